Source: an optimization exercise on an open RTL-to-GDS flow (aim: small area). Production flows keep margins and buffers that such runs may drop.
The RTL was checked by simulation tests, not by an equivalence proof against the original design.
The runs stand in the order in which they began. Some may have run side by side, so a run need not build on the results above it, and the first need not be the original design.
Some runs may be left out. An edit can pass the tests and still lose a function that they never use.
Power and IR drop assume default switching activity.

### run.sh
#!/bin/bash
# synth_recipe.tcl (not shown) runs the flow's synth.tcl, then flattens the netlist and writes it again
# the make line also repeats each setting of config.mk as NAME=value (left out here)
make -C /OpenROAD-flow-scripts/flow DESIGN_CONFIG=/design/flow/config.mk WORK_HOME=/design/flow/orfs CLKGATE_MAP_FILE= SYNTH_SCRIPT=/design/flow/synth_recipe.tcl finish
### config.mk
export PLATFORM = sky130hd
export DESIGN_NAME = RAM_assign
export DESIGN_NICKNAME = RAM_assign
export VERILOG_FILES = /design/flow/design.v
export SDC_FILE = /design/flow/constraint.sdc
export NUM_CORES = 4
export LEC_CHECK = 0
export CAP_MARGIN = 20
export CORE_MARGIN = 2
export CORE_UTILIZATION = 40
export SLEW_MARGIN = 20
### constraint.sdc
create_clock -name core_clock -period 8.0 [get_ports {clk}]
set_input_delay 1.6000 -clock core_clock [delete_from_list [all_inputs] [get_ports {clk}]]
set_output_delay 1.6000 -clock core_clock [all_outputs]
set_load 0.01 [all_outputs]
### design.v
module RAM_assign(
    input [7:0] add_a,add_b,
    input [7:0] din_a,din_b,
    input clk,we_a,we_b,rst,
    output reg [7:0] dout_a,dout_b
);
integer i;
parameter width = 8,
          depth = 8;
          reg [width-1:0] MEM [0:2**depth-1];
          always @(posedge clk) begin
            if(we_a)
            MEM[add_a]<=din_a;
            else
            dout_a <= MEM[add_a];
            if(we_b)
            MEM[add_b]<=din_b;
            else
            dout_b<=MEM[add_b];
            if(~rst)begin
                for (i =0 ;i<width;i=i+1 ) begin
                    MEM[i]<=8'b0;
                end
            end
          end
    endmodule
==> out/results.md, run 1 <==
| Parameter | This run |
|:---|:---|
| Post-CTS setup buffer count | 0 |
| Largest net degree at the start of global routing | 141 |
| Layout cells sized above 1 | 51.11% |
| Fraction of the yosys area taken by sequential cells | 50.44% |
| Origin of the worst min-delay path | MEM[7][5] |
| Top cells by area in the synthesized netlist | sky130_fd_sc_hd__edfxtp_1 49%, sky130_fd_sc_hd__mux4_2 19%, sky130_fd_sc_hd__mux2_2 18% |
| Result of the run | finished clean |
| Slew of the pin with the lowest slew margin | 1.219 ns |
| Worst Hold Class | reg2reg |
| Netlist Area Pre-Place | 121,600 um^2 |
| Xor and xnor area share after synthesis | 0% |
| Met3 Routed Length | 54,330 um |
| Number of flops mapped to enable cells by yosys | 2,000 |
| Die outline area | 308,400 um^2 |
| Relative area change from synthesis to final layout | 9.987% |
| Kind of critical path | in2reg |
| Post-detailed-routing wire length | 458,600 um |
| Post-detail-place hpwl | 279,200 um |
| Area fraction in compound gates after synthesis | 6.499% |
| Routed metal-1 wirelength | 165,900 um |
| Net count, final | 7,390 |
| Multiplexer share of the synthesized area | 37.47% |
| Std cell rows | 202 |
| Kind of end point of the critical path | register |
| Vias | 81,220 |
| Required time reported for the critical path endpoint | 8.55 ns |
| Global route overflow | 0 |
| Share of the cycle needed by the critical path after routing | 62.55% |
| Post-layout min period | 5.004 ns |
| Initial drt markers | 13,060 |
| Final weighted congestion in routability-driven placement | 0.9476 |
| Worst vdd rail ir drop | 194.0 uV |
| Flip-flop and latch count after synthesis | 2,064 |
| TritonCTS clock tree | done |
| Antenna violations before repair | 27 |
| Initial core utilization | 40.19% |
| Worst hold path depth | 2 |
| Number of buffers on the longest clock path | 4 |
| Max Freq | 199.8 MHz |
| Synth Net Count | 7,827 |
| Syn Area/Cell | 15.61 um^2 |
| Number of maximum-capacitance constraint violations | 0 |
| Worst path buffer plus inverter count | 2 |
| Kind of launch point of the worst setup path | input port |
| Number of buffers inserted during clock tree synthesis | 237 |
| Arrival time at the worst endpoint | 5.56 ns |
| Number of hold-repair buffers added at the cts stage | 0 |
| Highest layer used for signal routing | met5 |
| Quantity of gates resized following cts | 0 |
| Routed length per placed instance | 39.74 um |
| Placeable core region | 302,500 um^2 |
| Die Y-Extent | 555.4 um |
| R2R Path End | dout_b[2] |
| Destination of the worst hold path | MEM[7][5] |
| Number of detailed-route iterations in the first pass | 7 |
| Cell with the most instances after synthesis | sky130_fd_sc_hd__edfxtp_1 |
| Number of clock sinks | 2,064 |
| Maximum fanout along the worst path | 15 |
| Critical-path cell list | clkdlybuf4s50_1, or3b_1, nor3b_2, buf_4, nand2_1, o21ai_0 |
| Area fraction of the dominant cell type after synthesis | 49.39% |
| Power per cell area | 194.3 nW/um^2 |
| Top-Level Pins | 52 |
| Setup TNS | 0 ns |
| DRC violations left | 0 |
| Fraction of the mapped netlist area in adder cells | 0% |
| Clock-pin slew reported for the worst setup and hold paths after clock tree synthesis | 0.06 ns |
| Deepest level of the CTS H-tree | 4 |
| Leakage dissipation | 40.58 nW |
| Number of max-slew violations in the final report | 0 |
| Worst-skew pair later-pin latency | 0.96 ns |
| Master of the slowest instance on the critical path | sky130_fd_sc_hd__nor3b_2 |
| Final hold violations | 0 |
| Number of different library cells in the post-synthesis netlist | 40 |
| Register-to-register setup slack | 4.73 ns |
| Setup repair after global routing missed its margin | no |
| Setup violation total in the final timing report | 0 |
| Async S/R FF share, synth | 0% |
| Delay of the slowest cell on the worst path | 0.80 ns |
| Library cell with the largest summed area after synthesis | sky130_fd_sc_hd__edfxtp_1 |
| Ranking of synthesized cells by instance count | 2,000 x sky130_fd_sc_hd__edfxtp_1, 1,984 x sky130_fd_sc_hd__mux2_2, 1,024 x sky130_fd_sc_hd__mux4_2, 751 x sky130_fd_sc_hd__clkbuf_1, 512 x sky130_fd_sc_hd__a22oi_1 |
| Number of cells traversed by the worst register-to-register path | 6 |
| Vias in the first global route | 79,450 |
| Total routing resource utilization after global routing | 29.06% |
| Global-route wire length before repair | 636,900 um |
| IO Port Bufs | 51 |
| Synthesized netlist cell count | 7,791 |
| Dominant combinational cell family by area after synthesis | multiplexers |
| Met2 Routed Length | 207,500 um |
| Clock root buffer | sky130_fd_sc_hd__clkbuf_16 |
| Basic-gate share of the synthesized area counting and, or, nand and nor cells | 2.200% |
| Yosys synthesis warning count | 1 |
| Horizontal extent of the die | 555.4 um |
| Hold Slack | 0.5189 ns |
| Worst max-slew margin expressed relative to the limit | 17.66% |
| Post-synth top flop | sky130_fd_sc_hd__edfxtp_1 |
| Ratio of routed vias to standard cells | 7.038 |
| Final clock skew | 0.08173 ns |
| Detail Route Antenna Nets | 0 |
| Crit path max-delay family | simple AND/OR/NAND/NOR gates |
| Origin of the critical flop-to-flop path | MEM[137][2] |
## cell usage in the layout, fill, tap and decap left out, types with 43 or more instances in the layout
master,netlist,routed
sky130_fd_sc_hd__mux2_2,1984,1984
sky130_fd_sc_hd__nand2_1,187,168
sky130_fd_sc_hd__clkbuf_16,0,242
sky130_fd_sc_hd__a21oi_1,256,256
sky130_fd_sc_hd__o21ai_1,0,53
sky130_fd_sc_hd__buf_12,0,43
sky130_fd_sc_hd__o22ai_1,156,155
sky130_fd_sc_hd__mux4_2,1024,1024
sky130_fd_sc_hd__buf_4,17,203
sky130_fd_sc_hd__o21ai_0,140,87
sky130_fd_sc_hd__clkinv_2,0,47
sky130_fd_sc_hd__nor2_1,101,98
sky130_fd_sc_hd__clkinv_1,0,46
sky130_fd_sc_hd__a22oi_1,512,512
sky130_fd_sc_hd__a311oi_1,48,48
sky130_fd_sc_hd__nor2_2,131,132
sky130_fd_sc_hd__edfxtp_1,2000,2000
sky130_fd_sc_hd__dfxtp_1,64,64
## layout make-up
type                       instances  area [um^2]
clock inverter                   137         1420
multi-input combinational       4747        56600
sequential                      2064        61340
inverter                           3        11.26
timing repair buffer             301         3025
tap                             3978         4977
clock buffer                     291         6320
fill                           26100       168800
antenna                           18        45.04
## power by group
group | internal [mW] | switching, mW | total, mW
logic | 1.09 | 1.77 | 2.86
clock network | 6.44 | 4.72 | 11.2
registers | 11.9 | 0.0507 | 12.0
total | 19.4 | 6.54 | 26.0
## routing by layer
metal  track usage, %  up-vias
met4            16.86       26
met1            37.42    42800
li1                 -    31340
met2            44.23     5838
met3            7.686     1214
met5           0.1719        -
## state kept, by name (all words and copies together) (netlist names)
name,flops
MEM,2048
dout_a,8
dout_b,8
## worst max path at each step
stage | start | cells past startpoint | endpoint | slack (ns)
finish | add_b[2] | 6 | MEM[129][5] | 3.00
global route | add_a[0] | 8 | dout_a[4] | 2.96
CTS | add_a[5] | 4 | MEM[44][7] | 3.05
detailed placement | add_a[5] | 4 | MEM[44][7] | 2.13
global placement | add_b[0] | 7 | dout_b[7] | 1.74
floorplan | add_a[0] | 9 | MEM[103][0] | 4.20
## kinds of logic after synthesis
kind of cell           after synthesis
multiplexers                      3024
AND/OR/NAND/NOR                    531
flip-flops                        2064
buffers and inverters              980
AO/OA/AOI/OAI                     1192
## worst reg2reg max path: stages (launching register included)
cell and delay [ns]:
sky130_fd_sc_hd__edfxtp_1 0.42, sky130_fd_sc_hd__mux4_2 0.48, sky130_fd_sc_hd__a22oi_1 0.41, sky130_fd_sc_hd__a21oi_1 0.27, sky130_fd_sc_hd__o41ai_1 1.09, sky130_fd_sc_hd__buf_4 0.26
sky130_fd_sc_hd__nand4_1 0.06
## per-stage QoR
| stage | utilization [%] | instances | total power [mW] | cell area (um^2) | setup slack (ns) |
|---|---|---|---|---|---|
| 2_1_floorplan | - | 7791 | 13.90 | 121600 | 4.199 |
| 3_5_place_dp | 41.62 | 11090 | 14.96 | 125900 | 2.128 |
| 5_1_grt | 44.20 | 11530 | 26.49 | 133700 | 2.957 |
| 3_3_place_gp | 41.59 | 11080 | 14.91 | 125800 | 1.741 |
| 4_1_cts | 44.18 | 11520 | 25.94 | 133700 | 3.053 |
| 6_report | 44.21 | 11540 | 25.98 | 133700 | 2.996 |
==> run 2, diff against run 1 <==
==> design.v (replaced) <==
module ram_inv(input a, output y);
    assign y = ~a;
endmodule
module ram_nand2(input a, b, output y);
    assign y = ~(a & b);
endmodule
module ram_nor2(input a, b, output y);
    assign y = ~(a | b);
endmodule
module ram_nand3(input a, b, c, output y);
    assign y = ~(a & b & c);
endmodule
module ram_nand4(input a, b, c, d, output y);
    assign y = ~(a & b & c & d);
endmodule
module ram_aoi222(input a0, b0, a1, b1, a2, b2, output y);
    assign y = ~((a0 & b0) | (a1 & b1) | (a2 & b2));
endmodule
module ram_wbit(input wa, wb, h, da, db, q, output d);
    assign d = (wb & db) | (wa & da) | (h & q);
endmodule
module ram_predec(input [3:0] a, output [15:0] yn);
    wire [3:0] an;
    genvar i;
    generate
        for (i = 0; i < 4; i = i + 1) begin : g_inv
            ram_inv u (.a(a[i]), .y(an[i]));
        end
        for (i = 0; i < 16; i = i + 1) begin : g
            ram_nand4 u (.a(i & 1 ? a[0] : an[0]), .b(i & 2 ? a[1] : an[1]),
                         .c(i & 4 ? a[2] : an[2]), .d(i & 8 ? a[3] : an[3]),
                         .y(yn[i]));
        end
    endgenerate
endmodule
module ram_rmux(input [255:0] sel, input [255:0] q, output yn);
    wire t0;
    ram_aoi222 u_t0 (.a0(sel[0]), .b0(q[0]), .a1(sel[1]), .b1(q[1]), .a2(sel[2]), .b2(q[2]), .y(t0));
    wire t1;
    ram_aoi222 u_t1 (.a0(sel[3]), .b0(q[3]), .a1(sel[4]), .b1(q[4]), .a2(sel[5]), .b2(q[5]), .y(t1));
    wire t2;
    ram_aoi222 u_t2 (.a0(sel[6]), .b0(q[6]), .a1(sel[7]), .b1(q[7]), .a2(sel[8]), .b2(q[8]), .y(t2));
    wire t3;
    ram_aoi222 u_t3 (.a0(sel[9]), .b0(q[9]), .a1(sel[10]), .b1(q[10]), .a2(sel[11]), .b2(q[11]), .y(t3));
    wire t4;
    ram_aoi222 u_t4 (.a0(sel[12]), .b0(q[12]), .a1(sel[13]), .b1(q[13]), .a2(sel[14]), .b2(q[14]), .y(t4));
    wire t5;
    ram_aoi222 u_t5 (.a0(sel[15]), .b0(q[15]), .a1(sel[16]), .b1(q[16]), .a2(sel[17]), .b2(q[17]), .y(t5));
    wire t6;
    ram_aoi222 u_t6 (.a0(sel[18]), .b0(q[18]), .a1(sel[19]), .b1(q[19]), .a2(sel[20]), .b2(q[20]), .y(t6));
    wire t7;
    ram_aoi222 u_t7 (.a0(sel[21]), .b0(q[21]), .a1(sel[22]), .b1(q[22]), .a2(sel[23]), .b2(q[23]), .y(t7));
    wire t8;
    ram_aoi222 u_t8 (.a0(sel[24]), .b0(q[24]), .a1(sel[25]), .b1(q[25]), .a2(sel[26]), .b2(q[26]), .y(t8));
    wire t9;
    ram_aoi222 u_t9 (.a0(sel[27]), .b0(q[27]), .a1(sel[28]), .b1(q[28]), .a2(sel[29]), .b2(q[29]), .y(t9));
    wire t10;
    ram_aoi222 u_t10 (.a0(sel[30]), .b0(q[30]), .a1(sel[31]), .b1(q[31]), .a2(sel[32]), .b2(q[32]), .y(t10));
    wire t11;
    ram_aoi222 u_t11 (.a0(sel[33]), .b0(q[33]), .a1(sel[34]), .b1(q[34]), .a2(sel[35]), .b2(q[35]), .y(t11));
    wire t12;
    ram_aoi222 u_t12 (.a0(sel[36]), .b0(q[36]), .a1(sel[37]), .b1(q[37]), .a2(sel[38]), .b2(q[38]), .y(t12));
    wire t13;
    ram_aoi222 u_t13 (.a0(sel[39]), .b0(q[39]), .a1(sel[40]), .b1(q[40]), .a2(sel[41]), .b2(q[41]), .y(t13));
    wire t14;
    ram_aoi222 u_t14 (.a0(sel[42]), .b0(q[42]), .a1(sel[43]), .b1(q[43]), .a2(sel[44]), .b2(q[44]), .y(t14));
    wire t15;
    ram_aoi222 u_t15 (.a0(sel[45]), .b0(q[45]), .a1(sel[46]), .b1(q[46]), .a2(sel[47]), .b2(q[47]), .y(t15));
    wire t16;
    ram_aoi222 u_t16 (.a0(sel[48]), .b0(q[48]), .a1(sel[49]), .b1(q[49]), .a2(sel[50]), .b2(q[50]), .y(t16));
    wire t17;
    ram_aoi222 u_t17 (.a0(sel[51]), .b0(q[51]), .a1(sel[52]), .b1(q[52]), .a2(sel[53]), .b2(q[53]), .y(t17));
    wire t18;
    ram_aoi222 u_t18 (.a0(sel[54]), .b0(q[54]), .a1(sel[55]), .b1(q[55]), .a2(sel[56]), .b2(q[56]), .y(t18));
    wire t19;
    ram_aoi222 u_t19 (.a0(sel[57]), .b0(q[57]), .a1(sel[58]), .b1(q[58]), .a2(sel[59]), .b2(q[59]), .y(t19));
    wire t20;
    ram_aoi222 u_t20 (.a0(sel[60]), .b0(q[60]), .a1(sel[61]), .b1(q[61]), .a2(sel[62]), .b2(q[62]), .y(t20));
    wire t21;
    ram_aoi222 u_t21 (.a0(sel[63]), .b0(q[63]), .a1(sel[64]), .b1(q[64]), .a2(sel[65]), .b2(q[65]), .y(t21));
    wire t22;
    ram_aoi222 u_t22 (.a0(sel[66]), .b0(q[66]), .a1(sel[67]), .b1(q[67]), .a2(sel[68]), .b2(q[68]), .y(t22));
    wire t23;
    ram_aoi222 u_t23 (.a0(sel[69]), .b0(q[69]), .a1(sel[70]), .b1(q[70]), .a2(sel[71]), .b2(q[71]), .y(t23));
    wire t24;
    ram_aoi222 u_t24 (.a0(sel[72]), .b0(q[72]), .a1(sel[73]), .b1(q[73]), .a2(sel[74]), .b2(q[74]), .y(t24));
    wire t25;
    ram_aoi222 u_t25 (.a0(sel[75]), .b0(q[75]), .a1(sel[76]), .b1(q[76]), .a2(sel[77]), .b2(q[77]), .y(t25));
    wire t26;
    ram_aoi222 u_t26 (.a0(sel[78]), .b0(q[78]), .a1(sel[79]), .b1(q[79]), .a2(sel[80]), .b2(q[80]), .y(t26));
    wire t27;
    ram_aoi222 u_t27 (.a0(sel[81]), .b0(q[81]), .a1(sel[82]), .b1(q[82]), .a2(sel[83]), .b2(q[83]), .y(t27));
    wire t28;
    ram_aoi222 u_t28 (.a0(sel[84]), .b0(q[84]), .a1(sel[85]), .b1(q[85]), .a2(sel[86]), .b2(q[86]), .y(t28));
    wire t29;
    ram_aoi222 u_t29 (.a0(sel[87]), .b0(q[87]), .a1(sel[88]), .b1(q[88]), .a2(sel[89]), .b2(q[89]), .y(t29));
    wire t30;
    ram_aoi222 u_t30 (.a0(sel[90]), .b0(q[90]), .a1(sel[91]), .b1(q[91]), .a2(sel[92]), .b2(q[92]), .y(t30));
    wire t31;
    ram_aoi222 u_t31 (.a0(sel[93]), .b0(q[93]), .a1(sel[94]), .b1(q[94]), .a2(sel[95]), .b2(q[95]), .y(t31));
    wire t32;
    ram_aoi222 u_t32 (.a0(sel[96]), .b0(q[96]), .a1(sel[97]), .b1(q[97]), .a2(sel[98]), .b2(q[98]), .y(t32));
    wire t33;
    ram_aoi222 u_t33 (.a0(sel[99]), .b0(q[99]), .a1(sel[100]), .b1(q[100]), .a2(sel[101]), .b2(q[101]), .y(t33));
    wire t34;
    ram_aoi222 u_t34 (.a0(sel[102]), .b0(q[102]), .a1(sel[103]), .b1(q[103]), .a2(sel[104]), .b2(q[104]), .y(t34));
    wire t35;
    ram_aoi222 u_t35 (.a0(sel[105]), .b0(q[105]), .a1(sel[106]), .b1(q[106]), .a2(sel[107]), .b2(q[107]), .y(t35));
    wire t36;
    ram_aoi222 u_t36 (.a0(sel[108]), .b0(q[108]), .a1(sel[109]), .b1(q[109]), .a2(sel[110]), .b2(q[110]), .y(t36));
    wire t37;
    ram_aoi222 u_t37 (.a0(sel[111]), .b0(q[111]), .a1(sel[112]), .b1(q[112]), .a2(sel[113]), .b2(q[113]), .y(t37));
    wire t38;
    ram_aoi222 u_t38 (.a0(sel[114]), .b0(q[114]), .a1(sel[115]), .b1(q[115]), .a2(sel[116]), .b2(q[116]), .y(t38));
    wire t39;
    ram_aoi222 u_t39 (.a0(sel[117]), .b0(q[117]), .a1(sel[118]), .b1(q[118]), .a2(sel[119]), .b2(q[119]), .y(t39));
    wire t40;
    ram_aoi222 u_t40 (.a0(sel[120]), .b0(q[120]), .a1(sel[121]), .b1(q[121]), .a2(sel[122]), .b2(q[122]), .y(t40));
    wire t41;
    ram_aoi222 u_t41 (.a0(sel[123]), .b0(q[123]), .a1(sel[124]), .b1(q[124]), .a2(sel[125]), .b2(q[125]), .y(t41));
    wire t42;
    ram_aoi222 u_t42 (.a0(sel[126]), .b0(q[126]), .a1(sel[127]), .b1(q[127]), .a2(sel[128]), .b2(q[128]), .y(t42));
    wire t43;
    ram_aoi222 u_t43 (.a0(sel[129]), .b0(q[129]), .a1(sel[130]), .b1(q[130]), .a2(sel[131]), .b2(q[131]), .y(t43));
    wire t44;
    ram_aoi222 u_t44 (.a0(sel[132]), .b0(q[132]), .a1(sel[133]), .b1(q[133]), .a2(sel[134]), .b2(q[134]), .y(t44));
    wire t45;
    ram_aoi222 u_t45 (.a0(sel[135]), .b0(q[135]), .a1(sel[136]), .b1(q[136]), .a2(sel[137]), .b2(q[137]), .y(t45));
    wire t46;
    ram_aoi222 u_t46 (.a0(sel[138]), .b0(q[138]), .a1(sel[139]), .b1(q[139]), .a2(sel[140]), .b2(q[140]), .y(t46));
    wire t47;
    ram_aoi222 u_t47 (.a0(sel[141]), .b0(q[141]), .a1(sel[142]), .b1(q[142]), .a2(sel[143]), .b2(q[143]), .y(t47));
    wire t48;
    ram_aoi222 u_t48 (.a0(sel[144]), .b0(q[144]), .a1(sel[145]), .b1(q[145]), .a2(sel[146]), .b2(q[146]), .y(t48));
    wire t49;
    ram_aoi222 u_t49 (.a0(sel[147]), .b0(q[147]), .a1(sel[148]), .b1(q[148]), .a2(sel[149]), .b2(q[149]), .y(t49));
    wire t50;
    ram_aoi222 u_t50 (.a0(sel[150]), .b0(q[150]), .a1(sel[151]), .b1(q[151]), .a2(sel[152]), .b2(q[152]), .y(t50));
    wire t51;
    ram_aoi222 u_t51 (.a0(sel[153]), .b0(q[153]), .a1(sel[154]), .b1(q[154]), .a2(sel[155]), .b2(q[155]), .y(t51));
    wire t52;
    ram_aoi222 u_t52 (.a0(sel[156]), .b0(q[156]), .a1(sel[157]), .b1(q[157]), .a2(sel[158]), .b2(q[158]), .y(t52));
    wire t53;
    ram_aoi222 u_t53 (.a0(sel[159]), .b0(q[159]), .a1(sel[160]), .b1(q[160]), .a2(sel[161]), .b2(q[161]), .y(t53));
    wire t54;
    ram_aoi222 u_t54 (.a0(sel[162]), .b0(q[162]), .a1(sel[163]), .b1(q[163]), .a2(sel[164]), .b2(q[164]), .y(t54));
    wire t55;
    ram_aoi222 u_t55 (.a0(sel[165]), .b0(q[165]), .a1(sel[166]), .b1(q[166]), .a2(sel[167]), .b2(q[167]), .y(t55));
    wire t56;
    ram_aoi222 u_t56 (.a0(sel[168]), .b0(q[168]), .a1(sel[169]), .b1(q[169]), .a2(sel[170]), .b2(q[170]), .y(t56));
    wire t57;
    ram_aoi222 u_t57 (.a0(sel[171]), .b0(q[171]), .a1(sel[172]), .b1(q[172]), .a2(sel[173]), .b2(q[173]), .y(t57));
    wire t58;
    ram_aoi222 u_t58 (.a0(sel[174]), .b0(q[174]), .a1(sel[175]), .b1(q[175]), .a2(sel[176]), .b2(q[176]), .y(t58));
    wire t59;
    ram_aoi222 u_t59 (.a0(sel[177]), .b0(q[177]), .a1(sel[178]), .b1(q[178]), .a2(sel[179]), .b2(q[179]), .y(t59));
    wire t60;
    ram_aoi222 u_t60 (.a0(sel[180]), .b0(q[180]), .a1(sel[181]), .b1(q[181]), .a2(sel[182]), .b2(q[182]), .y(t60));
    wire t61;
    ram_aoi222 u_t61 (.a0(sel[183]), .b0(q[183]), .a1(sel[184]), .b1(q[184]), .a2(sel[185]), .b2(q[185]), .y(t61));
    wire t62;
    ram_aoi222 u_t62 (.a0(sel[186]), .b0(q[186]), .a1(sel[187]), .b1(q[187]), .a2(sel[188]), .b2(q[188]), .y(t62));
    wire t63;
    ram_aoi222 u_t63 (.a0(sel[189]), .b0(q[189]), .a1(sel[190]), .b1(q[190]), .a2(sel[191]), .b2(q[191]), .y(t63));
    wire t64;
    ram_aoi222 u_t64 (.a0(sel[192]), .b0(q[192]), .a1(sel[193]), .b1(q[193]), .a2(sel[194]), .b2(q[194]), .y(t64));
    wire t65;
    ram_aoi222 u_t65 (.a0(sel[195]), .b0(q[195]), .a1(sel[196]), .b1(q[196]), .a2(sel[197]), .b2(q[197]), .y(t65));
    wire t66;
    ram_aoi222 u_t66 (.a0(sel[198]), .b0(q[198]), .a1(sel[199]), .b1(q[199]), .a2(sel[200]), .b2(q[200]), .y(t66));
    wire t67;
    ram_aoi222 u_t67 (.a0(sel[201]), .b0(q[201]), .a1(sel[202]), .b1(q[202]), .a2(sel[203]), .b2(q[203]), .y(t67));
    wire t68;
    ram_aoi222 u_t68 (.a0(sel[204]), .b0(q[204]), .a1(sel[205]), .b1(q[205]), .a2(sel[206]), .b2(q[206]), .y(t68));
    wire t69;
    ram_aoi222 u_t69 (.a0(sel[207]), .b0(q[207]), .a1(sel[208]), .b1(q[208]), .a2(sel[209]), .b2(q[209]), .y(t69));
    wire t70;
    ram_aoi222 u_t70 (.a0(sel[210]), .b0(q[210]), .a1(sel[211]), .b1(q[211]), .a2(sel[212]), .b2(q[212]), .y(t70));
    wire t71;
    ram_aoi222 u_t71 (.a0(sel[213]), .b0(q[213]), .a1(sel[214]), .b1(q[214]), .a2(sel[215]), .b2(q[215]), .y(t71));
    wire t72;
    ram_aoi222 u_t72 (.a0(sel[216]), .b0(q[216]), .a1(sel[217]), .b1(q[217]), .a2(sel[218]), .b2(q[218]), .y(t72));
    wire t73;
    ram_aoi222 u_t73 (.a0(sel[219]), .b0(q[219]), .a1(sel[220]), .b1(q[220]), .a2(sel[221]), .b2(q[221]), .y(t73));
    wire t74;
    ram_aoi222 u_t74 (.a0(sel[222]), .b0(q[222]), .a1(sel[223]), .b1(q[223]), .a2(sel[224]), .b2(q[224]), .y(t74));
    wire t75;
    ram_aoi222 u_t75 (.a0(sel[225]), .b0(q[225]), .a1(sel[226]), .b1(q[226]), .a2(sel[227]), .b2(q[227]), .y(t75));
    wire t76;
    ram_aoi222 u_t76 (.a0(sel[228]), .b0(q[228]), .a1(sel[229]), .b1(q[229]), .a2(sel[230]), .b2(q[230]), .y(t76));
    wire t77;
    ram_aoi222 u_t77 (.a0(sel[231]), .b0(q[231]), .a1(sel[232]), .b1(q[232]), .a2(sel[233]), .b2(q[233]), .y(t77));
    wire t78;
    ram_aoi222 u_t78 (.a0(sel[234]), .b0(q[234]), .a1(sel[235]), .b1(q[235]), .a2(sel[236]), .b2(q[236]), .y(t78));
    wire t79;
    ram_aoi222 u_t79 (.a0(sel[237]), .b0(q[237]), .a1(sel[238]), .b1(q[238]), .a2(sel[239]), .b2(q[239]), .y(t79));
    wire t80;
    ram_aoi222 u_t80 (.a0(sel[240]), .b0(q[240]), .a1(sel[241]), .b1(q[241]), .a2(sel[242]), .b2(q[242]), .y(t80));
    wire t81;
    ram_aoi222 u_t81 (.a0(sel[243]), .b0(q[243]), .a1(sel[244]), .b1(q[244]), .a2(sel[245]), .b2(q[245]), .y(t81));
    wire t82;
    ram_aoi222 u_t82 (.a0(sel[246]), .b0(q[246]), .a1(sel[247]), .b1(q[247]), .a2(sel[248]), .b2(q[248]), .y(t82));
    wire t83;
    ram_aoi222 u_t83 (.a0(sel[249]), .b0(q[249]), .a1(sel[250]), .b1(q[250]), .a2(sel[251]), .b2(q[251]), .y(t83));
    wire t84;
    ram_aoi222 u_t84 (.a0(sel[252]), .b0(q[252]), .a1(sel[253]), .b1(q[253]), .a2(sel[254]), .b2(q[254]), .y(t84));
    wire t85;
    ram_nand2 u_t85 (.a(sel[255]), .b(q[255]), .y(t85));
    wire r0_0;
    ram_nand4 u_r0_0 (.a(t0), .b(t1), .c(t2), .d(t3), .y(r0_0));
    wire r0_1;
    ram_nand4 u_r0_1 (.a(t4), .b(t5), .c(t6), .d(t7), .y(r0_1));
    wire r0_2;
    ram_nand4 u_r0_2 (.a(t8), .b(t9), .c(t10), .d(t11), .y(r0_2));
    wire r0_3;
    ram_nand4 u_r0_3 (.a(t12), .b(t13), .c(t14), .d(t15), .y(r0_3));
    wire r0_4;
    ram_nand4 u_r0_4 (.a(t16), .b(t17), .c(t18), .d(t19), .y(r0_4));
    wire r0_5;
    ram_nand4 u_r0_5 (.a(t20), .b(t21), .c(t22), .d(t23), .y(r0_5));
    wire r0_6;
    ram_nand4 u_r0_6 (.a(t24), .b(t25), .c(t26), .d(t27), .y(r0_6));
    wire r0_7;
    ram_nand4 u_r0_7 (.a(t28), .b(t29), .c(t30), .d(t31), .y(r0_7));
    wire r0_8;
    ram_nand4 u_r0_8 (.a(t32), .b(t33), .c(t34), .d(t35), .y(r0_8));
    wire r0_9;
    ram_nand4 u_r0_9 (.a(t36), .b(t37), .c(t38), .d(t39), .y(r0_9));
    wire r0_10;
    ram_nand4 u_r0_10 (.a(t40), .b(t41), .c(t42), .d(t43), .y(r0_10));
    wire r0_11;
    ram_nand4 u_r0_11 (.a(t44), .b(t45), .c(t46), .d(t47), .y(r0_11));
    wire r0_12;
    ram_nand4 u_r0_12 (.a(t48), .b(t49), .c(t50), .d(t51), .y(r0_12));
    wire r0_13;
    ram_nand4 u_r0_13 (.a(t52), .b(t53), .c(t54), .d(t55), .y(r0_13));
    wire r0_14;
    ram_nand4 u_r0_14 (.a(t56), .b(t57), .c(t58), .d(t59), .y(r0_14));
    wire r0_15;
    ram_nand4 u_r0_15 (.a(t60), .b(t61), .c(t62), .d(t63), .y(r0_15));
    wire r0_16;
    ram_nand4 u_r0_16 (.a(t64), .b(t65), .c(t66), .d(t67), .y(r0_16));
    wire r0_17;
    ram_nand4 u_r0_17 (.a(t68), .b(t69), .c(t70), .d(t71), .y(r0_17));
    wire r0_18;
    ram_nand4 u_r0_18 (.a(t72), .b(t73), .c(t74), .d(t75), .y(r0_18));
    wire r0_19;
    ram_nand4 u_r0_19 (.a(t76), .b(t77), .c(t78), .d(t79), .y(r0_19));
    wire r0_20;
    ram_nand4 u_r0_20 (.a(t80), .b(t81), .c(t82), .d(t83), .y(r0_20));
    wire r0_21;
    ram_nand2 u_r0_21 (.a(t84), .b(t85), .y(r0_21));
    wire r1_22;
    ram_nor2 u_r1_22 (.a(r0_0), .b(r0_1), .y(r1_22));
    wire r1_23;
    ram_nor2 u_r1_23 (.a(r0_2), .b(r0_3), .y(r1_23));
    wire r1_24;
    ram_nor2 u_r1_24 (.a(r0_4), .b(r0_5), .y(r1_24));
    wire r1_25;
    ram_nor2 u_r1_25 (.a(r0_6), .b(r0_7), .y(r1_25));
    wire r1_26;
    ram_nor2 u_r1_26 (.a(r0_8), .b(r0_9), .y(r1_26));
    wire r1_27;
    ram_nor2 u_r1_27 (.a(r0_10), .b(r0_11), .y(r1_27));
    wire r1_28;
    ram_nor2 u_r1_28 (.a(r0_12), .b(r0_13), .y(r1_28));
    wire r1_29;
    ram_nor2 u_r1_29 (.a(r0_14), .b(r0_15), .y(r1_29));
    wire r1_30;
    ram_nor2 u_r1_30 (.a(r0_16), .b(r0_17), .y(r1_30));
    wire r1_31;
    ram_nor2 u_r1_31 (.a(r0_18), .b(r0_19), .y(r1_31));
    wire r1_32;
    ram_nor2 u_r1_32 (.a(r0_20), .b(r0_21), .y(r1_32));
    wire r2_33;
    ram_nand4 u_r2_33 (.a(r1_22), .b(r1_23), .c(r1_24), .d(r1_25), .y(r2_33));
    wire r2_34;
    ram_nand4 u_r2_34 (.a(r1_26), .b(r1_27), .c(r1_28), .d(r1_29), .y(r2_34));
    wire r2_35;
    ram_nand3 u_r2_35 (.a(r1_30), .b(r1_31), .c(r1_32), .y(r2_35));
    wire r3_36;
    ram_nor2 u_r3_36 (.a(r2_33), .b(r2_34), .y(r3_36));
    wire r3_37;
    ram_inv u_r3_37 (.a(r2_35), .y(r3_37));
    wire r4_38;
    ram_nand2 u_r4_38 (.a(r3_36), .b(r3_37), .y(r4_38));
    ram_inv u_out (.a(r4_38), .y(yn));
endmodule
module RAM_assign(
    input [7:0] add_a,add_b,
    input [7:0] din_a,din_b,
    input clk,we_a,we_b,rst,
    output reg [7:0] dout_a,dout_b
);
    reg  [2047:0] mem;
    wire [2047:0] nxt;
    wire wea = we_a & ~(we_b & (add_a == add_b));
    wire [15:0] al_n, ah_n, bl_n, bh_n;
    ram_predec u_pal (.a(add_a[3:0]), .yn(al_n));
    ram_predec u_pah (.a(add_a[7:4]), .yn(ah_n));
    ram_predec u_pbl (.a(add_b[3:0]), .yn(bl_n));
    ram_predec u_pbh (.a(add_b[7:4]), .yn(bh_n));
    wire [15:0] ahw_n, bhw_n;
    wire        ahr_n, bhr_n, rst_n;
    genvar w, b, i;
    generate
        for (i = 0; i < 16; i = i + 1) begin : g_row
            wire ah, bh;
            ram_inv   u_ia (.a(ah_n[i]), .y(ah));
            ram_inv   u_ib (.a(bh_n[i]), .y(bh));
            ram_nand2 u_ga (.a(ah), .b(wea),  .y(ahw_n[i]));
            ram_nand2 u_gb (.a(bh), .b(we_b), .y(bhw_n[i]));
        end
    endgenerate
    ram_nand3 u_ra (.a(g_row[0].ah), .b(wea),  .c(rst), .y(ahr_n));
    ram_nand3 u_rb (.a(g_row[0].bh), .b(we_b), .c(rst), .y(bhr_n));
    ram_inv   u_rn (.a(rst), .y(rst_n));
    wire [255:0] sel_a, sel_b;    
    wire [255:0] wr_a, wr_b;      
    wire [255:0] hold;
    wire [7:0]   rd_an, rd_bn;
    generate
        for (w = 0; w < 256; w = w + 1) begin : g_word
            ram_nor2 u_sa (.a(ah_n[w/16]), .b(al_n[w%16]), .y(sel_a[w]));
            ram_nor2 u_sb (.a(bh_n[w/16]), .b(bl_n[w%16]), .y(sel_b[w]));
            if (w >= 8) begin : g_plain
                ram_nor2 u_wa (.a(ahw_n[w/16]), .b(al_n[w%16]), .y(wr_a[w]));
                ram_nor2 u_wb (.a(bhw_n[w/16]), .b(bl_n[w%16]), .y(wr_b[w]));
                ram_nor2 u_h  (.a(wr_a[w]), .b(wr_b[w]), .y(hold[w]));
            end else begin : g_rst
                wire hh, hhn;
                ram_nor2 u_wa (.a(ahr_n), .b(al_n[w]), .y(wr_a[w]));
                ram_nor2 u_wb (.a(bhr_n), .b(bl_n[w]), .y(wr_b[w]));
                ram_nor2 u_hh (.a(wr_a[w]), .b(wr_b[w]), .y(hh));
                ram_inv  u_hi (.a(hh), .y(hhn));
                ram_nor2 u_h  (.a(hhn), .b(rst_n), .y(hold[w]));
            end
            for (b = 0; b < 8; b = b + 1) begin : g_bit
                ram_wbit u_b (.wa(wr_a[w]), .wb(wr_b[w]), .h(hold[w]),
                              .da(din_a[b]), .db(din_b[b]),
                              .q(mem[8*w + b]), .d(nxt[8*w + b]));
            end
        end
        for (b = 0; b < 8; b = b + 1) begin : g_col
            wire [255:0] col;
            for (w = 0; w < 256; w = w + 1) begin : g_w
                assign col[w] = mem[8*w + b];
            end
            ram_rmux u_ra (.sel(sel_a), .q(col), .yn(rd_an[b]));
            ram_rmux u_rb (.sel(sel_b), .q(col), .yn(rd_bn[b]));
        end
    endgenerate
    always @(posedge clk)
        mem <= nxt;
    always @(posedge clk) begin
        if (!we_a) dout_a <= ~rd_an;
        if (!we_b) dout_b <= ~rd_bn;
    end
endmodule
--- a/config.mk
+++ b/config.mk
@@ -7,5 +7,13 @@
 export LEC_CHECK = 0
 export CAP_MARGIN = 20
+export CELL_PAD_IN_SITES_DETAIL_PLACEMENT = 2
+export CELL_PAD_IN_SITES_GLOBAL_PLACEMENT = 2
 export CORE_MARGIN = 2
-export CORE_UTILIZATION = 40
+export CORE_UTILIZATION = 35
+export CTS_BUF_LIST = sky130_fd_sc_hd__clkbuf_8
+export CTS_CLUSTER_DIAMETER = 50
+export CTS_CLUSTER_SIZE = 20
+export PLACE_DENSITY = 0.5
 export SLEW_MARGIN = 20
+export SYNTH_HIERARCHICAL = 1
+export SYNTH_MINIMUM_KEEP_SIZE = 0
==> run 2 against run 1 <==
Clock power shrank 13%. Clock-buffer cell count grew 20. Area after synthesis shrank 24%. Still clean on timing, DRC and antenna. First-iteration DRC count grew 120%.
==> out/results.md, run 2 <==
| Parameter | This run | Delta |
|:---|:---|:---|
| Result of the run | finished clean |  |
| Clock root buffer | sky130_fd_sc_hd__clkbuf_8 |  |
| Fraction of the yosys area taken by sequential cells | 44.88% | -5.6 points |
| Horizontal extent of the die | 517.9 um | -6.8% |
| Final hold violations | 0 | unchanged |
| Routed length per placed instance | 41.46 um | +4.3% |
| Largest register by flop count | mem |  |
| Deepest level of the CTS H-tree | 5 | +1 |
| Placeable core region | 262,500 um^2 | -13% |
| Clock-pin slew reported for the worst setup and hold paths after clock tree synthesis | 0.08 ns | +0.02 ns |
| Number of cells traversed by the worst register-to-register path | 8 | +2 |
| Final weighted congestion in routability-driven placement | 0.9948 | +5.0% |
| Syn Area/Cell | 9.579 um^2 | -39% |
| Relative area change from synthesis to final layout | 14.63% |  |
| Post-layout min period | 5.714 ns | +0.7098 ns |
| Kind of critical path | in2reg |  |
| Async S/R FF share, synth | 0% | unchanged |
| Worst max-slew margin expressed relative to the limit | 21.26% | +3.6 points |
| Power per cell area | 231.3 nW/um^2 | +19% |
| Filler instances | 28,450 | +9.0% |
| Number of flops mapped to enable cells by yosys | 16 | -99% |
| Kind of launch point of the worst setup path | input port |  |
| Vias in the first global route | 106,400 | +34% |
| Number of max-slew violations in the final report | 0 | unchanged |
| Setup slack of the critical path after layout | 2.286 ns | -0.7098 ns |
| Required time reported for the critical path endpoint | 8.95 ns | +0.40 ns |
| Synthesized netlist cell count | 9,648 | +24% |
| Number of buffers inserted during clock tree synthesis | 288 | +22% |
| Initial drt markers | 28,530 | +120% |
| Origin of the critical flop-to-flop path | mem[534] |  |
| Worst-skew pair later-pin latency | 1.10 ns | +0.14 ns |
| Origin of the worst min-delay path | mem[1957] |  |
| Max Freq | 175.0 MHz | -12% |
| Global-route wire length before repair | 805,800 um | +27% |
| Number of hold-repair buffers added at the cts stage | 0 | unchanged |
| Antenna violations before repair | 23 | -15% |
| Die Y-Extent | 517.9 um | -6.8% |
| Ranking of synthesized cells by instance count | 3,408 x sky130_fd_sc_hd__a222oi_1, 2,155 x sky130_fd_sc_hd__inv_1, 2,048 x sky130_fd_sc_hd__dfxtp_1, 1,480 x sky130_fd_sc_hd__nor2_1, 432 x sky130_fd_sc_hd__nand4_1 |  |
| Number of different library cells in the post-synthesis netlist | 13 | -68% |
| Total routing resource utilization after global routing | 40.50% | +11 points |
| Setup slack after placement | 1.508 ns | -0.6199 ns |
| Leakage dissipation | 49.52 nW | +22% |
| Largest net degree at the start of global routing | 102 | -28% |
| Register-to-register setup slack | 4.88 ns | +0.15 ns |
| Netlist Area Pre-Place | 92,420 um^2 | -24% |
| Yosys synthesis warning count | 7 | +6 |
| Top-Level Pins | 52 | unchanged |
| DRC violations left | 0 | unchanged |
| Placed Area | 99,360 um^2 | -21% |
| Number of buffers on the longest clock path | 4 | unchanged |
| Highest-count cells in the layout ignoring fill and taps | 3,408 x sky130_fd_sc_hd__a222oi_1, 2,180 x sky130_fd_sc_hd__inv_1, 2,048 x sky130_fd_sc_hd__dfxtp_1 |  |
| Share of the cycle needed by the critical path after routing | 71.42% | +8.9 points |
| Slew of the pin with the lowest slew margin | 1.178 ns | -0.04095 ns |
| Top cells by area in the synthesized netlist | sky130_fd_sc_hd__dfxtp_1 44%, sky130_fd_sc_hd__a222oi_1 37%, sky130_fd_sc_hd__inv_1 8.8% |  |
| Detail Route Antenna Nets | 0 | unchanged |
| Initial core utilization | 35.21% | -5.0 points |
| Synth Net Count | 9,684 | +24% |
| Layout cells sized above 1 | 6.745% | -44 points |
| Setup violation total in the final timing report | 0 | unchanged |
| Area fraction of the dominant cell type after synthesis | 44.36% | -5.0 points |
| Most common cell after layout, fill and taps aside | sky130_fd_sc_hd__a222oi_1 |  |
| Post-detailed-routing wire length | 577,700 um | +26% |
| Setup repair after global routing missed its margin | no |  |
| TritonCTS clock tree | done |  |
| Global route overflow | 0 | unchanged |
| Post-synth top flop | sky130_fd_sc_hd__dfxtp_1 |  |
| Arrival time at the worst endpoint | 6.66 ns | +1.10 ns |
| R2R Path End | dout_b[6] |  |
| Number of maximum-capacitance constraint violations | 0 | unchanged |
| Ratio of routed vias to standard cells | 7.761 | +10% |
| Post-CTS setup buffer count | 0 | unchanged |
| Worst hold path depth | 2 | unchanged |
| Setup TNS | 0 ns | unchanged |
| Die outline area | 268,200 um^2 | -13% |
| Std cell rows | 188 | -6.9% |
| Area of all placed cells without fillers | 105,900 um^2 | -21% |
| Quantity of gates resized following cts | 0 | unchanged |
| Largest registers | mem x2048, dout_a x8, dout_b x8 |  |
| Net count, final | 10,210 | +38% |
| Vias | 108,200 | +33% |
| Hold Slack | 0.5203 ns | +0.001485 ns |
| Worst vdd rail ir drop | 193.3 uV | -0.37% |
| Cell with the most instances after synthesis | sky130_fd_sc_hd__a222oi_1 |  |
| Worst Hold Class | reg2reg |  |
| Post-layout power | 24.51 mW | -5.7% |
| Post-detail-place hpwl | 372,000 um | +33% |
| Maximum fanout along the worst path | 16 | +1 |
| Number of detailed-route iterations in the first pass | 12 | +5 |
| Max FFs per register | 2,048 | unchanged |
| Destination of the worst hold path | mem[1957] |  |
| Flip-flop and latch count after synthesis | 2,064 | unchanged |
| Kind of end point of the critical path | register |  |
| Number of clock sinks | 2,064 | unchanged |
| Final clock skew | 0.06863 ns | -0.01310 ns |
| IO Port Bufs | 51 | unchanged |
| Library cell with the largest summed area after synthesis | sky130_fd_sc_hd__dfxtp_1 |  |
run 2: changes by cell type in the layout (fill, tap and decap cells not counted), moves of 303 or more:
cell,delta
sky130_fd_sc_hd__a22oi_1,-512
sky130_fd_sc_hd__dfxtp_1,+1984
sky130_fd_sc_hd__nor2_1,+1382
sky130_fd_sc_hd__inv_1,+2178
sky130_fd_sc_hd__mux4_2,-1024
sky130_fd_sc_hd__a222oi_1,+3408
sky130_fd_sc_hd__mux2_2,-1984
sky130_fd_sc_hd__clkbuf_8,+303
sky130_fd_sc_hd__edfxtp_1,-1984
sky130_fd_sc_hd__nand4_1,+416
run 2: area by class of cell:
| cell class | count | area [um^2] | share of cell area [%] |
|---|---|---|---|
| multi-input combinational | 5429 | 42870 | 40.47 |
| sequential | 2064 | 41480 | 39.15 |
| inverter | 2155 | 8089 | 7.635 |
| tap | 3515 | 4398 | 4.151 |
| clock buffer | 311 | 4280 | 4.040 |
| timing repair buffer | 237 | 2519 | 2.377 |
| clock inverter | 212 | 2277 | 2.149 |
| antenna | 12 | 30.03 | 0.02834 |
run 2: cells by family (layout without fill, tap and decap cells):
logic type	after synthesis	count (layout)	share of synthesized area (%)
buf+inv	2155	2915	8.752
other cells	0	12	0
simple gates	2012	2012	9.370
compound gates	3409	3409	36.92
xor+xnor	8	8	0.07582
flops	2064	2064	44.88
run 2: through the flow:
stage	utilization [%]	std cells
after detailed placement	37.85	13400
after global placement	37.84	13400
after global routing	40.35	13930
after floorplan	-	9648
final	40.36	13940
after CTS	40.35	13920
run 2: routing by layer:
| metal | share of wire (%) | track usage [%] | wire length, um |
|---|---|---|---|
| met2 | 44 | 62.33 | 254500 |
| met3 | 10 | 7.128 | 59640 |
| met1 | 39 | 52.39 | 224200 |
| met4 | 6.8 | 25.62 | 39260 |
| met5 | 0.020 | 0 | 115 |
run 2: critical path, stage by stage:
cell and delay (ns):
sky130_fd_sc_hd__clkdlybuf4s50_1 0.72, sky130_fd_sc_hd__inv_1 0.36, sky130_fd_sc_hd__nand4_1 0.87, sky130_fd_sc_hd__buf_4 0.54
sky130_fd_sc_hd__inv_1 0.08, sky130_fd_sc_hd__nand2_1 0.68, sky130_fd_sc_hd__nor2_1 0.89, sky130_fd_sc_hd__nor2_1 0.34
sky130_fd_sc_hd__a222oi_1 0.48, sky130_fd_sc_hd__inv_1 0.08
run 2: power by group:
| group | switching (mW) | internal, mW | total, mW |
|---|---|---|---|
| clock network | 5.11 | 4.65 | 9.76 |
| registers | 1.12 | 11.3 | 12.4 |
| logic | 1.53 | 0.838 | 2.37 |
| total | 7.77 | 16.7 | 24.5 |
run 2: worst max-delay path by stage:
| stage | from | end | cells past startpoint |
|---|---|---|---|
| after detailed placement | add_a[3] | dout_a[6] | 14 |
| after global routing | add_a[6] | mem[412] | 10 |
| final | add_a[7] | mem[436] | 10 |
| after CTS | add_a[3] | dout_a[6] | 14 |
| after floorplan | add_a[5] | mem[1008] | 8 |
| after global placement | add_a[3] | dout_a[6] | 14 |
run 2: per-module statistics from Yosys, one instance, submodules excluded, excerpt:
module,cells inside,copies in the design
ram_wbit,2,2048
ram_nand2,1,80
ram_aoi222,1,1360
ram_nor2,1,1480
ram_nand3,1,18
RAM_assign,2093,1
ram_nand4,1,432
ram_inv,1,89
==> run 3, diff against run 2 <==
==> design.v (replaced) <==
module RAM_assign(
    input [7:0] add_a,add_b,
    input [7:0] din_a,din_b,
    input clk,we_a,we_b,rst,
    output reg [7:0] dout_a,dout_b
);
    reg  [2047:0] mem;
    wire [2047:0] nxt;
    wire wea = we_a & ~(we_b & (add_a == add_b));
    wire [255:0] sel_a, sel_b;    
    wire [255:0] wr_a, wr_b;      
    wire [255:0] hold;
    reg  [7:0] rd_a, rd_b;
    integer k;
    genvar w;
    generate
        for (w = 0; w < 256; w = w + 1) begin : g_word
            assign sel_a[w] = (add_a == w);
            assign sel_b[w] = (add_b == w);
            assign wr_a[w]  = sel_a[w] & wea;
            assign wr_b[w]  = sel_b[w] & we_b;
            assign hold[w]  = ~(wr_a[w] | wr_b[w]);
            if (w < 8) begin : g_rst
                assign nxt[8*w +: 8] = {8{rst}} &
                    (({8{wr_b[w]}} & din_b) | ({8{wr_a[w]}} & din_a) |
                     ({8{hold[w]}} & mem[8*w +: 8]));
            end else begin : g_norst
                assign nxt[8*w +: 8] =
                    (({8{wr_b[w]}} & din_b) | ({8{wr_a[w]}} & din_a) |
                     ({8{hold[w]}} & mem[8*w +: 8]));
            end
        end
    endgenerate
    always @(posedge clk)
        mem <= nxt;
    always @(*) begin
        rd_a = 8'd0;
        rd_b = 8'd0;
        for (k = 0; k < 256; k = k + 1) begin
            rd_a = rd_a | ({8{sel_a[k]}} & mem[8*k +: 8]);
            rd_b = rd_b | ({8{sel_b[k]}} & mem[8*k +: 8]);
        end
    end
    always @(posedge clk) begin
        if (!we_a) dout_a <= rd_a;
        if (!we_b) dout_b <= rd_b;
    end
endmodule
==> config.mk (replaced) <==
export PLATFORM = sky130hd
export DESIGN_NAME = RAM_assign
export DESIGN_NICKNAME = RAM_assign
export VERILOG_FILES = /design/flow/design.v
export SDC_FILE = /design/flow/constraint.sdc
export NUM_CORES = 4
export LEC_CHECK = 0
export CAP_MARGIN = 20
export CORE_MARGIN = 2
export CORE_UTILIZATION = 40
export CTS_BUF_LIST = sky130_fd_sc_hd__clkbuf_8
export CTS_CLUSTER_DIAMETER = 50
export CTS_CLUSTER_SIZE = 20
export SLEW_MARGIN = 20
==> run 3 against run 2 <==
The run now fails in global routing (5_1_grt). Synthesized cell count up 43%. Area after synthesis up 14%.
==> out/results.md, run 3 <==
| Parameter | This run | Delta |
|:---|:---|:---|
| Async S/R FF share, synth | 0% | unchanged |
| Clock root buffer | sky130_fd_sc_hd__clkbuf_8 |  |
| Global-route wire length before repair | 1,746,000 um |  |
| Netlist Area Pre-Place | 105,600 um^2 | +14% |
| Flip-flop and latch count after synthesis | 2,064 | unchanged |
| Vias in the first global route | 156,200 |  |
| Multiplexer share of the synthesized area | 0.2322% | +0.23 points |
| Result of the run | stopped before the end |  |
| Top cells by area in the synthesized netlist | sky130_fd_sc_hd__dfxtp_1 39%, sky130_fd_sc_hd__a22oi_1 22%, sky130_fd_sc_hd__nand2_1 15% |  |
| Cell with the most instances after synthesis | sky130_fd_sc_hd__nand2_1 |  |
| Area fraction of the dominant cell type after synthesis | 38.82% | -5.5 points |
| Number of hold-repair buffers added at the cts stage | 0 | unchanged |
| Post-synth top flop | sky130_fd_sc_hd__dfxtp_1 |  |
| Xor and xnor area share after synthesis | 0.06634% | -0.0095 points |
| Library cell with the largest summed area after synthesis | sky130_fd_sc_hd__dfxtp_1 |  |
| Synthesized netlist cell count | 13,750 | +43% |
| Yosys synthesis warning count | 1 | -6 |
| Last stage the flow got to | global routing (5_1_grt) |  |
| Number of buffers inserted during clock tree synthesis | 243 | -16% |
| Initial core utilization | 40.24% | +5.0 points |
| Area fraction in compound gates after synthesis | 32.54% | -4.4 points |
| Basic-gate share of the synthesized area counting and, or, nand and nor cells | 23.71% | +14 points |
| Number of flops mapped to enable cells by yosys | 16 | unchanged |
| Top-Level Pins | 52 | unchanged |
| Horizontal extent of the die | 517.9 um | about the same |
| Final weighted congestion in routability-driven placement | 1.490 | +50% |
| IO Port Bufs | 51 | unchanged |
| Post-CTS setup buffer count | 0 | unchanged |
| Setup slack after placement | 1.271 ns | -0.2367 ns |
| Std cell rows | 188 | unchanged |
| Deepest level of the CTS H-tree | 4 | -1 |
| Fraction of the mapped netlist area in adder cells | 0% | unchanged |
| Total routing resource utilization after global routing | 93.23% |  |
| Number of buffers on the longest clock path | 4 | unchanged |
| Ranking of synthesized cells by instance count | 4,191 x sky130_fd_sc_hd__nand2_1, 3,048 x sky130_fd_sc_hd__a22oi_1, 2,048 x sky130_fd_sc_hd__dfxtp_1, 893 x sky130_fd_sc_hd__clkbuf_1, 651 x sky130_fd_sc_hd__nor2_1 |  |
| Synth Net Count | 13,790 | +42% |
| Error message | [ERROR GRT-0116] Global routing finished with congestion. Check the congestion regions in the DRC Viewer. |  |
| Global route overflow | 5,107 |  |
| Placed Area | 115,100 um^2 | +16% |
| Fraction of the yosys area taken by sequential cells | 39.27% | -5.6 points |
| Post-detail-place hpwl | 886,800 um | +140% |
| Number of different library cells in the post-synthesis netlist | 63 | +50 |
| Die Y-Extent | 517.9 um | about the same |
| Syn Area/Cell | 7.680 um^2 | -20% |
| Dominant combinational cell family by area after synthesis | compound AO/OA/AOI/OAI gates |  |
| Largest net degree at the start of global routing | 106 |  |
| Quantity of gates resized following cts | 0 | unchanged |
| Number of clock sinks | 2,064 | unchanged |
-- run 3: cell count changes after synthesis, sizes merged, moves of 233 or more --
| cell | before | now |
|---|---|---|
| o22ai | 0 | 253 |
| clkbuf | 0 | 893 |
| a222oi | 3408 | 52 |
| nand4 | 432 | 145 |
| a22o | 0 | 283 |
| nand2 | 80 | 4191 |
| nor3 | 1 | 338 |
| a22oi | 0 | 3048 |
| buf | 0 | 245 |
| nand3 | 18 | 251 |
| inv | 2155 | 3 |
| nor2 | 1480 | 651 |
-- run 3: cell families after synthesis --
family | after synthesis
multiplexers | 24
AND/OR/NAND/NOR | 5962
XOR/XNOR | 8
buffers and inverters | 1141
flip-flops | 2064
AO/OA/AOI/OAI | 4554
-- run 3: per-stage QoR --
step           std cells  utilization, %
2_1_floorplan      13750               -
3_3_place_gp       17020           43.69
3_5_place_dp       17050           43.84
4_1_cts            17500           46.23
-- run 3: power by group through the flow --
stage	Combinational (mW)	Sequential, mW	Clock [mW]
after floorplan	1.36	12.0	0
after CTS	2.89	13.6	9.38
after detailed placement	2.88	13.8	0
after global placement	2.82	13.9	0
-- run 3: per-layer routing --
metal / GRT overflow / GRT usage, %
met3: 482 / 88.59
met2: 2836 / 99.68
met1: 437 / 93.42
met5: 67 / 78.08
met4: 1285 / 89.66
-- run 3: worst max-delay path by stage --
stage                           end  slack [ns]  cells after the start
after CTS                 dout_a[6]        2.46                      9
after detailed placement  dout_a[2]        1.27                     10
after global placement    dout_a[5]        1.29                     11
after floorplan           dout_a[3]        3.47                     10
==> run 4, diff against run 3 <==
==> design.v (replaced) <==
module ram_inv(input a, output y);
    assign y = ~a;
endmodule
module ram_nand2(input a, b, output y);
    assign y = ~(a & b);
endmodule
module ram_nor2(input a, b, output y);
    assign y = ~(a | b);
endmodule
module ram_and2(input a, b, output y);
    assign y = a & b;
endmodule
module ram_nand4(input a, b, c, d, output y);
    assign y = ~(a & b & c & d);
endmodule
module ram_oai22(input a0, b0, a1, b1, output y);
    assign y = ~((a0 | b0) & (a1 | b1));
endmodule
module ram_ao21(input a, b, c, output y);
    assign y = (a & b) | c;
endmodule
module ram_wbit(input wan, wbn, h, dan, dbn, q, output d);
    wire w;
    ram_oai22 u_w (.a0(wan), .b0(dan), .a1(wbn), .b1(dbn), .y(w));
    ram_ao21  u_d (.a(h), .b(q), .c(w), .y(d));
endmodule
module ram_predec(input [3:0] a, output [15:0] y, output [15:0] yn);
    wire [3:0] an;
    genvar i;
    generate
        for (i = 0; i < 4; i = i + 1) begin : g_inv
            ram_inv u (.a(a[i]), .y(an[i]));
        end
        for (i = 0; i < 16; i = i + 1) begin : g
            ram_nand4 u (.a(i & 1 ? a[0] : an[0]), .b(i & 2 ? a[1] : an[1]),
                         .c(i & 4 ? a[2] : an[2]), .d(i & 8 ? a[3] : an[3]),
                         .y(yn[i]));
            ram_inv ui (.a(yn[i]), .y(y[i]));
        end
    endgenerate
endmodule
module ram_rmux(input [255:0] seln, input [255:0] q, output y);
    wire t0;
    ram_oai22 u_t0 (.a0(seln[0]), .b0(q[0]), .a1(seln[1]), .b1(q[1]), .y(t0));
    wire t1;
    ram_oai22 u_t1 (.a0(seln[2]), .b0(q[2]), .a1(seln[3]), .b1(q[3]), .y(t1));
    wire t2;
    ram_oai22 u_t2 (.a0(seln[4]), .b0(q[4]), .a1(seln[5]), .b1(q[5]), .y(t2));
    wire t3;
    ram_oai22 u_t3 (.a0(seln[6]), .b0(q[6]), .a1(seln[7]), .b1(q[7]), .y(t3));
    wire t4;
    ram_oai22 u_t4 (.a0(seln[8]), .b0(q[8]), .a1(seln[9]), .b1(q[9]), .y(t4));
    wire t5;
    ram_oai22 u_t5 (.a0(seln[10]), .b0(q[10]), .a1(seln[11]), .b1(q[11]), .y(t5));
    wire t6;
    ram_oai22 u_t6 (.a0(seln[12]), .b0(q[12]), .a1(seln[13]), .b1(q[13]), .y(t6));
    wire t7;
    ram_oai22 u_t7 (.a0(seln[14]), .b0(q[14]), .a1(seln[15]), .b1(q[15]), .y(t7));
    wire t8;
    ram_oai22 u_t8 (.a0(seln[16]), .b0(q[16]), .a1(seln[17]), .b1(q[17]), .y(t8));
    wire t9;
    ram_oai22 u_t9 (.a0(seln[18]), .b0(q[18]), .a1(seln[19]), .b1(q[19]), .y(t9));
    wire t10;
    ram_oai22 u_t10 (.a0(seln[20]), .b0(q[20]), .a1(seln[21]), .b1(q[21]), .y(t10));
    wire t11;
    ram_oai22 u_t11 (.a0(seln[22]), .b0(q[22]), .a1(seln[23]), .b1(q[23]), .y(t11));
    wire t12;
    ram_oai22 u_t12 (.a0(seln[24]), .b0(q[24]), .a1(seln[25]), .b1(q[25]), .y(t12));
    wire t13;
    ram_oai22 u_t13 (.a0(seln[26]), .b0(q[26]), .a1(seln[27]), .b1(q[27]), .y(t13));
    wire t14;
    ram_oai22 u_t14 (.a0(seln[28]), .b0(q[28]), .a1(seln[29]), .b1(q[29]), .y(t14));
    wire t15;
    ram_oai22 u_t15 (.a0(seln[30]), .b0(q[30]), .a1(seln[31]), .b1(q[31]), .y(t15));
    wire t16;
    ram_oai22 u_t16 (.a0(seln[32]), .b0(q[32]), .a1(seln[33]), .b1(q[33]), .y(t16));
    wire t17;
    ram_oai22 u_t17 (.a0(seln[34]), .b0(q[34]), .a1(seln[35]), .b1(q[35]), .y(t17));
    wire t18;
    ram_oai22 u_t18 (.a0(seln[36]), .b0(q[36]), .a1(seln[37]), .b1(q[37]), .y(t18));
    wire t19;
    ram_oai22 u_t19 (.a0(seln[38]), .b0(q[38]), .a1(seln[39]), .b1(q[39]), .y(t19));
    wire t20;
    ram_oai22 u_t20 (.a0(seln[40]), .b0(q[40]), .a1(seln[41]), .b1(q[41]), .y(t20));
    wire t21;
    ram_oai22 u_t21 (.a0(seln[42]), .b0(q[42]), .a1(seln[43]), .b1(q[43]), .y(t21));
    wire t22;
    ram_oai22 u_t22 (.a0(seln[44]), .b0(q[44]), .a1(seln[45]), .b1(q[45]), .y(t22));
    wire t23;
    ram_oai22 u_t23 (.a0(seln[46]), .b0(q[46]), .a1(seln[47]), .b1(q[47]), .y(t23));
    wire t24;
    ram_oai22 u_t24 (.a0(seln[48]), .b0(q[48]), .a1(seln[49]), .b1(q[49]), .y(t24));
    wire t25;
    ram_oai22 u_t25 (.a0(seln[50]), .b0(q[50]), .a1(seln[51]), .b1(q[51]), .y(t25));
    wire t26;
    ram_oai22 u_t26 (.a0(seln[52]), .b0(q[52]), .a1(seln[53]), .b1(q[53]), .y(t26));
    wire t27;
    ram_oai22 u_t27 (.a0(seln[54]), .b0(q[54]), .a1(seln[55]), .b1(q[55]), .y(t27));
    wire t28;
    ram_oai22 u_t28 (.a0(seln[56]), .b0(q[56]), .a1(seln[57]), .b1(q[57]), .y(t28));
    wire t29;
    ram_oai22 u_t29 (.a0(seln[58]), .b0(q[58]), .a1(seln[59]), .b1(q[59]), .y(t29));
    wire t30;
    ram_oai22 u_t30 (.a0(seln[60]), .b0(q[60]), .a1(seln[61]), .b1(q[61]), .y(t30));
    wire t31;
    ram_oai22 u_t31 (.a0(seln[62]), .b0(q[62]), .a1(seln[63]), .b1(q[63]), .y(t31));
    wire t32;
    ram_oai22 u_t32 (.a0(seln[64]), .b0(q[64]), .a1(seln[65]), .b1(q[65]), .y(t32));
    wire t33;
    ram_oai22 u_t33 (.a0(seln[66]), .b0(q[66]), .a1(seln[67]), .b1(q[67]), .y(t33));
    wire t34;
    ram_oai22 u_t34 (.a0(seln[68]), .b0(q[68]), .a1(seln[69]), .b1(q[69]), .y(t34));
    wire t35;
    ram_oai22 u_t35 (.a0(seln[70]), .b0(q[70]), .a1(seln[71]), .b1(q[71]), .y(t35));
    wire t36;
    ram_oai22 u_t36 (.a0(seln[72]), .b0(q[72]), .a1(seln[73]), .b1(q[73]), .y(t36));
    wire t37;
    ram_oai22 u_t37 (.a0(seln[74]), .b0(q[74]), .a1(seln[75]), .b1(q[75]), .y(t37));
    wire t38;
    ram_oai22 u_t38 (.a0(seln[76]), .b0(q[76]), .a1(seln[77]), .b1(q[77]), .y(t38));
    wire t39;
    ram_oai22 u_t39 (.a0(seln[78]), .b0(q[78]), .a1(seln[79]), .b1(q[79]), .y(t39));
    wire t40;
    ram_oai22 u_t40 (.a0(seln[80]), .b0(q[80]), .a1(seln[81]), .b1(q[81]), .y(t40));
    wire t41;
    ram_oai22 u_t41 (.a0(seln[82]), .b0(q[82]), .a1(seln[83]), .b1(q[83]), .y(t41));
    wire t42;
    ram_oai22 u_t42 (.a0(seln[84]), .b0(q[84]), .a1(seln[85]), .b1(q[85]), .y(t42));
    wire t43;
    ram_oai22 u_t43 (.a0(seln[86]), .b0(q[86]), .a1(seln[87]), .b1(q[87]), .y(t43));
    wire t44;
    ram_oai22 u_t44 (.a0(seln[88]), .b0(q[88]), .a1(seln[89]), .b1(q[89]), .y(t44));
    wire t45;
    ram_oai22 u_t45 (.a0(seln[90]), .b0(q[90]), .a1(seln[91]), .b1(q[91]), .y(t45));
    wire t46;
    ram_oai22 u_t46 (.a0(seln[92]), .b0(q[92]), .a1(seln[93]), .b1(q[93]), .y(t46));
    wire t47;
    ram_oai22 u_t47 (.a0(seln[94]), .b0(q[94]), .a1(seln[95]), .b1(q[95]), .y(t47));
    wire t48;
    ram_oai22 u_t48 (.a0(seln[96]), .b0(q[96]), .a1(seln[97]), .b1(q[97]), .y(t48));
    wire t49;
    ram_oai22 u_t49 (.a0(seln[98]), .b0(q[98]), .a1(seln[99]), .b1(q[99]), .y(t49));
    wire t50;
    ram_oai22 u_t50 (.a0(seln[100]), .b0(q[100]), .a1(seln[101]), .b1(q[101]), .y(t50));
    wire t51;
    ram_oai22 u_t51 (.a0(seln[102]), .b0(q[102]), .a1(seln[103]), .b1(q[103]), .y(t51));
    wire t52;
    ram_oai22 u_t52 (.a0(seln[104]), .b0(q[104]), .a1(seln[105]), .b1(q[105]), .y(t52));
    wire t53;
    ram_oai22 u_t53 (.a0(seln[106]), .b0(q[106]), .a1(seln[107]), .b1(q[107]), .y(t53));
    wire t54;
    ram_oai22 u_t54 (.a0(seln[108]), .b0(q[108]), .a1(seln[109]), .b1(q[109]), .y(t54));
    wire t55;
    ram_oai22 u_t55 (.a0(seln[110]), .b0(q[110]), .a1(seln[111]), .b1(q[111]), .y(t55));
    wire t56;
    ram_oai22 u_t56 (.a0(seln[112]), .b0(q[112]), .a1(seln[113]), .b1(q[113]), .y(t56));
    wire t57;
    ram_oai22 u_t57 (.a0(seln[114]), .b0(q[114]), .a1(seln[115]), .b1(q[115]), .y(t57));
    wire t58;
    ram_oai22 u_t58 (.a0(seln[116]), .b0(q[116]), .a1(seln[117]), .b1(q[117]), .y(t58));
    wire t59;
    ram_oai22 u_t59 (.a0(seln[118]), .b0(q[118]), .a1(seln[119]), .b1(q[119]), .y(t59));
    wire t60;
    ram_oai22 u_t60 (.a0(seln[120]), .b0(q[120]), .a1(seln[121]), .b1(q[121]), .y(t60));
    wire t61;
    ram_oai22 u_t61 (.a0(seln[122]), .b0(q[122]), .a1(seln[123]), .b1(q[123]), .y(t61));
    wire t62;
    ram_oai22 u_t62 (.a0(seln[124]), .b0(q[124]), .a1(seln[125]), .b1(q[125]), .y(t62));
    wire t63;
    ram_oai22 u_t63 (.a0(seln[126]), .b0(q[126]), .a1(seln[127]), .b1(q[127]), .y(t63));
    wire t64;
    ram_oai22 u_t64 (.a0(seln[128]), .b0(q[128]), .a1(seln[129]), .b1(q[129]), .y(t64));
    wire t65;
    ram_oai22 u_t65 (.a0(seln[130]), .b0(q[130]), .a1(seln[131]), .b1(q[131]), .y(t65));
    wire t66;
    ram_oai22 u_t66 (.a0(seln[132]), .b0(q[132]), .a1(seln[133]), .b1(q[133]), .y(t66));
    wire t67;
    ram_oai22 u_t67 (.a0(seln[134]), .b0(q[134]), .a1(seln[135]), .b1(q[135]), .y(t67));
    wire t68;
    ram_oai22 u_t68 (.a0(seln[136]), .b0(q[136]), .a1(seln[137]), .b1(q[137]), .y(t68));
    wire t69;
    ram_oai22 u_t69 (.a0(seln[138]), .b0(q[138]), .a1(seln[139]), .b1(q[139]), .y(t69));
    wire t70;
    ram_oai22 u_t70 (.a0(seln[140]), .b0(q[140]), .a1(seln[141]), .b1(q[141]), .y(t70));
    wire t71;
    ram_oai22 u_t71 (.a0(seln[142]), .b0(q[142]), .a1(seln[143]), .b1(q[143]), .y(t71));
    wire t72;
    ram_oai22 u_t72 (.a0(seln[144]), .b0(q[144]), .a1(seln[145]), .b1(q[145]), .y(t72));
    wire t73;
    ram_oai22 u_t73 (.a0(seln[146]), .b0(q[146]), .a1(seln[147]), .b1(q[147]), .y(t73));
    wire t74;
    ram_oai22 u_t74 (.a0(seln[148]), .b0(q[148]), .a1(seln[149]), .b1(q[149]), .y(t74));
    wire t75;
    ram_oai22 u_t75 (.a0(seln[150]), .b0(q[150]), .a1(seln[151]), .b1(q[151]), .y(t75));
    wire t76;
    ram_oai22 u_t76 (.a0(seln[152]), .b0(q[152]), .a1(seln[153]), .b1(q[153]), .y(t76));
    wire t77;
    ram_oai22 u_t77 (.a0(seln[154]), .b0(q[154]), .a1(seln[155]), .b1(q[155]), .y(t77));
    wire t78;
    ram_oai22 u_t78 (.a0(seln[156]), .b0(q[156]), .a1(seln[157]), .b1(q[157]), .y(t78));
    wire t79;
    ram_oai22 u_t79 (.a0(seln[158]), .b0(q[158]), .a1(seln[159]), .b1(q[159]), .y(t79));
    wire t80;
    ram_oai22 u_t80 (.a0(seln[160]), .b0(q[160]), .a1(seln[161]), .b1(q[161]), .y(t80));
    wire t81;
    ram_oai22 u_t81 (.a0(seln[162]), .b0(q[162]), .a1(seln[163]), .b1(q[163]), .y(t81));
    wire t82;
    ram_oai22 u_t82 (.a0(seln[164]), .b0(q[164]), .a1(seln[165]), .b1(q[165]), .y(t82));
    wire t83;
    ram_oai22 u_t83 (.a0(seln[166]), .b0(q[166]), .a1(seln[167]), .b1(q[167]), .y(t83));
    wire t84;
    ram_oai22 u_t84 (.a0(seln[168]), .b0(q[168]), .a1(seln[169]), .b1(q[169]), .y(t84));
    wire t85;
    ram_oai22 u_t85 (.a0(seln[170]), .b0(q[170]), .a1(seln[171]), .b1(q[171]), .y(t85));
    wire t86;
    ram_oai22 u_t86 (.a0(seln[172]), .b0(q[172]), .a1(seln[173]), .b1(q[173]), .y(t86));
    wire t87;
    ram_oai22 u_t87 (.a0(seln[174]), .b0(q[174]), .a1(seln[175]), .b1(q[175]), .y(t87));
    wire t88;
    ram_oai22 u_t88 (.a0(seln[176]), .b0(q[176]), .a1(seln[177]), .b1(q[177]), .y(t88));
    wire t89;
    ram_oai22 u_t89 (.a0(seln[178]), .b0(q[178]), .a1(seln[179]), .b1(q[179]), .y(t89));
    wire t90;
    ram_oai22 u_t90 (.a0(seln[180]), .b0(q[180]), .a1(seln[181]), .b1(q[181]), .y(t90));
    wire t91;
    ram_oai22 u_t91 (.a0(seln[182]), .b0(q[182]), .a1(seln[183]), .b1(q[183]), .y(t91));
    wire t92;
    ram_oai22 u_t92 (.a0(seln[184]), .b0(q[184]), .a1(seln[185]), .b1(q[185]), .y(t92));
    wire t93;
    ram_oai22 u_t93 (.a0(seln[186]), .b0(q[186]), .a1(seln[187]), .b1(q[187]), .y(t93));
    wire t94;
    ram_oai22 u_t94 (.a0(seln[188]), .b0(q[188]), .a1(seln[189]), .b1(q[189]), .y(t94));
    wire t95;
    ram_oai22 u_t95 (.a0(seln[190]), .b0(q[190]), .a1(seln[191]), .b1(q[191]), .y(t95));
    wire t96;
    ram_oai22 u_t96 (.a0(seln[192]), .b0(q[192]), .a1(seln[193]), .b1(q[193]), .y(t96));
    wire t97;
    ram_oai22 u_t97 (.a0(seln[194]), .b0(q[194]), .a1(seln[195]), .b1(q[195]), .y(t97));
    wire t98;
    ram_oai22 u_t98 (.a0(seln[196]), .b0(q[196]), .a1(seln[197]), .b1(q[197]), .y(t98));
    wire t99;
    ram_oai22 u_t99 (.a0(seln[198]), .b0(q[198]), .a1(seln[199]), .b1(q[199]), .y(t99));
    wire t100;
    ram_oai22 u_t100 (.a0(seln[200]), .b0(q[200]), .a1(seln[201]), .b1(q[201]), .y(t100));
    wire t101;
    ram_oai22 u_t101 (.a0(seln[202]), .b0(q[202]), .a1(seln[203]), .b1(q[203]), .y(t101));
    wire t102;
    ram_oai22 u_t102 (.a0(seln[204]), .b0(q[204]), .a1(seln[205]), .b1(q[205]), .y(t102));
    wire t103;
    ram_oai22 u_t103 (.a0(seln[206]), .b0(q[206]), .a1(seln[207]), .b1(q[207]), .y(t103));
    wire t104;
    ram_oai22 u_t104 (.a0(seln[208]), .b0(q[208]), .a1(seln[209]), .b1(q[209]), .y(t104));
    wire t105;
    ram_oai22 u_t105 (.a0(seln[210]), .b0(q[210]), .a1(seln[211]), .b1(q[211]), .y(t105));
    wire t106;
    ram_oai22 u_t106 (.a0(seln[212]), .b0(q[212]), .a1(seln[213]), .b1(q[213]), .y(t106));
    wire t107;
    ram_oai22 u_t107 (.a0(seln[214]), .b0(q[214]), .a1(seln[215]), .b1(q[215]), .y(t107));
    wire t108;
    ram_oai22 u_t108 (.a0(seln[216]), .b0(q[216]), .a1(seln[217]), .b1(q[217]), .y(t108));
    wire t109;
    ram_oai22 u_t109 (.a0(seln[218]), .b0(q[218]), .a1(seln[219]), .b1(q[219]), .y(t109));
    wire t110;
    ram_oai22 u_t110 (.a0(seln[220]), .b0(q[220]), .a1(seln[221]), .b1(q[221]), .y(t110));
    wire t111;
    ram_oai22 u_t111 (.a0(seln[222]), .b0(q[222]), .a1(seln[223]), .b1(q[223]), .y(t111));
    wire t112;
    ram_oai22 u_t112 (.a0(seln[224]), .b0(q[224]), .a1(seln[225]), .b1(q[225]), .y(t112));
    wire t113;
    ram_oai22 u_t113 (.a0(seln[226]), .b0(q[226]), .a1(seln[227]), .b1(q[227]), .y(t113));
    wire t114;
    ram_oai22 u_t114 (.a0(seln[228]), .b0(q[228]), .a1(seln[229]), .b1(q[229]), .y(t114));
    wire t115;
    ram_oai22 u_t115 (.a0(seln[230]), .b0(q[230]), .a1(seln[231]), .b1(q[231]), .y(t115));
    wire t116;
    ram_oai22 u_t116 (.a0(seln[232]), .b0(q[232]), .a1(seln[233]), .b1(q[233]), .y(t116));
    wire t117;
    ram_oai22 u_t117 (.a0(seln[234]), .b0(q[234]), .a1(seln[235]), .b1(q[235]), .y(t117));
    wire t118;
    ram_oai22 u_t118 (.a0(seln[236]), .b0(q[236]), .a1(seln[237]), .b1(q[237]), .y(t118));
    wire t119;
    ram_oai22 u_t119 (.a0(seln[238]), .b0(q[238]), .a1(seln[239]), .b1(q[239]), .y(t119));
    wire t120;
    ram_oai22 u_t120 (.a0(seln[240]), .b0(q[240]), .a1(seln[241]), .b1(q[241]), .y(t120));
    wire t121;
    ram_oai22 u_t121 (.a0(seln[242]), .b0(q[242]), .a1(seln[243]), .b1(q[243]), .y(t121));
    wire t122;
    ram_oai22 u_t122 (.a0(seln[244]), .b0(q[244]), .a1(seln[245]), .b1(q[245]), .y(t122));
    wire t123;
    ram_oai22 u_t123 (.a0(seln[246]), .b0(q[246]), .a1(seln[247]), .b1(q[247]), .y(t123));
    wire t124;
    ram_oai22 u_t124 (.a0(seln[248]), .b0(q[248]), .a1(seln[249]), .b1(q[249]), .y(t124));
    wire t125;
    ram_oai22 u_t125 (.a0(seln[250]), .b0(q[250]), .a1(seln[251]), .b1(q[251]), .y(t125));
    wire t126;
    ram_oai22 u_t126 (.a0(seln[252]), .b0(q[252]), .a1(seln[253]), .b1(q[253]), .y(t126));
    wire t127;
    ram_oai22 u_t127 (.a0(seln[254]), .b0(q[254]), .a1(seln[255]), .b1(q[255]), .y(t127));
    wire r0_0;
    ram_nor2 u_r0_0 (.a(t0), .b(t1), .y(r0_0));
    wire r0_1;
    ram_nor2 u_r0_1 (.a(t2), .b(t3), .y(r0_1));
    wire r0_2;
    ram_nor2 u_r0_2 (.a(t4), .b(t5), .y(r0_2));
    wire r0_3;
    ram_nor2 u_r0_3 (.a(t6), .b(t7), .y(r0_3));
    wire r0_4;
    ram_nor2 u_r0_4 (.a(t8), .b(t9), .y(r0_4));
    wire r0_5;
    ram_nor2 u_r0_5 (.a(t10), .b(t11), .y(r0_5));
    wire r0_6;
    ram_nor2 u_r0_6 (.a(t12), .b(t13), .y(r0_6));
    wire r0_7;
    ram_nor2 u_r0_7 (.a(t14), .b(t15), .y(r0_7));
    wire r0_8;
    ram_nor2 u_r0_8 (.a(t16), .b(t17), .y(r0_8));
    wire r0_9;
    ram_nor2 u_r0_9 (.a(t18), .b(t19), .y(r0_9));
    wire r0_10;
    ram_nor2 u_r0_10 (.a(t20), .b(t21), .y(r0_10));
    wire r0_11;
    ram_nor2 u_r0_11 (.a(t22), .b(t23), .y(r0_11));
    wire r0_12;
    ram_nor2 u_r0_12 (.a(t24), .b(t25), .y(r0_12));
    wire r0_13;
    ram_nor2 u_r0_13 (.a(t26), .b(t27), .y(r0_13));
    wire r0_14;
    ram_nor2 u_r0_14 (.a(t28), .b(t29), .y(r0_14));
    wire r0_15;
    ram_nor2 u_r0_15 (.a(t30), .b(t31), .y(r0_15));
    wire r0_16;
    ram_nor2 u_r0_16 (.a(t32), .b(t33), .y(r0_16));
    wire r0_17;
    ram_nor2 u_r0_17 (.a(t34), .b(t35), .y(r0_17));
    wire r0_18;
    ram_nor2 u_r0_18 (.a(t36), .b(t37), .y(r0_18));
    wire r0_19;
    ram_nor2 u_r0_19 (.a(t38), .b(t39), .y(r0_19));
    wire r0_20;
    ram_nor2 u_r0_20 (.a(t40), .b(t41), .y(r0_20));
    wire r0_21;
    ram_nor2 u_r0_21 (.a(t42), .b(t43), .y(r0_21));
    wire r0_22;
    ram_nor2 u_r0_22 (.a(t44), .b(t45), .y(r0_22));
    wire r0_23;
    ram_nor2 u_r0_23 (.a(t46), .b(t47), .y(r0_23));
    wire r0_24;
    ram_nor2 u_r0_24 (.a(t48), .b(t49), .y(r0_24));
    wire r0_25;
    ram_nor2 u_r0_25 (.a(t50), .b(t51), .y(r0_25));
    wire r0_26;
    ram_nor2 u_r0_26 (.a(t52), .b(t53), .y(r0_26));
    wire r0_27;
    ram_nor2 u_r0_27 (.a(t54), .b(t55), .y(r0_27));
    wire r0_28;
    ram_nor2 u_r0_28 (.a(t56), .b(t57), .y(r0_28));
    wire r0_29;
    ram_nor2 u_r0_29 (.a(t58), .b(t59), .y(r0_29));
    wire r0_30;
    ram_nor2 u_r0_30 (.a(t60), .b(t61), .y(r0_30));
    wire r0_31;
    ram_nor2 u_r0_31 (.a(t62), .b(t63), .y(r0_31));
    wire r0_32;
    ram_nor2 u_r0_32 (.a(t64), .b(t65), .y(r0_32));
    wire r0_33;
    ram_nor2 u_r0_33 (.a(t66), .b(t67), .y(r0_33));
    wire r0_34;
    ram_nor2 u_r0_34 (.a(t68), .b(t69), .y(r0_34));
    wire r0_35;
    ram_nor2 u_r0_35 (.a(t70), .b(t71), .y(r0_35));
    wire r0_36;
    ram_nor2 u_r0_36 (.a(t72), .b(t73), .y(r0_36));
    wire r0_37;
    ram_nor2 u_r0_37 (.a(t74), .b(t75), .y(r0_37));
    wire r0_38;
    ram_nor2 u_r0_38 (.a(t76), .b(t77), .y(r0_38));
    wire r0_39;
    ram_nor2 u_r0_39 (.a(t78), .b(t79), .y(r0_39));
    wire r0_40;
    ram_nor2 u_r0_40 (.a(t80), .b(t81), .y(r0_40));
    wire r0_41;
    ram_nor2 u_r0_41 (.a(t82), .b(t83), .y(r0_41));
    wire r0_42;
    ram_nor2 u_r0_42 (.a(t84), .b(t85), .y(r0_42));
    wire r0_43;
    ram_nor2 u_r0_43 (.a(t86), .b(t87), .y(r0_43));
    wire r0_44;
    ram_nor2 u_r0_44 (.a(t88), .b(t89), .y(r0_44));
    wire r0_45;
    ram_nor2 u_r0_45 (.a(t90), .b(t91), .y(r0_45));
    wire r0_46;
    ram_nor2 u_r0_46 (.a(t92), .b(t93), .y(r0_46));
    wire r0_47;
    ram_nor2 u_r0_47 (.a(t94), .b(t95), .y(r0_47));
    wire r0_48;
    ram_nor2 u_r0_48 (.a(t96), .b(t97), .y(r0_48));
    wire r0_49;
    ram_nor2 u_r0_49 (.a(t98), .b(t99), .y(r0_49));
    wire r0_50;
    ram_nor2 u_r0_50 (.a(t100), .b(t101), .y(r0_50));
    wire r0_51;
    ram_nor2 u_r0_51 (.a(t102), .b(t103), .y(r0_51));
    wire r0_52;
    ram_nor2 u_r0_52 (.a(t104), .b(t105), .y(r0_52));
    wire r0_53;
    ram_nor2 u_r0_53 (.a(t106), .b(t107), .y(r0_53));
    wire r0_54;
    ram_nor2 u_r0_54 (.a(t108), .b(t109), .y(r0_54));
    wire r0_55;
    ram_nor2 u_r0_55 (.a(t110), .b(t111), .y(r0_55));
    wire r0_56;
    ram_nor2 u_r0_56 (.a(t112), .b(t113), .y(r0_56));
    wire r0_57;
    ram_nor2 u_r0_57 (.a(t114), .b(t115), .y(r0_57));
    wire r0_58;
    ram_nor2 u_r0_58 (.a(t116), .b(t117), .y(r0_58));
    wire r0_59;
    ram_nor2 u_r0_59 (.a(t118), .b(t119), .y(r0_59));
    wire r0_60;
    ram_nor2 u_r0_60 (.a(t120), .b(t121), .y(r0_60));
    wire r0_61;
    ram_nor2 u_r0_61 (.a(t122), .b(t123), .y(r0_61));
    wire r0_62;
    ram_nor2 u_r0_62 (.a(t124), .b(t125), .y(r0_62));
    wire r0_63;
    ram_nor2 u_r0_63 (.a(t126), .b(t127), .y(r0_63));
    wire r1_64;
    ram_nand4 u_r1_64 (.a(r0_0), .b(r0_1), .c(r0_2), .d(r0_3), .y(r1_64));
    wire r1_65;
    ram_nand4 u_r1_65 (.a(r0_4), .b(r0_5), .c(r0_6), .d(r0_7), .y(r1_65));
    wire r1_66;
    ram_nand4 u_r1_66 (.a(r0_8), .b(r0_9), .c(r0_10), .d(r0_11), .y(r1_66));
    wire r1_67;
    ram_nand4 u_r1_67 (.a(r0_12), .b(r0_13), .c(r0_14), .d(r0_15), .y(r1_67));
    wire r1_68;
    ram_nand4 u_r1_68 (.a(r0_16), .b(r0_17), .c(r0_18), .d(r0_19), .y(r1_68));
    wire r1_69;
    ram_nand4 u_r1_69 (.a(r0_20), .b(r0_21), .c(r0_22), .d(r0_23), .y(r1_69));
    wire r1_70;
    ram_nand4 u_r1_70 (.a(r0_24), .b(r0_25), .c(r0_26), .d(r0_27), .y(r1_70));
    wire r1_71;
    ram_nand4 u_r1_71 (.a(r0_28), .b(r0_29), .c(r0_30), .d(r0_31), .y(r1_71));
    wire r1_72;
    ram_nand4 u_r1_72 (.a(r0_32), .b(r0_33), .c(r0_34), .d(r0_35), .y(r1_72));
    wire r1_73;
    ram_nand4 u_r1_73 (.a(r0_36), .b(r0_37), .c(r0_38), .d(r0_39), .y(r1_73));
    wire r1_74;
    ram_nand4 u_r1_74 (.a(r0_40), .b(r0_41), .c(r0_42), .d(r0_43), .y(r1_74));
    wire r1_75;
    ram_nand4 u_r1_75 (.a(r0_44), .b(r0_45), .c(r0_46), .d(r0_47), .y(r1_75));
    wire r1_76;
    ram_nand4 u_r1_76 (.a(r0_48), .b(r0_49), .c(r0_50), .d(r0_51), .y(r1_76));
    wire r1_77;
    ram_nand4 u_r1_77 (.a(r0_52), .b(r0_53), .c(r0_54), .d(r0_55), .y(r1_77));
    wire r1_78;
    ram_nand4 u_r1_78 (.a(r0_56), .b(r0_57), .c(r0_58), .d(r0_59), .y(r1_78));
    wire r1_79;
    ram_nand4 u_r1_79 (.a(r0_60), .b(r0_61), .c(r0_62), .d(r0_63), .y(r1_79));
    wire r2_80;
    ram_nor2 u_r2_80 (.a(r1_64), .b(r1_65), .y(r2_80));
    wire r2_81;
    ram_nor2 u_r2_81 (.a(r1_66), .b(r1_67), .y(r2_81));
    wire r2_82;
    ram_nor2 u_r2_82 (.a(r1_68), .b(r1_69), .y(r2_82));
    wire r2_83;
    ram_nor2 u_r2_83 (.a(r1_70), .b(r1_71), .y(r2_83));
    wire r2_84;
    ram_nor2 u_r2_84 (.a(r1_72), .b(r1_73), .y(r2_84));
    wire r2_85;
    ram_nor2 u_r2_85 (.a(r1_74), .b(r1_75), .y(r2_85));
    wire r2_86;
    ram_nor2 u_r2_86 (.a(r1_76), .b(r1_77), .y(r2_86));
    wire r2_87;
    ram_nor2 u_r2_87 (.a(r1_78), .b(r1_79), .y(r2_87));
    wire r3_88;
    ram_nand4 u_r3_88 (.a(r2_80), .b(r2_81), .c(r2_82), .d(r2_83), .y(r3_88));
    wire r3_89;
    ram_nand4 u_r3_89 (.a(r2_84), .b(r2_85), .c(r2_86), .d(r2_87), .y(r3_89));
    wire r4_90;
    ram_nor2 u_r4_90 (.a(r3_88), .b(r3_89), .y(r4_90));
    assign y = r4_90;
endmodule
module RAM_assign(
    input [7:0] add_a,add_b,
    input [7:0] din_a,din_b,
    input clk,we_a,we_b,rst,
    output reg [7:0] dout_a,dout_b
);
    reg  [2047:0] mem;
    wire [2047:0] nxt;
    wire wea = we_a & ~(we_b & (add_a == add_b));
    wire [15:0] al, al_n, ah, ah_n, bl, bl_n, bh, bh_n;
    ram_predec u_pal (.a(add_a[3:0]), .y(al), .yn(al_n));
    ram_predec u_pah (.a(add_a[7:4]), .y(ah), .yn(ah_n));
    ram_predec u_pbl (.a(add_b[3:0]), .y(bl), .yn(bl_n));
    ram_predec u_pbh (.a(add_b[7:4]), .y(bh), .yn(bh_n));
    wire [15:0] ahw, bhw;
    wire        ahr, bhr;
    genvar w, b, i;
    generate
        for (i = 0; i < 16; i = i + 1) begin : g_row
            ram_and2 u_ga (.a(ah[i]), .b(wea),  .y(ahw[i]));
            ram_and2 u_gb (.a(bh[i]), .b(we_b), .y(bhw[i]));
        end
    endgenerate
    ram_and2 u_ra (.a(ahw[0]), .b(rst), .y(ahr));
    ram_and2 u_rb (.a(bhw[0]), .b(rst), .y(bhr));
    wire [7:0] dan = ~din_a;
    wire [7:0] dbn = ~din_b;
    wire [255:0] seln_a, seln_b;    
    wire [255:0] wan, wbn;          
    wire [255:0] hold;
    generate
        for (w = 0; w < 256; w = w + 1) begin : g_word
            ram_nand2 u_sa (.a(ah[w/16]), .b(al[w%16]), .y(seln_a[w]));
            ram_nand2 u_sb (.a(bh[w/16]), .b(bl[w%16]), .y(seln_b[w]));
            if (w >= 8) begin : g_plain
                ram_nand2 u_wa (.a(ahw[w/16]), .b(al[w%16]), .y(wan[w]));
                ram_nand2 u_wb (.a(bhw[w/16]), .b(bl[w%16]), .y(wbn[w]));
                ram_and2  u_h  (.a(wan[w]), .b(wbn[w]), .y(hold[w]));
            end else begin : g_rst
                wire hh;
                ram_nand2 u_wa (.a(ahr), .b(al[w]), .y(wan[w]));
                ram_nand2 u_wb (.a(bhr), .b(bl[w]), .y(wbn[w]));
                ram_and2  u_hh (.a(wan[w]), .b(wbn[w]), .y(hh));
                ram_and2  u_h  (.a(hh), .b(rst), .y(hold[w]));
            end
            for (b = 0; b < 8; b = b + 1) begin : g_bit
                ram_wbit u_b (.wan(wan[w]), .wbn(wbn[w]), .h(hold[w]),
                              .dan(dan[b]), .dbn(dbn[b]),
                              .q(mem[8*w + b]), .d(nxt[8*w + b]));
            end
        end
    endgenerate
    wire [7:0] rd_a, rd_b;
    generate
        for (b = 0; b < 8; b = b + 1) begin : g_col
            wire [255:0] col;
            for (w = 0; w < 256; w = w + 1) begin : g_w
                assign col[w] = mem[8*w + b];
            end
            ram_rmux u_ra (.seln(seln_a), .q(col), .y(rd_a[b]));
            ram_rmux u_rb (.seln(seln_b), .q(col), .y(rd_b[b]));
        end
    endgenerate
    always @(posedge clk)
        mem <= nxt;
    always @(posedge clk) begin
        if (!we_a) dout_a <= rd_a;
        if (!we_b) dout_b <= rd_b;
    end
endmodule
--- a/config.mk
+++ b/config.mk
@@ -13,2 +13,4 @@
 export CTS_CLUSTER_SIZE = 20
 export SLEW_MARGIN = 20
+export SYNTH_HIERARCHICAL = 1
+export SYNTH_MINIMUM_KEEP_SIZE = 0
==> run 4 against run 3 <==
Now clean on timing, DRC and antenna. Area after synthesis is 9.8% lower. Synthesized cell count is 19% lower.
==> out/results.md, run 4 <==
| Parameter | This run | Delta |
|:---|:---|:---|
| Initial core utilization | 40.11% | -0.12 points |
| IO Port Bufs | 51 | unchanged |
| Kind of critical path | in2reg |  |
| Fraction of the yosys area taken by sequential cells | 43.56% | +4.3 points |
| Share of power burned in combinational logic | 10.1% |  |
| Layout cells sized above 1 | 5.162% |  |
| Placeable core region | 237,400 um^2 |  |
| Top-Level Pins | 52 | unchanged |
| Total stage count of the critical path | 13 |  |
| Number of hold-repair buffers added at the cts stage | 0 | unchanged |
| Highest layer used for signal routing | met5 |  |
| Max Freq | 174.7 MHz |  |
| Worst vdd rail ir drop | 157.0 uV |  |
| Detail Route Antenna Nets | 0 |  |
| Required time reported for the critical path endpoint | 8.93 ns |  |
| Maximum fanout along the worst path | 18 |  |
| Flip-flop and latch count after synthesis | 2,064 | unchanged |
| Routed metal-1 wirelength | 188,500 um |  |
| Met3 Routed Length | 59,190 um |  |
| Library cell with the largest summed area after synthesis | sky130_fd_sc_hd__dfxtp_1 |  |
| Worst max-slew margin expressed relative to the limit | 20.91% |  |
| Synth Net Count | 11,200 | -19% |
| Met2 Routed Length | 211,000 um |  |
| Quantity of gates resized following cts | 0 | unchanged |
| Kind of end point of the critical path | register |  |
| DRC violations left | 0 |  |
| Top cells by area in the synthesized netlist | sky130_fd_sc_hd__dfxtp_1 43%, sky130_fd_sc_hd__o22ai_1 27%, sky130_fd_sc_hd__a21o_1 16% |  |
| Worst-skew pair later-pin latency | 1.11 ns |  |
| Master of the slowest instance on the critical path | sky130_fd_sc_hd__nor2_1 |  |
| Horizontal extent of the die | 491.9 um | -5.0% |
| Clock root buffer | sky130_fd_sc_hd__clkbuf_8 |  |
| Cell with the most instances after synthesis | sky130_fd_sc_hd__o22ai_1 |  |
| Synthesized netlist cell count | 11,160 | -19% |
| Post-CTS setup buffer count | 0 | unchanged |
| Number of flops mapped to enable cells by yosys | 16 | unchanged |
| Setup violation total in the final timing report | 0 |  |
| Number of clock sinks | 2,064 | unchanged |
| Number of buffers inserted during clock tree synthesis | 237 | -2.5% |
| Number of buffers on the longest clock path | 3 | -1 |
| Internal cell power | 15.82 mW |  |
| Power per cell area | 218.6 nW/um^2 |  |
| Post-layout min period | 5.723 ns |  |
| Slew of the pin with the lowest slew margin | 1.186 ns |  |
| Die Y-Extent | 491.9 um | -5.0% |
| Largest net degree at the start of global routing | 128 |  |
| Syn Area/Cell | 8.534 um^2 | +11% |
| Antenna violations before repair | 26 |  |
| Number of cells traversed by the worst register-to-register path | 6 |  |
| Crit path max-delay family | simple AND/OR/NAND/NOR gates |  |
| Highest-count cells in the layout ignoring fill and taps | 4,096 x sky130_fd_sc_hd__o22ai_1, 2,048 x sky130_fd_sc_hd__a21o_1, 2,048 x sky130_fd_sc_hd__dfxtp_1 |  |
| Number of maximum-capacitance constraint violations | 0 |  |
| Setup TNS | 0 ns |  |
| Global-route wire length before repair | 702,900 um |  |
| Fraction of power spent switching nets | 32.33% |  |
| Vias | 108,200 |  |
| Ranking of synthesized cells by instance count | 4,096 x sky130_fd_sc_hd__o22ai_1, 2,048 x sky130_fd_sc_hd__a21o_1, 2,048 x sky130_fd_sc_hd__dfxtp_1, 1,168 x sky130_fd_sc_hd__nor2_1, 1,024 x sky130_fd_sc_hd__nand2_1 |  |
| Number of detailed-route iterations in the first pass | 9 |  |
| Max FFs per register | 2,048 |  |
| Clock-pin slew reported for the worst setup and hold paths after clock tree synthesis | 0.09 ns |  |
| Relative area change from synthesis to final layout | 12.29% |  |
| Hold Slack | 0.4836 ns |  |
| Global route overflow | 0 |  |
| Total routing resource utilization after global routing | 38.79% |  |
| Kind of launch point of the worst setup path | input port |  |
| Post-detailed-routing wire length | 498,800 um |  |
| Setup repair after global routing missed its margin | no |  |
| Worst hold path depth | 1 |  |
| Worst path buffer plus inverter count | 5 |  |
| Setup slack after placement | 1.555 ns | +0.2836 ns |
| Delay of the slowest cell on the worst path | 0.97 ns |  |
| Setup slack of the critical path after layout | 2.277 ns |  |
| Final hold violations | 0 |  |
| Worst Hold Class | reg2reg |  |
| Post-layout power | 23.38 mW |  |
| Most common cell after layout, fill and taps aside | sky130_fd_sc_hd__o22ai_1 |  |
| Die outline area | 242,000 um^2 |  |
| Final weighted congestion in routability-driven placement | 1.108 | -26% |
| Deepest level of the CTS H-tree | 4 | unchanged |
| Critical-path cell list | clkdlybuf4s50_1, inv_1, nand4_1, inv_2, buf_4, buf_4, nand2_1, o22ai_1, nor2_1, nand4_1, nor2_1, nand4_1, nor2_1 |  |
| Largest registers | mem x2048, dout_a x8, dout_b x8 |  |
| Largest register by flop count | mem |  |
| Post-synth top flop | sky130_fd_sc_hd__dfxtp_1 |  |
| Number of different library cells in the post-synthesis netlist | 14 | -78% |
| Net count, final | 11,600 |  |
| Vias in the first global route | 100,500 |  |
| Clock share of power | 37.4% |  |
| Async S/R FF share, synth | 0% | unchanged |
| Number of max-slew violations in the final report | 0 |  |
| Share of the cycle needed by the critical path after routing | 71.54% |  |
| Leakage dissipation | 53.23 nW |  |
| Initial drt markers | 16,930 |  |
| Area fraction of the dominant cell type after synthesis | 43.05% | +4.2 points |
| Yosys synthesis warning count | 7 | +6 |
| Sequential cell fraction of total power | 52.5% |  |
| Routed length per placed instance | 33.33 um |  |
| Ratio of routed vias to standard cells | 7.231 |  |
| Result of the run | finished clean |  |
| Std cell rows | 179 | -4.8% |
| Netlist Area Pre-Place | 95,230 um^2 | -9.8% |
| P_sw | 7.558 mW |  |
| TritonCTS clock tree | done |  |
| Post-detail-place hpwl | 314,200 um | -65% |
| Final clock skew | 0.07667 ns |  |
| Arrival time at the worst endpoint | 6.66 ns |  |
==> run 4: cell count changes after synthesis, moves of 251 or more <==
cell	previous run	this run
sky130_fd_sc_hd__a21o_1	3	2048
sky130_fd_sc_hd__a22o_1	283	0
sky130_fd_sc_hd__a22oi_1	3048	0
sky130_fd_sc_hd__and2_1	4	298
sky130_fd_sc_hd__clkbuf_1	893	0
sky130_fd_sc_hd__nand2_1	4191	1024
sky130_fd_sc_hd__nand3_1	251	0
sky130_fd_sc_hd__nor2_1	651	1168
sky130_fd_sc_hd__nor3_1	338	1
sky130_fd_sc_hd__o22ai_1	253	4096
==> run 4: worst paths after layout <==
kind	from	slack, ns	to
worst min-delay path	mem[1384]	0.48	mem[1384]
worst max register to register	mem[1783]	4.82	dout_a[7]
worst min register to register	mem[1384]	0.48	mem[1384]
worst max-delay path	add_a[2]	2.28	dout_a[3]
==> run 4: layout make-up <==
class	instances	area, um^2
fillers	23360	130500
multi-input cells	8997	53410
flip-flops and latches	2064	41480
well taps	3167	3963
clock buffers	247	3400
clock inverters	208	2412
repair buffers	165	1737
inverters	98	491.7
diodes	20	50.05
==> run 4: layer usage <==
| layer | global-route usage (%) | vias up |
|---|---|---|
| met1 | 49.05 | 52210 |
| met2 | 57.93 | 7891 |
| met3 | 9.382 | 1922 |
| met4 | 27.18 | 30 |
| met5 | 0 | - |
| li1 | - | 46170 |
==> run 4: power groups by stage <==
| stage | Clock (mW) | Sequential [mW] | Combinational, mW |
|---|---|---|---|
| finish | 8.73 | 12.3 | 2.37 |
| global route | 9.21 | 12.4 | 2.39 |
| CTS | 8.79 | 12.2 | 2.25 |
| detailed placement | 0 | 12.5 | 2.25 |
| global placement | 0 | 12.4 | 2.19 |
| floorplan | 0 | 12.0 | 1.26 |
==> run 4: through the flow <==
step | cell area (um^2) | instances | utilization [%]
after global placement | 101100 | 14490 | 42.57
after floorplan | 95230 | 11160 | -
after CTS | 106900 | 14950 | 45.02
final | 106900 | 14970 | 45.05
after detailed placement | 101100 | 14490 | 42.57
after global routing | 106900 | 14960 | 45.04
==> run 4: Yosys stat by module, one instance, submodules excluded, excerpt <==
module	flops+latches	times used	cells	area [um^2]
ram_nand2	0	1024	1	3.754
RAM_assign	2064	1	2093	41640
ram_nand4	0	352	1	6.256
ram_ao21	0	2048	1	7.507
ram_inv	0	80	1	3.754
ram_nor2	0	1168	1	3.754
ram_oai22	0	4096	1	6.256
ram_and2	0	298	1	6.256
==> run 4: cells by family after synthesis <==
logic type / Yosys count / share of synthesized area, %
AOI/OAI and AO/OA: 6145 / 43.06
xor gates and xnor gates: 8 / 0.07358
DFF: 2064 / 43.56
buffers and inverters: 98 / 0.3863
and+or+nand+nor: 2844 / 12.92

==> port drivers added, routing unchanged <==
No port has a modelled driver above. Below, the same layouts with a new extraction and two added sets of constraints. Step 1 (the two cells are an assumption about what drives the block):
set clk [get_ports {clk}]
set_driving_cell -lib_cell sky130_fd_sc_hd__clkbuf_16 $clk
set_driving_cell -lib_cell sky130_fd_sc_hd__buf_2 [delete_from_list [all_inputs] $clk]
Step 2 times the ports against the registers' clock, not the clock port: input delays grow and output delays shrink by t, the midpoint of the rising clock arrivals with the driver on. Three values: no drivers, after step 1, after step 2; two values: the first two.
run	t (ns)	setup WS [ns]	worst data-port slew with drivers (ns)
run 1	1.035	2.996 / 3.084 / 2.049	0.18
run 2	1.160	2.286 / 2.359 / 1.199	0.08
run 4	1.168	2.277 / 2.331 / 1.163	0.20
After both steps setup and hold are still met in every run listed. The setup slack of run 4, which loses most, moves by +0.054 ns with the drivers and by -1.114 ns with both steps.
